From an optimization exercise on the open Yosys and OpenROAD flow, aimed at small area, a short achievable clock period and few clock cycles; shortcuts taken in it are not production practice.
Only simulation tests tie the RTL to the original design; equivalence was not proved.
The runs stand in the order in which they began. Some may have run side by side, so a run need not build on the results above it, and the first need not be the original design.
The series may have gaps, and a smaller design here may also do less where the tests do not look.

==> flow/design.v <==
module rasterizer #(
    parameter COORD_W = 12,       
    parameter ATTR_W = 24,        
    parameter NUM_ATTR = 2,       
    parameter SUBPIX_BITS = 4     
) (
    input logic clk,
    input logic rst_n,
    input logic prim_valid,
    output logic prim_ready,
    input logic [COORD_W-1:0] v0_x, v0_y,   
    input logic [COORD_W-1:0] v1_x, v1_y,   
    input logic [COORD_W-1:0] v2_x, v2_y,   
    input logic [COORD_W-1:0] v0_z, v0_w,   
    input logic [COORD_W-1:0] v1_z, v1_w,
    input logic [COORD_W-1:0] v2_z, v2_w,
    input logic [NUM_ATTR*ATTR_W-1:0] v0_attr,
    input logic [NUM_ATTR*ATTR_W-1:0] v1_attr,
    input logic [NUM_ATTR*ATTR_W-1:0] v2_attr,
    output logic frag_valid,
    input logic frag_ready,
    output logic [COORD_W-1:0] frag_x, frag_y,
    output logic [COORD_W-1:0] frag_z,
    output logic [NUM_ATTR*ATTR_W-1:0] frag_attr,
    input logic [COORD_W-1:0] vp_x, vp_y, vp_w, vp_h,
    input logic [COORD_W-1:0] sc_x, sc_y, sc_w, sc_h,
    output logic [31:0] perf_prims_in,
    output logic [31:0] perf_frags_out,
    output logic [31:0] perf_pixels_covered
);
    function automatic [2:0] bdec(input [2:0] b);
        case (b)
            3'b001, 3'b010: bdec = 3'b001;
            3'b011:         bdec = 3'b010;
            3'b100:         bdec = 3'b110;
            3'b101, 3'b110: bdec = 3'b101;
            default:        bdec = 3'b000;
        endcase
    endfunction
    function automatic [25:0] bt26(input [2:0] d, input [25:0] m);
        logic [25:0] mag;
        mag = d[1] ? {m[24:0], 1'b0} : (d[0] ? m : 26'd0);
        bt26 = d[2] ? ~mag : mag;
    endfunction
    function automatic [23:0] bt24(input [2:0] d, input [23:0] m);
        logic [23:0] mag;
        mag = d[1] ? {m[22:0], 1'b0} : (d[0] ? m : 24'd0);
        bt24 = d[2] ? ~mag : mag;
    endfunction
    function automatic [2:0] nd13(input [12:0] v);
        logic [2:0] n;
        n = 3'd7;
        for (int k = 6; k >= 1; k--) begin
            if ((v[12:0] >> (2*k-1)) == 13'd0 || (v[12:0] >> (2*k-1)) == (13'h1fff >> (2*k-1)))
                n = 3'(k);
        end
        nd13 = n;
    endfunction
    function automatic [3:0] nd26(input [25:0] v);
        logic [3:0] n;
        n = 4'd13;
        for (int k = 12; k >= 1; k--) begin
            if ((v >> (2*k-1)) == 26'd0 || (v >> (2*k-1)) == (26'h3ffffff >> (2*k-1)))
                n = 4'(k);
        end
        nd26 = n;
    endfunction
    function automatic [2:0] max3(input [2:0] a, input [2:0] b, input [2:0] c);
        logic [2:0] m;
        m = (a > b) ? a : b;
        max3 = (m > c) ? m : c;
    endfunction
    logic l_full;
    logic [2:0][11:0] lx, ly, lz, lw;
    logic [2:0][1:0][23:0] lA;
    logic s1_last;
    assign prim_ready = ~l_full | s1_last;
    always_ff @(posedge clk) begin
        if (prim_ready) begin
            lx <= {v2_x, v1_x, v0_x};
            ly <= {v2_y, v1_y, v0_y};
            lz <= {v2_z, v1_z, v0_z};
            lw <= {v2_w, v1_w, v0_w};
            lA <= {v2_attr, v1_attr, v0_attr};
        end
    end
    always_ff @(posedge clk or negedge rst_n) begin
        if (!rst_n) begin
            l_full <= 1'b0;
            perf_prims_in <= '0;
        end else if (prim_ready) begin
            l_full <= prim_valid;
            if (prim_valid) perf_prims_in <= perf_prims_in + 32'd1;
        end
    end
    logic g_full;
    logic [2:0] s1_cnt;
    wire s1_go = l_full & ~g_full;
    assign s1_last = s1_go & (s1_cnt == 3'd6);
    wire s1_first = (s1_cnt == 3'd0);
    wire [2:0] s1_j = 3'd6 - s1_cnt;
    logic [2:0][12:0] la, lb;
    always_comb begin
        la[0] = {1'b0, ly[1]} - {1'b0, ly[2]};
        la[1] = {1'b0, ly[2]} - {1'b0, ly[0]};
        la[2] = {1'b0, ly[0]} - {1'b0, ly[1]};
        lb[0] = {1'b0, lx[2]} - {1'b0, lx[1]};
        lb[1] = {1'b0, lx[0]} - {1'b0, lx[2]};
        lb[2] = {1'b0, lx[1]} - {1'b0, lx[0]};
    end
    logic [2:0][23:0] gz;           
    logic [2:0][1:0][25:0] ga;      
    logic [25:0] gS;                
    logic [2:0][14:0] s1_wx;
    logic [2:0][2:0] s1_d;
    logic [14:0] s1_b2x, s1_b1x;
    logic [2:0] s1_d2, s1_d1, s1_d1n;
    always_comb begin
        for (int k = 0; k < 3; k++) begin
            s1_wx[k] = {2'b00, lw[k], 1'b0};
            s1_d[k] = bdec(s1_wx[k][2*s1_j +: 3]);
        end
        s1_b2x = {lb[2][12], lb[2], 1'b0};
        s1_b1x = {lb[1][12], lb[1], 1'b0};
        s1_d2 = bdec(s1_b2x[2*s1_j +: 3]);
        s1_d1 = bdec(s1_b1x[2*s1_j +: 3]);
        s1_d1n = {~s1_d1[2] & (s1_d1[1] | s1_d1[0]), s1_d1[1], s1_d1[0]};
    end
    always_ff @(posedge clk) begin
        if (s1_go) begin
            for (int k = 0; k < 3; k++) begin
                gz[k] <= (s1_first ? 24'd0 : {gz[k][21:0], 2'b00}) +
                         bt24(s1_d[k], {12'd0, lz[k]}) + {23'd0, s1_d[k][2]};
                for (int i = 0; i < 2; i++)
                    ga[k][i] <= (s1_first ? 26'd0 : {ga[k][i][23:0], 2'b00}) +
                                bt26(s1_d[k], {2'b00, lA[k][i]}) + {25'd0, s1_d[k][2]};
            end
            gS <= (s1_first ? 26'd0 : {gS[23:0], 2'b00}) +
                  bt26(s1_d2, {{13{la[1][12]}}, la[1]}) + {25'd0, s1_d2[2]} +
                  bt26(s1_d1n, {{13{la[2][12]}}, la[2]}) + {25'd0, s1_d1n[2]};
        end
    end
    always_ff @(posedge clk or negedge rst_n) begin
        if (!rst_n) s1_cnt <= 3'd0;
        else if (s1_go) s1_cnt <= s1_last ? 3'd0 : s1_cnt + 3'd1;
    end
    logic [2:0][12:0] g_a, g_b;
    logic [2:0][11:0] g_w;
    logic [2:0][1:0][1:0] g_a3;
    logic [1:0] g_t;
    logic [11:0] g_xt, g_yt, g_minx, g_maxx, g_miny, g_maxy;
    logic g_extok, g_empty;
    logic [1:0] c_t;
    logic [11:0] c_xt, c_yt, c_mnx, c_mxx, c_mny, c_mxy;
    logic [11:0] c_minx, c_maxx, c_miny, c_maxy, c_sxe, c_sye, c_dx, c_dy;
    logic [23:0] k0, k1, k2;
    always_comb begin
        k0 = {ly[0], lx[0]};
        k1 = {ly[1], lx[1]};
        k2 = {ly[2], lx[2]};
        if (k0 <= k1) c_t = (k0 <= k2) ? 2'd0 : 2'd2;
        else          c_t = (k1 <= k2) ? 2'd1 : 2'd2;
        c_xt = lx[c_t];
        c_yt = ly[c_t];
        c_mnx = (lx[0] < lx[1]) ? ((lx[0] < lx[2]) ? lx[0] : lx[2]) : ((lx[1] < lx[2]) ? lx[1] : lx[2]);
        c_mny = (ly[0] < ly[1]) ? ((ly[0] < ly[2]) ? ly[0] : ly[2]) : ((ly[1] < ly[2]) ? ly[1] : ly[2]);
        c_mxx = (lx[0] > lx[1]) ? ((lx[0] > lx[2]) ? lx[0] : lx[2]) : ((lx[1] > lx[2]) ? lx[1] : lx[2]);
        c_mxy = (ly[0] > ly[1]) ? ((ly[0] > ly[2]) ? ly[0] : ly[2]) : ((ly[1] > ly[2]) ? ly[1] : ly[2]);
        c_sxe = sc_x + sc_w;
        c_sye = sc_y + sc_h;
        c_minx = (c_mnx < sc_x) ? sc_x : c_mnx;
        c_miny = (c_mny < sc_y) ? sc_y : c_mny;
        c_maxx = (c_mxx > c_sxe) ? c_sxe : c_mxx;
        c_maxy = (c_mxy > c_sye) ? c_sye : c_mxy;
        c_dx = c_mxx - c_mnx;
        c_dy = c_mxy - c_mny;
    end
    always_ff @(posedge clk) begin
        if (s1_go && s1_first) begin
            g_a <= la;
            g_b <= lb;
            g_w <= lw;
            for (int k = 0; k < 3; k++)
                for (int i = 0; i < 2; i++)
                    g_a3[k][i] <= lA[k][i][1:0];
            g_t <= c_t;
            g_xt <= c_xt;
            g_yt <= c_yt;
            g_minx <= c_minx;
            g_maxx <= c_maxx;
            g_miny <= c_miny;
            g_maxy <= c_maxy;
            g_extok <= ~c_dx[11] & ~c_dy[11];
            g_empty <= (c_minx > c_maxx) | (c_miny > c_maxy);
        end
    end
    localparam [1:0] BK_FREE = 2'd0, BK_FULL = 2'd1, BK_TUSE = 2'd2, BK_TDONE = 2'd3;
    localparam [1:0] M_SKIP = 2'd0, M_FAST = 2'd1, M_SLOW = 2'd2;
    logic [1:0][1:0] bk_st;
    logic wsel, start_full;
    logic [4:0] s2_cnt;
    wire s2_go = g_full & (bk_st[wsel] == BK_FREE) & ~start_full;
    logic [1:0][2:0][12:0] bk_ex, bk_ey;
    logic [1:0][2:0][25:0] bk_Bx, bk_By;
    logic [1:0][23:0] bk_Zx, bk_Zy;
    logic [1:0][1:0][25:0] bk_Lx, bk_Ly;
    logic [1:0][23:0] bk_S;
    logic [1:0][11:0] bk_minx, bk_maxx, bk_maxy;
    logic [1:0][2:0][1:0][1:0] bk_a3;
    logic [1:0][1:0] bk_mode;
    logic [25:0] st_B;
    logic [23:0] st_Z;
    logic [1:0][25:0] st_L;
    logic [1:0] st_t;
    logic [11:0] st_xt, st_yt, st_miny, st_tgt;
    logic [2:0][25:0] xy_B;
    logic [23:0] xy_Z;
    logic [1:0][25:0] xy_L;
    wire s2_neg = gS[25];
    wire s2_zero = (gS == 26'd0);
    wire s2_skip = g_empty | (g_extok & s2_neg);
    wire s2_fast = ~g_empty & g_extok & ~s2_neg & ~s2_zero;
    wire [2:0] s2_nx = max3(nd13(g_a[0]), nd13(g_a[1]), nd13(g_a[2]));
    wire [2:0] s2_ny = max3(nd13(g_b[0]), nd13(g_b[1]), nd13(g_b[2]));
    wire [3:0] s2_nxy = {1'b0, s2_nx} + {1'b0, s2_ny};
    wire [3:0] s2_ns = nd26(gS);
    wire [3:0] s2_tot = s2_skip ? 4'd1 : ((s2_nxy > s2_ns) ? s2_nxy : s2_ns);
    wire s2_last = s2_go & (s2_cnt == {1'b0, s2_tot - 4'd1});
    wire s2_phx = (s2_cnt < {2'b00, s2_nx});
    wire s2_xend = (s2_cnt == {2'b00, s2_nx - 3'd1});
    wire s2_yend = (s2_cnt == {1'b0, s2_nxy - 4'd1});
    logic [2:0][25:0] xyn_B;
    logic [23:0] xyn_Z;
    logic [1:0][25:0] xyn_L;
    logic [3:0] xy_j;
    logic xy_first;
    logic [2:0][2:0] xy_d;
    logic [2:0][14:0] xy_mx;
    always_comb begin
        xy_j = s2_phx ? ({1'b0, s2_nx} - 4'd1 - s2_cnt[3:0]) : (s2_nxy - 4'd1 - s2_cnt[3:0]);
        xy_first = (s2_cnt == 5'd0) | (s2_cnt == {2'b00, s2_nx});
        for (int k = 0; k < 3; k++) begin
            xy_mx[k] = s2_phx ? {g_a[k][12], g_a[k], 1'b0} : {g_b[k][12], g_b[k], 1'b0};
            xy_d[k] = bdec(xy_mx[k][2*xy_j[2:0] +: 3]);
            xyn_B[k] = (xy_first ? 26'd0 : {xy_B[k][23:0], 2'b00}) +
                       bt26(xy_d[k], {14'd0, g_w[k]}) + {25'd0, xy_d[k][2]};
        end
        xyn_Z = (xy_first ? 24'd0 : {xy_Z[21:0], 2'b00}) +
                bt24(xy_d[0], gz[0]) + bt24(xy_d[1], gz[1]) + bt24(xy_d[2], gz[2]) +
                {23'd0, xy_d[0][2]} + {23'd0, xy_d[1][2]} + {23'd0, xy_d[2][2]};
        for (int i = 0; i < 2; i++)
            xyn_L[i] = (xy_first ? 26'd0 : {xy_L[i][23:0], 2'b00}) +
                       bt26(xy_d[0], ga[0][i]) + bt26(xy_d[1], ga[1][i]) + bt26(xy_d[2], ga[2][i]) +
                       {25'd0, xy_d[0][2]} + {25'd0, xy_d[1][2]} + {25'd0, xy_d[2][2]};
    end
    logic [25:0] stn_B;
    logic [23:0] stn_Z;
    logic [1:0][25:0] stn_L;
    wire s2_sact = (s2_cnt < {1'b0, s2_ns});
    logic [3:0] st_j;
    logic [26:0] st_sx;
    logic [2:0] st_d;
    logic st_first;
    always_comb begin
        st_j = s2_ns - 4'd1 - s2_cnt[3:0];
        st_sx = {gS, 1'b0};
        st_d = bdec(st_sx[2*st_j +: 3]);
        st_first = (s2_cnt == 5'd0);
        stn_B = (st_first ? 26'd0 : {st_B[23:0], 2'b00}) + bt26(st_d, {14'd0, g_w[g_t]}) + {25'd0, st_d[2]};
        stn_Z = (st_first ? 24'd0 : {st_Z[21:0], 2'b00}) + bt24(st_d, gz[g_t]) + {23'd0, st_d[2]};
        for (int i = 0; i < 2; i++)
            stn_L[i] = (st_first ? 26'd0 : {st_L[i][23:0], 2'b00}) + bt26(st_d, ga[g_t][i]) + {25'd0, st_d[2]};
    end
    always_ff @(posedge clk) begin
        if (s2_go) begin
            xy_B <= xyn_B;
            xy_Z <= xyn_Z;
            xy_L <= xyn_L;
            if (s2_xend) begin
                bk_Bx[wsel] <= xyn_B;
                bk_Zx[wsel] <= xyn_Z;
                bk_Lx[wsel] <= xyn_L;
            end
            if (s2_yend) begin
                bk_By[wsel] <= xyn_B;
                bk_Zy[wsel] <= xyn_Z;
                bk_Ly[wsel] <= xyn_L;
            end
            if (s2_sact) begin
                st_B <= stn_B;
                st_Z <= stn_Z;
                st_L <= stn_L;
            end
            if (s2_last) begin
                bk_ex[wsel] <= g_a;
                bk_ey[wsel] <= g_b;
                bk_S[wsel] <= gS[23:0];
                bk_minx[wsel] <= g_minx;
                bk_maxx[wsel] <= g_maxx;
                bk_maxy[wsel] <= g_maxy;
                bk_a3[wsel] <= g_a3;
                bk_mode[wsel] <= s2_skip ? M_SKIP : (s2_fast ? M_FAST : M_SLOW);
                st_t <= g_t;
                st_xt <= g_xt;
                st_yt <= g_yt;
                st_miny <= g_miny;
                st_tgt <= ~s2_fast ? g_minx :
                          (g_xt < g_minx) ? g_minx : ((g_xt > g_maxx) ? g_maxx : g_xt);
            end
        end
    end
    logic t_act, t_rows, tsel;
    logic [1:0] t_dir;                  
    logic [11:0] t_x, t_y, t_miny, t_tgt;
    logic [2:0][23:0] t_e;
    logic [2:0][25:0] t_B;
    logic [23:0] t_Z;
    logic [1:0][25:0] t_L;
    logic e_act, e_tag;
    logic e_free;
    wire e_adv;
    wire [2:0][12:0] tp_ex = bk_ex[tsel];
    wire [2:0][12:0] tp_ey = bk_ey[tsel];
    wire [11:0] tp_minx = bk_minx[tsel];
    wire [11:0] tp_maxx = bk_maxx[tsel];
    wire [11:0] tp_maxy = bk_maxy[tsel];
    wire tp_slow = (bk_mode[tsel] == M_SLOW);
    logic [2:0][23:0] t_exs, t_eys;
    always_comb begin
        for (int k = 0; k < 3; k++) begin
            t_exs[k] = {{11{tp_ex[k][12]}}, tp_ex[k]};
            t_eys[k] = {{11{tp_ey[k][12]}}, tp_ey[k]};
        end
    end
    logic t_cov0, t_covL, t_needR, t_needL, t_needX;
    logic [2:0][23:0] el;
    always_comb begin
        t_cov0 = ~(t_e[0][23] | t_e[1][23] | t_e[2][23]);
        for (int k = 0; k < 3; k++) el[k] = t_e[k] - t_exs[k];
        t_covL = (t_x != tp_minx) & ~(el[0][23] | el[1][23] | el[2][23]);
        t_needR = 1'b0; t_needL = 1'b0; t_needX = 1'b0;
        for (int k = 0; k < 3; k++) begin
            if (t_e[k][23]) begin
                if (tp_ex[k][12]) t_needL = 1'b1;
                else if (tp_ex[k] != 13'd0) t_needR = 1'b1;
                else t_needX = 1'b1;
            end
        end
    end
    wire t_at_tgt = (t_y == t_miny) & (t_x == t_tgt);
    wire t_in_rows = t_rows | t_at_tgt;
    wire t_last_row = (t_y == tp_maxy);
    wire t_found = t_in_rows & (tp_slow | (t_cov0 & ~t_covL));
    wire t_offer = t_act & t_found;
    wire t_take = t_offer & e_adv & e_free;
    wire t_empty = t_needX | (t_needR & t_needL) |
                   (t_needR & ((t_x == tp_maxx) | (t_dir == 2'd2))) |
                   (t_needL & ((t_x == tp_minx) | (t_dir == 2'd1)));
    localparam [2:0] OP_HOLD = 3'd0, OP_DX = 3'd1, OP_NDX = 3'd2, OP_DY = 3'd3;
    logic [2:0] t_op;
    logic [1:0] t_dir_n;
    logic t_fin;
    always_comb begin
        t_op = OP_HOLD;
        t_dir_n = t_dir;
        t_fin = 1'b0;
        if (t_act) begin
            if (!t_in_rows) begin
                if (t_y != t_miny) t_op = OP_DY;
                else if (t_x < t_tgt) t_op = OP_DX;
                else t_op = OP_NDX;
            end else if (t_found) begin
                if (t_take) begin
                    if (t_last_row) t_fin = 1'b1;
                    else begin t_op = OP_DY; t_dir_n = 2'd0; end
                end
            end else if (t_cov0) begin
                t_op = OP_NDX; t_dir_n = 2'd2;
            end else if (t_empty) begin
                if (t_last_row) t_fin = 1'b1;
                else begin t_op = OP_DY; t_dir_n = 2'd0; end
            end else if (t_needR) begin
                t_op = OP_DX; t_dir_n = 2'd1;
            end else begin
                t_op = OP_NDX; t_dir_n = 2'd2;
            end
        end
    end
    wire t_ldsel = t_act ? ~tsel : tsel;
    wire t_ld = (~t_act | t_fin) & start_full & (bk_st[t_ldsel] == BK_FULL);
    wire t_ld_skip = (bk_mode[t_ldsel] == M_SKIP);
    logic [2:0][23:0] t_en;
    logic [2:0][25:0] t_Bn;
    logic [23:0] t_Zn;
    logic [1:0][25:0] t_Ln;
    wire t_inv = (t_op == OP_NDX);
    wire t_useY = (t_op == OP_DY);
    logic [2:0][23:0] t_de;
    logic [2:0][25:0] t_db;
    logic [23:0] t_dz;
    logic [1:0][25:0] t_dl;
    always_comb begin
        for (int k = 0; k < 3; k++) begin
            t_de[k] = t_useY ? t_eys[k] : t_exs[k];
            t_db[k] = t_useY ? bk_By[tsel][k] : bk_Bx[tsel][k];
            t_en[k] = t_e[k] + (t_inv ? ~t_de[k] : t_de[k]) + {23'd0, t_inv};
            t_Bn[k] = t_B[k] + (t_inv ? ~t_db[k] : t_db[k]) + {25'd0, t_inv};
        end
        t_dz = t_useY ? bk_Zy[tsel] : bk_Zx[tsel];
        t_Zn = t_Z + (t_inv ? ~t_dz : t_dz) + {23'd0, t_inv};
        for (int i = 0; i < 2; i++) begin
            t_dl[i] = t_useY ? bk_Ly[tsel][i] : bk_Lx[tsel][i];
            t_Ln[i] = t_L[i] + (t_inv ? ~t_dl[i] : t_dl[i]) + {25'd0, t_inv};
        end
    end
    always_ff @(posedge clk) begin
        if (t_ld && !t_ld_skip) begin
            t_x <= st_xt;
            t_y <= st_yt;
            t_miny <= st_miny;
            t_tgt <= st_tgt;
            for (int k = 0; k < 3; k++) begin
                t_e[k] <= (st_t == 2'(k)) ? bk_S[t_ldsel] : 24'd0;
                t_B[k] <= (st_t == 2'(k)) ? st_B : 26'd0;
            end
            t_Z <= st_Z;
            t_L <= st_L;
        end else if (t_op != OP_HOLD) begin
            t_e <= t_en;
            t_B <= t_Bn;
            t_Z <= t_Zn;
            t_L <= t_Ln;
            if (t_op == OP_DX) t_x <= t_x + 12'd1;
            if (t_op == OP_NDX) t_x <= t_x - 12'd1;
            if (t_op == OP_DY) t_y <= t_y + 12'd1;
        end
    end
    always_ff @(posedge clk or negedge rst_n) begin
        if (!rst_n) begin
            t_act <= 1'b0;
            t_rows <= 1'b0;
            t_dir <= 2'd0;
            tsel <= 1'b0;
        end else begin
            if (t_ld) begin
                t_act <= ~t_ld_skip;
                t_rows <= 1'b0;
                t_dir <= 2'd0;
                tsel <= t_ld_skip ? ~t_ldsel : t_ldsel;
            end else if (t_fin) begin
                t_act <= 1'b0;
                tsel <= ~tsel;
            end else begin
                if (t_in_rows) t_rows <= 1'b1;
                t_dir <= t_dir_n;
            end
        end
    end
    always_ff @(posedge clk or negedge rst_n) begin
        if (!rst_n) begin
            g_full <= 1'b0;
            s2_cnt <= 5'd0;
            wsel <= 1'b0;
            start_full <= 1'b0;
            bk_st <= '0;
        end else begin
            if (s1_last) g_full <= 1'b1;
            else if (s2_last) g_full <= 1'b0;
            if (s2_go) s2_cnt <= s2_last ? 5'd0 : s2_cnt + 5'd1;
            if (s2_last) wsel <= ~wsel;
            if (s2_last) start_full <= 1'b1;
            else if (t_ld) start_full <= 1'b0;
            for (int b = 0; b < 2; b++) begin
                if (s2_last && wsel == 1'(b)) bk_st[b] <= BK_FULL;
                else if (t_ld && t_ldsel == 1'(b)) bk_st[b] <= t_ld_skip ? BK_FREE : BK_TUSE;
                else if (t_fin && tsel == 1'(b)) bk_st[b] <= BK_TDONE;
                else if (bk_st[b] == BK_TDONE && !(e_act && e_tag == 1'(b))) bk_st[b] <= BK_FREE;
            end
        end
    end
    logic [11:0] e_x, e_y;
    logic [2:0][23:0] e_e;
    logic [2:0][25:0] e_B;
    logic [23:0] e_Z;
    logic [1:0][25:0] e_L;
    logic skid_v;
    assign e_adv = ~skid_v;
    wire [11:0] ep_maxx = bk_maxx[e_tag];
    wire ep_slow = (bk_mode[e_tag] == M_SLOW);
    logic [2:0][23:0] e_en;
    logic [2:0][25:0] e_Bn;
    logic [23:0] e_Zn;
    logic [1:0][25:0] e_Ln;
    logic e_cov, e_covN, e_cont, e_emit;
    logic [1:0][9:0] e_attr;
    logic [1:0][1:0] e_corr;
    always_comb begin
        for (int k = 0; k < 3; k++) begin
            e_en[k] = e_e[k] + {{11{bk_ex[e_tag][k][12]}}, bk_ex[e_tag][k]};
            e_Bn[k] = e_B[k] + bk_Bx[e_tag][k];
        end
        e_Zn = e_Z + bk_Zx[e_tag];
        for (int i = 0; i < 2; i++) e_Ln[i] = e_L[i] + bk_Lx[e_tag][i];
        e_cov = ~(e_e[0][23] | e_e[1][23] | e_e[2][23]);
        e_covN = ~(e_en[0][23] | e_en[1][23] | e_en[2][23]);
        e_cont = e_act & (e_x != ep_maxx) & (ep_slow | e_covN);
        e_emit = e_act & e_cov;
        e_free = ~e_cont;
        for (int i = 0; i < 2; i++) begin
            e_corr[i] = 2'(bk_a3[e_tag][0][i] * e_B[0][25:24]) +
                        2'(bk_a3[e_tag][1][i] * e_B[1][25:24]) +
                        2'(bk_a3[e_tag][2][i] * e_B[2][25:24]);
            e_attr[i] = {e_L[i][25:24] - e_corr[i], e_L[i][23:16]};
        end
    end
    always_ff @(posedge clk) begin
        if (e_adv) begin
            if (e_cont) begin
                e_x <= e_x + 12'd1;
                e_e <= e_en;
                e_B <= e_Bn;
                e_Z <= e_Zn;
                e_L <= e_Ln;
            end else if (t_offer) begin
                e_x <= t_x;
                e_y <= t_y;
                e_e <= t_e;
                e_B <= t_B;
                e_Z <= t_Z;
                e_L <= t_L;
            end
        end
    end
    always_ff @(posedge clk or negedge rst_n) begin
        if (!rst_n) begin
            e_act <= 1'b0;
            e_tag <= 1'b0;
            perf_pixels_covered <= '0;
        end else if (e_adv) begin
            if (!e_cont) begin
                e_act <= t_offer;
                if (t_offer) e_tag <= tsel;
            end
            if (e_emit) perf_pixels_covered <= perf_pixels_covered + 32'd1;
        end
    end
    localparam int P1 = 12;
    localparam int P2 = 6;
    logic d0_v, d1_v, d2_v;
    logic [11:0] d0_x, d0_y, d1_x, d1_y, d2_x, d2_y;
    logic [1:0][9:0] d0_a, d1_a, d2_a;
    logic [23:0] d0_R, d0_S, d1_R, d1_S, d2_R, d2_S;
    logic [11:0] d2_q;
    wire [23:0] rr [0:24];
    wire [23:0] qq;
    genvar gi;
    generate
        for (gi = 23; gi >= 0; gi--) begin : divrow
            localparam int W = 24 - gi;
            wire [23:0] rin = (gi == 23) ? d0_R : ((gi == P1 - 1) ? d1_R : ((gi == P2 - 1) ? d2_R : rr[gi + 1]));
            wire [23:0] sv = (gi >= P1) ? d0_S : ((gi >= P2) ? d1_S : d2_S);
            wire [W:0] df = {1'b0, rin[23:gi]} - {1'b0, sv[W-1:0]};
            wire big;
            wire q;
            if (gi == 0) begin : nb
                assign big = 1'b0;
            end else begin : hb
                assign big = |sv[23:W];
            end
            assign q = ~big & ~df[W];
            if (gi == 0) begin : r0
                assign rr[gi] = q ? df[W-1:0] : rin;
            end else begin : rn
                assign rr[gi] = q ? {df[W-1:0], rin[gi-1:0]} : rin;
            end
            assign qq[gi] = q;
        end
    endgenerate
    always_ff @(posedge clk) begin
        if (e_adv) begin
            d0_x <= e_x;
            d0_y <= e_y;
            d0_a <= e_attr;
            d0_R <= e_Z;
            d0_S <= bk_S[e_tag];
            d1_x <= d0_x;
            d1_y <= d0_y;
            d1_a <= d0_a;
            d1_R <= rr[P1];
            d1_S <= d0_S;
            d2_x <= d1_x;
            d2_y <= d1_y;
            d2_a <= d1_a;
            d2_R <= rr[P2];
            d2_S <= d1_S;
            d2_q <= qq[11:0];
        end
    end
    always_ff @(posedge clk or negedge rst_n) begin
        if (!rst_n) begin
            d0_v <= 1'b0;
            d1_v <= 1'b0;
            d2_v <= 1'b0;
        end else if (e_adv) begin
            d0_v <= e_emit;
            d1_v <= d0_v;
            d2_v <= d1_v;
        end
    end
    wire [11:0] dq = {d2_q[11:P2], qq[P2-1:0]};
    wire [11:0] dz = (d2_S == 24'd0) ? 12'd0 : dq;
    logic [11:0] sk_x, sk_y, sk_z;
    logic [1:0][9:0] sk_a;
    logic [1:0][9:0] o_a;
    wire push = d2_v & e_adv;
    wire out_rdy = ~frag_valid | frag_ready;
    always_ff @(posedge clk) begin
        if (out_rdy) begin
            if (skid_v) begin
                frag_x <= sk_x; frag_y <= sk_y; frag_z <= sk_z; o_a <= sk_a;
            end else begin
                frag_x <= d2_x; frag_y <= d2_y; frag_z <= dz; o_a <= d2_a;
            end
        end else if (push) begin
            sk_x <= d2_x; sk_y <= d2_y; sk_z <= dz; sk_a <= d2_a;
        end
    end
    always_ff @(posedge clk or negedge rst_n) begin
        if (!rst_n) begin
            frag_valid <= 1'b0;
            skid_v <= 1'b0;
            perf_frags_out <= '0;
        end else begin
            if (out_rdy) begin
                frag_valid <= skid_v | push;
                skid_v <= 1'b0;
            end else if (push) begin
                skid_v <= 1'b1;
            end
            if (frag_valid && frag_ready) perf_frags_out <= perf_frags_out + 32'd1;
        end
    end
    assign frag_attr = {14'd0, o_a[1], 14'd0, o_a[0]};
endmodule
==> flow/run.sh <==
#!/bin/bash
# synth_recipe.tcl (not shown) runs the flow's synth.tcl, then flattens the netlist and writes it again
# the make line also repeats each setting of config.mk as NAME=value (left out here)
make -C /OpenROAD-flow-scripts/flow DESIGN_CONFIG=/design/flow/config.mk WORK_HOME=/design/flow/orfs CLKGATE_MAP_FILE= SYNTH_SCRIPT=/design/flow/synth_recipe.tcl finish
==> flow/config.mk <==
export PLATFORM = sky130hd
export DESIGN_NAME = rasterizer
export DESIGN_NICKNAME = rasterizer
export VERILOG_FILES = /design/flow/design.v
export SDC_FILE = /design/flow/constraint.sdc
export NUM_CORES = 8
export LEC_CHECK = 0
export CAP_MARGIN = 20
export CORE_MARGIN = 2
export CORE_UTILIZATION = 45
export PLACE_DENSITY = 0.6
export SLEW_MARGIN = 20
==> flow/constraint.sdc <==
create_clock -name core_clock -period 55.0 [get_ports {clk}]
set_input_delay 11.0000 -clock core_clock [delete_from_list [all_inputs] [get_ports {clk}]]
set_output_delay 11.0000 -clock core_clock [all_outputs]
set_load 0.01 [all_outputs]
==> results of run 1 <==
## worst max-delay path, delay by kind of cell (launching register included)
family	cells	cell delay, ns
flops	1	0.62
simple gates	10	1.26
buf+inv	7	1.78
fa+ha+maj	6	1.91
mux	2	0.57
compound gates	88	17.94
## cells in the mapped netlist (103+ instances only)
cell type | count | share of area (%)
a21boi_0 | 153 | 0.56
a21o_1 | 419 | 1.5
a21oi_1 | 1192 | 2.9
a221oi_1 | 159 | 0.68
and2_1 | 616 | 1.9
and3_1 | 226 | 0.69
clkbuf_1 | 580 | 1.1
dfrtp_1 | 124 | 1.5
edfxtp_1 | 2876 | 42
fa_1 | 224 | 2.2
ha_1 | 1616 | 9.9
inv_1 | 1245 | 2.3
mux2_2 | 488 | 2.7
mux2i_1 | 480 | 2.4
mux4_2 | 184 | 2.0
nand2_1 | 1334 | 2.5
nand2b_1 | 187 | 0.57
nand3_1 | 256 | 0.63
nand4_1 | 117 | 0.36
nor2_1 | 1092 | 2.0
nor2b_1 | 158 | 0.49
nor3_1 | 269 | 0.66
o21a_1 | 103 | 0.38
o21ai_0 | 1311 | 3.2
o21bai_1 | 249 | 0.92
o22ai_1 | 154 | 0.47
o31ai_1 | 103 | 0.38
xnor2_1 | 1459 | 6.3
xor2_1 | 497 | 2.1
## layer usage
layer  track usage (%)  share of wire, %  vias to the layer above
li1                  -                 -                    70002
met1              36.6                47                    71729
met2              37.9                43                     4412
met3              3.18               6.8                      726
met4              6.70               2.8                        4
met5                 0            0.0046                        -
## cell families after synthesis
group | Yosys count | share of synthesized area, %
XOR/XNOR | 1960 | 8.45
adder cells (fa/ha/maj) | 1840 | 12.1
AND/OR/NAND/NOR | 4523 | 10.7
AO/OA/AOI/OAI | 4513 | 13.9
flip-flops | 3000 | 43.9
multiplexers | 1161 | 7.15
buffers and inverters | 1986 | 3.75
other | 1 | 0.00184
## area by class of cell
type	count	area [µm²]	share of cell area, %
multi-input cells	14025	107000	47.1
diodes	10	25.0	0.0110
well taps	5976	7480	3.28
repair buffers	715	6760	2.97
clock buffers	415	9270	4.07
inverters	1250	4720	2.07
flip-flops and latches	3000	89500	39.3
clock inverters	229	2740	1.20
## cell usage in the layout (no fill, tap or decap), types with 103 or more instances in the layout
master,netlist,routed
and3_1,226,225
o21a_1,103,103
clkdlybuf4s50_1,0,492
inv_1,1245,1241
fa_1,224,224
mux2_2,488,487
edfxtp_1,2876,2876
xor2_1,497,496
o21ai_0,1311,1306
mux2i_1,480,478
a21boi_0,153,153
nand2b_1,187,184
clkbuf_16,0,358
a21oi_1,1192,1188
nor2b_1,158,156
dfrtp_1,124,119
a221oi_1,159,159
xnor2_1,1459,1454
nand3_1,256,255
nand4_1,117,117
o22ai_1,154,154
ha_1,1616,1613
nand2_1,1334,1328
buf_4,31,210
o21bai_1,249,248
nor2_1,1092,1083
mux4_2,184,182
and2_1,616,610
nor3_1,269,256
a21o_1,419,419
## how the worst min path moves through the flow
stage               startpoint  endpoint  slack [ns]  cells past startpoint
floorplan               e_y[0]   d0_y[0]        0.40                      0
global placement        e_y[2]   d0_y[2]        0.40                      0
detailed placement      e_y[1]   d0_y[1]        0.40                      0
CTS                    g_yt[7]  st_yt[7]        0.41                      0
global route           g_yt[7]  st_yt[7]        0.41                      0
finish                d1_x[11]  d2_x[11]        0.42                      0
## per-stage QoR
step	setup slack (ns)	instances	util, %
global route	27.81	25613	50.4
detailed placement	30.61	24965	47.7
global placement	30.49	24965	47.7
CTS	30.51	25609	50.4
finish	30.54	25620	50.4
floorplan	22.65	19011	-
==> metrics.csv, run 1 <==
metric;value;unit
Post-synth top flop;edfxtp_1;
Die W;677;µm
1st-iter DRT viols;13153;
Crit Path Class;register to register;
CP Capture Type;register;
post-synth cell types;107;
Worst Tran Pin Value;1.19;ns
FFs w/ async S/R, synth;4.13;%
final net count;21575;
Bufs on Longest Clock Path;4;
port bufs;493;
Final setup viols;0;
max frequency;40.9;MHz
GPL Wtd Cong;0.923;
Critical path origin;d2_S[1];
Fin. Hold Viols;0;
Hold-fix buffers, CTS;0;
first-pass GRT wire length;874000;µm
initial antenna violation count;36;
DRC Markers;0;
vias after detailed routing;146873;
maximum fanout along the worst path;38;
placed inst area;216000;µm²
HP Class;register to register;
final instance area;228000;µm²
CP max stage delay;0.65;ns
Fin Hold WS;0.415;ns
DP HPWL;432000;µm
die footprint;458000;µm²
EDFF count, synth;2876;
reg2reg start;d2_S[1];
GR Util All Layers;24.7;%
final slew viol count;0;
H-Tree Depth;5;
Total Wirelength;582000;µm
Starting Density;45.1;%
Setup TNS;0;ns
# IOs;570;
Vias/cell;5.73;
root buffer cell;clkbuf_16;
CTS tree;yes;
gr ovfl total;0;
Crit path arrival time;25.15;ns
max cap viols;0;
reg-to-reg endpoint;frag_z[0];
Post-Syn Area;204000;µm²
per-cell routed wire length;22.7;µm
final worst path period share;44.5;%
worst path required time;55.70;ns
clock skew;0.0770;ns
Slowest-stage cell, CP;o41ai_1;
CP dominant cell by count;o21ai_0;
R2R depth;113;
clock sinks;3000;
clk latency of the worst-skew pair;1.02;ns
vias in the first global route;141606;
#FFs+latches synth;3000;
num rows;247;
Area growth, synth to finish;11.8;%
R2R Setup Slk;30.54;ns
core area;452000;µm²
TritonCTS buffer count;355;
clock-pin slew on the worst setup and hold paths;0.06;ns
status;complete, no violations;
largest net degree at the start of global routing;179;
Critical Path Start Type;register;
post-CTS resize count;0;
postcts setup bufs;0;
RSZ-0062 raised after global routing;false;
Post-Synthesis Cells;18984;
Final Critical Period;24.46;ns
Setup crit end;frag_z[0];
drt pass-1 iters;8;
Yosys Warn Count;1;
register area share after synthesis;43.9;%
share of cells above drive strength 1;8.32;%
die height;677;µm
Rel. slew slack;20.8;%
fill count;40224;
Avg Inst Size Synth;10.7;µm²
post-route ant nets;0;
Testbench counts, summed over its fixed seeds: cycles 6,159.
Power of run 1 is not shown: default switching activity piles up to over one toggle a cycle in this logic, so the estimate is an artifact.
==> inputs of run 2 (changes only) <==
--- a/flow/design.v
+++ b/flow/design.v
@@ -74,8 +74,10 @@
     logic [2:0][11:0] lx, ly, lz, lw;
     logic [2:0][1:0][23:0] lA;
+    logic [11:0] lsx, lsy, lsw, lsh;
     logic s1_last;
-    assign prim_ready = ~l_full | s1_last;
+    logic pr_q;
+    assign prim_ready = pr_q;
     always_ff @(posedge clk) begin
-        if (prim_ready) begin
+        if (pr_q) begin
             lx <= {v2_x, v1_x, v0_x};
             ly <= {v2_y, v1_y, v0_y};
@@ -83,4 +85,8 @@
             lw <= {v2_w, v1_w, v0_w};
             lA <= {v2_attr, v1_attr, v0_attr};
+            lsx <= sc_x;
+            lsy <= sc_y;
+            lsw <= sc_w;
+            lsh <= sc_h;
         end
     end
@@ -89,5 +95,5 @@
             l_full <= 1'b0;
             perf_prims_in <= '0;
-        end else if (prim_ready) begin
+        end else if (pr_q) begin
             l_full <= prim_valid;
             if (prim_valid) perf_prims_in <= perf_prims_in + 32'd1;
@@ -127,4 +133,7 @@
         s1_d1n = {~s1_d1[2] & (s1_d1[1] | s1_d1[0]), s1_d1[1], s1_d1[0]};
     end
+    wire [25:0] gS_n = (s1_first ? 26'd0 : {gS[23:0], 2'b00}) +
+                       bt26(s1_d2, {{13{la[1][12]}}, la[1]}) + {25'd0, s1_d2[2]} +
+                       bt26(s1_d1n, {{13{la[2][12]}}, la[2]}) + {25'd0, s1_d1n[2]};
     always_ff @(posedge clk) begin
         if (s1_go) begin
@@ -136,9 +145,11 @@
                                 bt26(s1_d[k], {2'b00, lA[k][i]}) + {25'd0, s1_d[k][2]};
             end
-            gS <= (s1_first ? 26'd0 : {gS[23:0], 2'b00}) +
-                  bt26(s1_d2, {{13{la[1][12]}}, la[1]}) + {25'd0, s1_d2[2]} +
-                  bt26(s1_d1n, {{13{la[2][12]}}, la[2]}) + {25'd0, s1_d1n[2]};
+            gS <= gS_n;
         end
     end
+    wire l_full_n = pr_q ? prim_valid : l_full;
+    wire g_full_n = s1_last | (g_full & ~s2_last);
+    wire [2:0] s1_cnt_n = s1_go ? (s1_last ? 3'd0 : s1_cnt + 3'd1) : s1_cnt;
+    wire pr_n = ~l_full_n | (~g_full_n & (s1_cnt_n == 3'd6));
     always_ff @(posedge clk or negedge rst_n) begin
         if (!rst_n) s1_cnt <= 3'd0;
@@ -151,4 +162,7 @@
     logic [11:0] g_xt, g_yt, g_minx, g_maxx, g_miny, g_maxy;
     logic g_extok, g_empty;
+    logic [2:0] g_nx, g_ny;
+    logic [3:0] g_nxy, g_ns, g_tot;
+    logic g_skip, g_fast;
     logic [1:0] c_t;
     logic [11:0] c_xt, c_yt, c_mnx, c_mxx, c_mny, c_mxy;
@@ -167,8 +181,8 @@
         c_mxx = (lx[0] > lx[1]) ? ((lx[0] > lx[2]) ? lx[0] : lx[2]) : ((lx[1] > lx[2]) ? lx[1] : lx[2]);
         c_mxy = (ly[0] > ly[1]) ? ((ly[0] > ly[2]) ? ly[0] : ly[2]) : ((ly[1] > ly[2]) ? ly[1] : ly[2]);
-        c_sxe = sc_x + sc_w;
-        c_sye = sc_y + sc_h;
-        c_minx = (c_mnx < sc_x) ? sc_x : c_mnx;
-        c_miny = (c_mny < sc_y) ? sc_y : c_mny;
+        c_sxe = lsx + lsw;
+        c_sye = lsy + lsh;
+        c_minx = (c_mnx < lsx) ? lsx : c_mnx;
+        c_miny = (c_mny < lsy) ? lsy : c_mny;
         c_maxx = (c_mxx > c_sxe) ? c_sxe : c_mxx;
         c_maxy = (c_mxy > c_sye) ? c_sye : c_mxy;
@@ -193,6 +207,19 @@
             g_extok <= ~c_dx[11] & ~c_dy[11];
             g_empty <= (c_minx > c_maxx) | (c_miny > c_maxy);
+            g_nx <= c_nx;
+            g_ny <= c_ny;
+            g_nxy <= {1'b0, c_nx} + {1'b0, c_ny};
+        end
+        if (s1_last) begin
+            g_ns <= c_ns;
+            g_tot <= c_skip ? 4'd1 : ((g_nxy > c_ns) ? g_nxy : c_ns);
+            g_skip <= c_skip;
+            g_fast <= ~g_empty & g_extok & ~gS_n[25] & (gS_n != 26'd0);
         end
     end
+    wire [2:0] c_nx = max3(nd13(la[0]), nd13(la[1]), nd13(la[2]));
+    wire [2:0] c_ny = max3(nd13(lb[0]), nd13(lb[1]), nd13(lb[2]));
+    wire [3:0] c_ns = nd26(gS_n);
+    wire c_skip = g_empty | (g_extok & gS_n[25]);
     localparam [1:0] BK_FREE = 2'd0, BK_FULL = 2'd1, BK_TUSE = 2'd2, BK_TDONE = 2'd3;
     localparam [1:0] M_SKIP = 2'd0, M_FAST = 2'd1, M_SLOW = 2'd2;
@@ -201,8 +228,8 @@
     logic [4:0] s2_cnt;
     wire s2_go = g_full & (bk_st[wsel] == BK_FREE) & ~start_full;
-    logic [1:0][2:0][12:0] bk_ex, bk_ey;
-    logic [1:0][2:0][25:0] bk_Bx, bk_By;
-    logic [1:0][23:0] bk_Zx, bk_Zy;
-    logic [1:0][1:0][25:0] bk_Lx, bk_Ly;
+    logic [1:0][2:0][12:0] bk_ex;
+    logic [1:0][2:0][25:0] bk_Bx;
+    logic [1:0][23:0] bk_Zx;
+    logic [1:0][1:0][25:0] bk_Lx;
     logic [1:0][23:0] bk_S;
     logic [1:0][11:0] bk_minx, bk_maxx, bk_maxy;
@@ -214,20 +241,18 @@
     logic [1:0] st_t;
     logic [11:0] st_xt, st_yt, st_miny, st_tgt;
+    logic [2:0][12:0] st_ey;
     logic [2:0][25:0] xy_B;
     logic [23:0] xy_Z;
     logic [1:0][25:0] xy_L;
-    wire s2_neg = gS[25];
-    wire s2_zero = (gS == 26'd0);
-    wire s2_skip = g_empty | (g_extok & s2_neg);
-    wire s2_fast = ~g_empty & g_extok & ~s2_neg & ~s2_zero;
-    wire [2:0] s2_nx = max3(nd13(g_a[0]), nd13(g_a[1]), nd13(g_a[2]));
-    wire [2:0] s2_ny = max3(nd13(g_b[0]), nd13(g_b[1]), nd13(g_b[2]));
-    wire [3:0] s2_nxy = {1'b0, s2_nx} + {1'b0, s2_ny};
-    wire [3:0] s2_ns = nd26(gS);
-    wire [3:0] s2_tot = s2_skip ? 4'd1 : ((s2_nxy > s2_ns) ? s2_nxy : s2_ns);
+    wire s2_skip = g_skip;
+    wire s2_fast = g_fast;
+    wire [2:0] s2_nx = g_nx;
+    wire [2:0] s2_ny = g_ny;
+    wire [3:0] s2_nxy = g_nxy;
+    wire [3:0] s2_ns = g_ns;
+    wire [3:0] s2_tot = g_tot;
     wire s2_last = s2_go & (s2_cnt == {1'b0, s2_tot - 4'd1});
     wire s2_phx = (s2_cnt < {2'b00, s2_nx});
     wire s2_xend = (s2_cnt == {2'b00, s2_nx - 3'd1});
-    wire s2_yend = (s2_cnt == {1'b0, s2_nxy - 4'd1});
     logic [2:0][25:0] xyn_B;
     logic [23:0] xyn_Z;
@@ -274,7 +299,9 @@
     always_ff @(posedge clk) begin
         if (s2_go) begin
-            xy_B <= xyn_B;
-            xy_Z <= xyn_Z;
-            xy_L <= xyn_L;
+            if (s2_cnt < {1'b0, s2_nxy}) begin
+                xy_B <= xyn_B;
+                xy_Z <= xyn_Z;
+                xy_L <= xyn_L;
+            end
             if (s2_xend) begin
                 bk_Bx[wsel] <= xyn_B;
@@ -282,9 +309,4 @@
                 bk_Lx[wsel] <= xyn_L;
             end
-            if (s2_yend) begin
-                bk_By[wsel] <= xyn_B;
-                bk_Zy[wsel] <= xyn_Z;
-                bk_Ly[wsel] <= xyn_L;
-            end
             if (s2_sact) begin
                 st_B <= stn_B;
@@ -294,5 +316,5 @@
             if (s2_last) begin
                 bk_ex[wsel] <= g_a;
-                bk_ey[wsel] <= g_b;
+                st_ey <= g_b;
                 bk_S[wsel] <= gS[23:0];
                 bk_minx[wsel] <= g_minx;
@@ -321,5 +343,8 @@
     wire e_adv;
     wire [2:0][12:0] tp_ex = bk_ex[tsel];
-    wire [2:0][12:0] tp_ey = bk_ey[tsel];
+    logic [2:0][12:0] tp_ey;
+    logic [2:0][25:0] t_By;
+    logic [23:0] t_Zy;
+    logic [1:0][25:0] t_Ly;
     wire [11:0] tp_minx = bk_minx[tsel];
     wire [11:0] tp_maxx = bk_maxx[tsel];
@@ -403,12 +428,12 @@
         for (int k = 0; k < 3; k++) begin
             t_de[k] = t_useY ? t_eys[k] : t_exs[k];
-            t_db[k] = t_useY ? bk_By[tsel][k] : bk_Bx[tsel][k];
+            t_db[k] = t_useY ? t_By[k] : bk_Bx[tsel][k];
             t_en[k] = t_e[k] + (t_inv ? ~t_de[k] : t_de[k]) + {23'd0, t_inv};
             t_Bn[k] = t_B[k] + (t_inv ? ~t_db[k] : t_db[k]) + {25'd0, t_inv};
         end
-        t_dz = t_useY ? bk_Zy[tsel] : bk_Zx[tsel];
+        t_dz = t_useY ? t_Zy : bk_Zx[tsel];
         t_Zn = t_Z + (t_inv ? ~t_dz : t_dz) + {23'd0, t_inv};
         for (int i = 0; i < 2; i++) begin
-            t_dl[i] = t_useY ? bk_Ly[tsel][i] : bk_Lx[tsel][i];
+            t_dl[i] = t_useY ? t_Ly[i] : bk_Lx[tsel][i];
             t_Ln[i] = t_L[i] + (t_inv ? ~t_dl[i] : t_dl[i]) + {25'd0, t_inv};
         end
@@ -426,4 +451,8 @@
             t_Z <= st_Z;
             t_L <= st_L;
+            tp_ey <= st_ey;
+            t_By <= xy_B;
+            t_Zy <= xy_Z;
+            t_Ly <= xy_L;
         end else if (t_op != OP_HOLD) begin
             t_e <= t_en;
@@ -460,4 +489,5 @@
         if (!rst_n) begin
             g_full <= 1'b0;
+            pr_q <= 1'b1;
             s2_cnt <= 5'd0;
             wsel <= 1'b0;
@@ -467,4 +497,5 @@
             if (s1_last) g_full <= 1'b1;
             else if (s2_last) g_full <= 1'b0;
+            pr_q <= pr_n;
             if (s2_go) s2_cnt <= s2_last ? 5'd0 : s2_cnt + 5'd1;
             if (s2_last) wsel <= ~wsel;
@@ -545,19 +576,44 @@
         end
     end
-    localparam int P1 = 12;
-    localparam int P2 = 6;
-    logic d0_v, d1_v, d2_v;
-    logic [11:0] d0_x, d0_y, d1_x, d1_y, d2_x, d2_y;
-    logic [1:0][9:0] d0_a, d1_a, d2_a;
-    logic [23:0] d0_R, d0_S, d1_R, d1_S, d2_R, d2_S;
-    logic [11:0] d2_q;
+    localparam int NST = 6;
+    localparam int B1 = 17, B2 = 13, B3 = 10, B4 = 7, B5 = 4, B6 = 2;
+    logic [NST:1] dv;
+    logic [NST:1][11:0] dx, dy, dq;
+    logic [NST:1][1:0][9:0] da;
+    logic [NST:1][23:0] dR, dS;
     wire [23:0] rr [0:24];
     wire [23:0] qq;
+    wire [NST:0][23:0] stS;
+    assign stS[0] = bk_S[e_tag];
+    genvar gk;
+    generate
+        for (gk = 1; gk <= NST; gk++) begin : sts
+            assign stS[gk] = dS[gk];
+        end
+    endgenerate
+    function automatic int stage_of(input int r);
+        if (r >= B1) stage_of = 0;
+        else if (r >= B2) stage_of = 1;
+        else if (r >= B3) stage_of = 2;
+        else if (r >= B4) stage_of = 3;
+        else if (r >= B5) stage_of = 4;
+        else if (r >= B6) stage_of = 5;
+        else stage_of = 6;
+    endfunction
     genvar gi;
     generate
         for (gi = 23; gi >= 0; gi--) begin : divrow
             localparam int W = 24 - gi;
-            wire [23:0] rin = (gi == 23) ? d0_R : ((gi == P1 - 1) ? d1_R : ((gi == P2 - 1) ? d2_R : rr[gi + 1]));
-            wire [23:0] sv = (gi >= P1) ? d0_S : ((gi >= P2) ? d1_S : d2_S);
+            localparam int ST = stage_of(gi);
+            localparam bit FIRST = (gi == 23) || (stage_of(gi + 1) != ST);
+            wire [23:0] rin;
+            if (gi == 23) begin : ri0
+                assign rin = e_Z;
+            end else if (FIRST) begin : rir
+                assign rin = dR[ST];
+            end else begin : rip
+                assign rin = rr[gi + 1];
+            end
+            wire [23:0] sv = stS[ST];
             wire [W:0] df = {1'b0, rin[23:gi]} - {1'b0, sv[W-1:0]};
             wire big;
@@ -577,41 +633,45 @@
         end
     endgenerate
+    localparam logic [11:0] QM0 = 12'h000;
+    localparam logic [11:0] QM1 = 12'h000;
+    localparam logic [11:0] QM2 = 12'hc00;    
+    localparam logic [11:0] QM3 = 12'h380;    
+    localparam logic [11:0] QM4 = 12'h070;    
+    localparam logic [11:0] QM5 = 12'h00c;    
+    localparam logic [11:0] QM6 = 12'h003;    
     always_ff @(posedge clk) begin
         if (e_adv) begin
-            d0_x <= e_x;
-            d0_y <= e_y;
-            d0_a <= e_attr;
-            d0_R <= e_Z;
-            d0_S <= bk_S[e_tag];
-            d1_x <= d0_x;
-            d1_y <= d0_y;
-            d1_a <= d0_a;
-            d1_R <= rr[P1];
-            d1_S <= d0_S;
-            d2_x <= d1_x;
-            d2_y <= d1_y;
-            d2_a <= d1_a;
-            d2_R <= rr[P2];
-            d2_S <= d1_S;
-            d2_q <= qq[11:0];
+            dx[1] <= e_x;
+            dy[1] <= e_y;
+            da[1] <= e_attr;
+            dR[1] <= rr[B1];
+            dS[1] <= bk_S[e_tag];
+            dq[1] <= 12'd0;
+            dx[2] <= dx[1]; dy[2] <= dy[1]; da[2] <= da[1]; dS[2] <= dS[1];
+            dR[2] <= rr[B2]; dq[2] <= dq[1];
+            dx[3] <= dx[2]; dy[3] <= dy[2]; da[3] <= da[2]; dS[3] <= dS[2];
+            dR[3] <= rr[B3]; dq[3] <= dq[2] | (qq[11:0] & QM2);
+            dx[4] <= dx[3]; dy[4] <= dy[3]; da[4] <= da[3]; dS[4] <= dS[3];
+            dR[4] <= rr[B4]; dq[4] <= dq[3] | (qq[11:0] & QM3);
+            dx[5] <= dx[4]; dy[5] <= dy[4]; da[5] <= da[4]; dS[5] <= dS[4];
+            dR[5] <= rr[B5]; dq[5] <= dq[4] | (qq[11:0] & QM4);
+            dx[6] <= dx[5]; dy[6] <= dy[5]; da[6] <= da[5]; dS[6] <= dS[5];
+            dR[6] <= rr[B6]; dq[6] <= dq[5] | (qq[11:0] & QM5);
         end
     end
     always_ff @(posedge clk or negedge rst_n) begin
-        if (!rst_n) begin
-            d0_v <= 1'b0;
-            d1_v <= 1'b0;
-            d2_v <= 1'b0;
-        end else if (e_adv) begin
-            d0_v <= e_emit;
-            d1_v <= d0_v;
-            d2_v <= d1_v;
-        end
+        if (!rst_n) dv <= '0;
+        else if (e_adv) dv <= {dv[NST-1:1], e_emit};
     end
-    wire [11:0] dq = {d2_q[11:P2], qq[P2-1:0]};
-    wire [11:0] dz = (d2_S == 24'd0) ? 12'd0 : dq;
+    wire [11:0] dqf = dq[NST] | (qq[11:0] & QM6);
+    wire [11:0] dz = (dS[NST] == 24'd0) ? 12'd0 : dqf;
+    wire d_last_v = dv[NST];
+    wire [11:0] d_last_x = dx[NST];
+    wire [11:0] d_last_y = dy[NST];
+    wire [1:0][9:0] d_last_a = da[NST];
     logic [11:0] sk_x, sk_y, sk_z;
     logic [1:0][9:0] sk_a;
     logic [1:0][9:0] o_a;
-    wire push = d2_v & e_adv;
+    wire push = d_last_v & e_adv;
     wire out_rdy = ~frag_valid | frag_ready;
     always_ff @(posedge clk) begin
@@ -620,8 +680,8 @@
                 frag_x <= sk_x; frag_y <= sk_y; frag_z <= sk_z; o_a <= sk_a;
             end else begin
-                frag_x <= d2_x; frag_y <= d2_y; frag_z <= dz; o_a <= d2_a;
+                frag_x <= d_last_x; frag_y <= d_last_y; frag_z <= dz; o_a <= d_last_a;
             end
         end else if (push) begin
-            sk_x <= d2_x; sk_y <= d2_y; sk_z <= dz; sk_a <= d2_a;
+            sk_x <= d_last_x; sk_y <= d_last_y; sk_z <= dz; sk_a <= d_last_a;
         end
     end
==> run 2 against run 1 <==
Against the previous run:
- now fails the layout checks on antenna violations
- register-to-register slack improved by 11 ns
- global-route usage about the same
- via count is 1.6% higher
- final area rose by 2.1%
- sequential cell count rose by 222
- wire length rose by 2.5%
- critical path depth down 112
- non-clock buffer count increased by 10
- clock skew shrank 0.0091 ns
- synthesized area increased by 2.1%
- sequential share of layout area up 2.1 points
- final cell count up 1.3%
==> metrics.csv, run 2 <==
metric;value;unit;change
status;failed layout checks;;
layout violations;antenna violations;;
final slew viol count;0;;unchanged
register area share after synthesis;46.2;%;+2.3 points
Avg Inst Size Synth;10.9;µm²;+1.7%
GRT busiest layer;met1;;
cell family with most CP delay;flip-flops;;
post-CTS resize count;0;;unchanged
clock skew;0.0679;ns;-0.00911 ns
CTS tree;yes;;
most frequent cells in the layout;edfxtp_1 (3094), ha_1 (1612), xnor2_1 (1330), a21oi_1 (1321), nor2_1 (1246);;
per-cell routed wire length;23.0;µm;+1.1%
Fin. Hold Viols;0;;unchanged
root buffer cell;clkbuf_16;;
core area;460000;µm²;+1.9%
placed instance count;25270;;+1.2%
crit-path cells;clkdlybuf4s50_1;;
gr ovfl total;0;;unchanged
TritonCTS buffer count;370;;+4.2%
CP Capture Type;primary output;;
final worst path period share;24.8;%;-20 points
Vias/cell;5.75;;+0.28%
cell taking the most area after synthesis;edfxtp_1;;
final instance area;232000;µm²;+2.1%
Critical Path Start Type;register;;
Yosys Warn Count;1;;unchanged
Post-Layout Cell Count;25963;;+1.3%
fill count;40938;;+1.8%
Total Wirelength;597000;µm;+2.5%
# IOs;570;;unchanged
most common cell after layout, fill and taps aside;edfxtp_1;;
H-Tree Depth;5;;unchanged
post-route ant nets;1;;+1
vias after detailed routing;149253;;+1.6%
Slowest-stage cell, CP;dfstp_4;;
max frequency;73.4;MHz;+80%
most common library cells after synthesis;edfxtp_1 (3094), ha_1 (1614), xnor2_1 (1332);;
EDFF count, synth;3094;;+7.6%
placed inst area;220000;µm²;+2.2%
num rows;249;;+0.81%
Setup TNS;0;ns;unchanged
Post-synth top flop;edfxtp_1;;
die height;684;µm;+1.1%
Area growth, synth to finish;11.8;%;about the same
worst path required time;44.00;ns;-11.70 ns
Bufs on Longest Clock Path;4;;unchanged
RSZ-0062 raised after global routing;false;;
vias in the first global route;141971;;+0.26%
CP max stage delay;0.92;ns;+0.27 ns
Post-Syn Area;208000;µm²;+2.1%
top post-synthesis cells by area;edfxtp_1 (45%), ha_1 (9.7%), xnor2_1 (5.6%);;
Synth top area share;44.7;%;+2.3 points
register area;96100;µm²;+7.4%
Die W;684;µm;+1.1%
DP HPWL;444000;µm;+2.7%
met2 usage;36.4;%;-1.4 points
maximum fanout along the worst path;38;;unchanged
max cap viols;0;;unchanged
Final Critical Period;13.62;ns;-10.83 ns
Crit Path Class;register to primary output;;
GR Util met3;4.65;%;+1.5 points
final net count;21719;;+0.67%
largest net degree at the start of global routing;147;;-18%
1st-iter DRT viols;14517;;+10%
GR Util All Layers;24.7;%;+0.027 points
share of cells above drive strength 1;7.90;%;-0.42 points
met1 Track Usage GR;37.4;%;+0.78 points
Worst Path Buf+Inv;1;;-6
first-pass GRT wire length;890000;µm;+1.8%
FFs w/ async S/R, synth;3.97;%;-0.16 points
Rel. slew slack;14.0;%;-6.8 points
GPL Wtd Cong;0.911;;-1.3%
clock sinks;3222;;+7.4%
die footprint;467000;µm²;+2.1%
Worst Tran Pin Value;1.28;ns;+0.0954 ns
Starting Density;45.2;%;+0.097 points
clk latency of the worst-skew pair;1.02;ns;about the same
HP Class;register to register;;
#FFs+latches synth;3222;;+7.4%
port bufs;493;;unchanged
clock-pin slew on the worst setup and hold paths;0.06;ns;about the same
footprint of the multi-input gates;105000;µm²;-1.9%
initial antenna violation count;33;;-8.3%
Hold-fix buffers, CTS;0;;unchanged
DRC Markers;0;;unchanged
most numerous cell in the Yosys netlist;edfxtp_1;;
drt pass-1 iters;6;;-2
Post-Synthesis Cells;19074;;+0.47%
postcts setup bufs;0;;unchanged
post-synth cell types;121;;+13%
Final setup viols;0;;unchanged
Crit path arrival time;2.62;ns;-22.53 ns
run 2: cell types whose count changed after synthesis, moves of 54 or more:
| cell | delta |
|---|---|
| a21o_1 | -103 |
| a21oi_1 | +134 |
| a221o_1 | +107 |
| edfxtp_1 | +218 |
| inv_1 | -54 |
| mux4_2 | -156 |
| nand2_1 | -202 |
| nor2_1 | +166 |
| nor2b_1 | +67 |
| nor3_1 | +95 |
| o21ai_0 | -306 |
| o22ai_1 | +84 |
| xnor2_1 | -127 |
run 2: stage by stage:
step | worst slack [ns] | util (%) | hold slack (ns)
after floorplan | 28.75 | - | 0.400
after global placement | 41.29 | 47.9 | 0.401
after detailed placement | 41.23 | 47.9 | 0.405
after CTS | 41.15 | 50.5 | 0.407
after global routing | 40.11 | 50.5 | 0.414
final | 41.38 | 50.5 | 0.410
run 2: layer usage:
layer	routed length, µm	share of wire [%]
met5	80	0.013
met3	52200	8.8
met1	282000	47
met4	13300	2.2
met2	249000	42
run 2: cell families after synthesis:
| logic type | after synthesis | share of synthesized area (%) |
|---|---|---|
| flip-flops | 3222 | 46.2 |
| AO/OA/AOI/OAI | 4512 | 14.0 |
| adder cells (fa/ha/maj) | 1838 | 11.9 |
| multiplexers | 1071 | 5.65 |
| other | 1 | 0.00180 |
| AND/OR/NAND/NOR | 4740 | 11.2 |
| XOR/XNOR | 1789 | 7.55 |
| buffers and inverters | 1901 | 3.54 |
run 2: layout make-up:
cell class,count,share of cell area (%)
antenna,11,0.0118
timing repair buffer,725,2.94
multi-input combinational,13978,45.2
clock inverter,224,0.946
sequential,3222,41.4
tap,6149,3.31
clock buffer,458,4.25
inverter,1196,1.94
run 2: path summary, 6_finish.rpt:
path / from / end / slack, ns / cells past startpoint
min in group asynchronous: rst_n / t_dir[0] / 10.15 / 1
worst min-delay path: xy_Z[22] / t_Zy[22] / 0.41 / 0
worst max register to register: dS[73] / dR[106] / 41.45 / 56
max in group asynchronous: rst_n / skid_v / 43.36 / 2
worst min register to register: xy_Z[22] / t_Zy[22] / 0.41 / 0
worst max-delay path: pr_q / prim_ready / 41.38 / 1
Testbench counts for the RTL of run 2, summed over its fixed seeds: cycles 6,183.
Power of run 2 is left out for the same reason.
==> inputs of run 3 (changes only) <==
--- a/flow/design.v
+++ b/flow/design.v
@@ -76,6 +76,8 @@
     logic [11:0] lsx, lsy, lsw, lsh;
     logic s1_last;
-    logic pr_q;
-    assign prim_ready = pr_q;
+    logic npr_q;
+    wire pr_q = ~npr_q;
+    logic pr_port;
+    assign prim_ready = pr_port;
     always_ff @(posedge clk) begin
         if (pr_q) begin
@@ -215,5 +217,5 @@
             g_tot <= c_skip ? 4'd1 : ((g_nxy > c_ns) ? g_nxy : c_ns);
             g_skip <= c_skip;
-            g_fast <= ~g_empty & g_extok & ~gS_n[25] & (gS_n != 26'd0);
+            g_fast <= ~g_empty & g_extok & ~gS_n[25];
         end
     end
@@ -385,29 +387,32 @@
     logic [2:0] t_op;
     logic [1:0] t_dir_n;
-    logic t_fin;
+    logic t_move, t_fin;
     always_comb begin
         t_op = OP_HOLD;
         t_dir_n = t_dir;
+        t_move = 1'b0;
         t_fin = 1'b0;
-        if (t_act) begin
-            if (!t_in_rows) begin
-                if (t_y != t_miny) t_op = OP_DY;
-                else if (t_x < t_tgt) t_op = OP_DX;
-                else t_op = OP_NDX;
-            end else if (t_found) begin
-                if (t_take) begin
-                    if (t_last_row) t_fin = 1'b1;
-                    else begin t_op = OP_DY; t_dir_n = 2'd0; end
-                end
-            end else if (t_cov0) begin
-                t_op = OP_NDX; t_dir_n = 2'd2;
-            end else if (t_empty) begin
+        if (!t_in_rows) begin
+            if (t_y != t_miny) t_op = OP_DY;
+            else if (t_x < t_tgt) t_op = OP_DX;
+            else t_op = OP_NDX;
+            t_move = t_act;
+        end else if (t_found) begin
+            t_op = OP_DY;
+            if (t_take) begin
+                t_dir_n = 2'd0;
                 if (t_last_row) t_fin = 1'b1;
-                else begin t_op = OP_DY; t_dir_n = 2'd0; end
-            end else if (t_needR) begin
-                t_op = OP_DX; t_dir_n = 2'd1;
-            end else begin
-                t_op = OP_NDX; t_dir_n = 2'd2;
+                else t_move = 1'b1;
             end
+        end else if (t_cov0) begin
+            t_op = OP_NDX; t_dir_n = 2'd2; t_move = t_act;
+        end else if (t_empty) begin
+            t_op = OP_DY; t_dir_n = 2'd0;
+            if (t_last_row) t_fin = t_act;
+            else t_move = t_act;
+        end else if (t_needR) begin
+            t_op = OP_DX; t_dir_n = 2'd1; t_move = t_act;
+        end else begin
+            t_op = OP_NDX; t_dir_n = 2'd2; t_move = t_act;
         end
     end
@@ -455,5 +460,5 @@
             t_Zy <= xy_Z;
             t_Ly <= xy_L;
-        end else if (t_op != OP_HOLD) begin
+        end else if (t_move) begin
             t_e <= t_en;
             t_B <= t_Bn;
@@ -480,5 +485,5 @@
                 t_act <= 1'b0;
                 tsel <= ~tsel;
-            end else begin
+            end else if (t_act) begin
                 if (t_in_rows) t_rows <= 1'b1;
                 t_dir <= t_dir_n;
@@ -489,5 +494,6 @@
         if (!rst_n) begin
             g_full <= 1'b0;
-            pr_q <= 1'b1;
+            npr_q <= 1'b0;
+            pr_port <= 1'b1;
             s2_cnt <= 5'd0;
             wsel <= 1'b0;
@@ -497,5 +503,6 @@
             if (s1_last) g_full <= 1'b1;
             else if (s2_last) g_full <= 1'b0;
-            pr_q <= pr_n;
+            npr_q <= ~pr_n;
+            pr_port <= pr_n;
             if (s2_go) s2_cnt <= s2_last ? 5'd0 : s2_cnt + 5'd1;
             if (s2_last) wsel <= ~wsel;
@@ -576,6 +583,6 @@
         end
     end
-    localparam int NST = 6;
-    localparam int B1 = 17, B2 = 13, B3 = 10, B4 = 7, B5 = 4, B6 = 2;
+    localparam int NST = 7;
+    localparam int B1 = 18, B2 = 14, B3 = 11, B4 = 8, B5 = 6, B6 = 4, B7 = 2;
     logic [NST:1] dv;
     logic [NST:1][11:0] dx, dy, dq;
@@ -599,5 +606,6 @@
         else if (r >= B5) stage_of = 4;
         else if (r >= B6) stage_of = 5;
-        else stage_of = 6;
+        else if (r >= B7) stage_of = 6;
+        else stage_of = 7;
     endfunction
     genvar gi;
@@ -633,11 +641,10 @@
         end
     endgenerate
-    localparam logic [11:0] QM0 = 12'h000;
-    localparam logic [11:0] QM1 = 12'h000;
-    localparam logic [11:0] QM2 = 12'hc00;    
-    localparam logic [11:0] QM3 = 12'h380;    
-    localparam logic [11:0] QM4 = 12'h070;    
-    localparam logic [11:0] QM5 = 12'h00c;    
-    localparam logic [11:0] QM6 = 12'h003;    
+    localparam logic [11:0] QM2 = 12'h800;    
+    localparam logic [11:0] QM3 = 12'h700;    
+    localparam logic [11:0] QM4 = 12'h0c0;    
+    localparam logic [11:0] QM5 = 12'h030;    
+    localparam logic [11:0] QM6 = 12'h00c;    
+    localparam logic [11:0] QM7 = 12'h003;    
     always_ff @(posedge clk) begin
         if (e_adv) begin
@@ -658,4 +665,6 @@
             dx[6] <= dx[5]; dy[6] <= dy[5]; da[6] <= da[5]; dS[6] <= dS[5];
             dR[6] <= rr[B6]; dq[6] <= dq[5] | (qq[11:0] & QM5);
+            dx[7] <= dx[6]; dy[7] <= dy[6]; da[7] <= da[6]; dS[7] <= dS[6];
+            dR[7] <= rr[B7]; dq[7] <= dq[6] | (qq[11:0] & QM6);
         end
     end
@@ -664,5 +673,5 @@
         else if (e_adv) dv <= {dv[NST-1:1], e_emit};
     end
-    wire [11:0] dqf = dq[NST] | (qq[11:0] & QM6);
+    wire [11:0] dqf = dq[NST] | (qq[11:0] & QM7);
     wire [11:0] dz = (dS[NST] == 24'd0) ? 12'd0 : dqf;
     wire d_last_v = dv[NST];
==> flow/flow/run.sh (new file) <==
#!/bin/bash
set -uo pipefail
export BUFFER_PORTS_ARGS="-buffer_cell sky130_fd_sc_hd__buf_4"
R=orfs/results/sky130hd/rasterizer/base

bash standard.sh > standard_flow.log 2>&1
st=$?

antenna_nets() {
    printf 'read_db %s\ncheck_antennas\n' "$R/6_final.odb" > check_antennas.tcl
    openroad -no_init -exit check_antennas.tcl > check_antennas.log 2>&1
    grep -c "Found [1-9][0-9]* net violations" check_antennas.log
}

for dens in 0.58 0.62 0.56; do
    if [[ $st -eq 0 && -f $R/6_final.odb ]] && [[ $(antenna_nets) -eq 0 ]]; then
        break
    fi
    echo "retrying place and route with PLACE_DENSITY=$dens" >> standard_flow_retry.log
    bash standard.sh clean_place clean_cts clean_route clean_finish >> standard_flow_retry.log 2>&1
    rm -f out/final.def
    bash standard.sh PLACE_DENSITY=$dens finish >> standard_flow_retry.log 2>&1
    st=$?
done
exit $st
==> flow/standard.sh (new file) <==
#!/bin/bash
# synth_recipe.tcl (not shown) runs the flow's synth.tcl, then flattens the netlist and writes it again
# the make line also repeats each setting of config.mk as NAME=value (left out here)
make -C /OpenROAD-flow-scripts/flow DESIGN_CONFIG=/design/flow/config.mk WORK_HOME=/design/flow/orfs CLKGATE_MAP_FILE= SYNTH_SCRIPT=/design/flow/synth_recipe.tcl "${@:-finish}"
removed: flow/run.sh
==> run 3 against run 2 <==
Against the previous run:
- synthesized cell count grew 2.4%
- final area grew 1.1%
- fmax grew 7.3%
- critical endpoint unchanged
- synthesized area grew 1.8%
- the run now finishes clean
- via count grew 1.6%
- critical path depth is the same
- critical path type unchanged
==> metrics.csv, run 3 <==
metric;value;unit;change
RSZ-0062 raised after global routing;false;;
Post-Synthesis Cells;19526;;+2.4%
clk latency of the worst-skew pair;1.02;ns;about the same
initial antenna violation count;35;;+6.1%
DP HPWL;446000;µm;+0.39%
worst hold stages;0;;unchanged
1st-iter DRT viols;14984;;+3.2%
Vias/cell;5.73;;-0.26%
final net count;22165;;+2.1%
top post-synthesis cells by area;edfxtp_1 (45%), ha_1 (9.6%), xnor2_1 (5.9%);;
Avg Inst Size Synth;10.8;µm²;-0.54%
Yosys Warn Count;1;;unchanged
H-Tree Depth;5;;unchanged
most numerous cell in the Yosys netlist;edfxtp_1;;
area share of xor/xnor cells in the synthesized design;7.47;%;-0.073 points
Final Critical Period;12.70;ns;-0.925 ns
EDFF count, synth;3190;;+3.1%
R2R depth;48;;-14%
cell family with most CP delay;flip-flops;;
Post-synth top flop;edfxtp_1;;
max cap viols;0;;unchanged
share of cells above drive strength 1;9.79;%;+1.9 points
register area share after synthesis;46.8;%;+0.56 points
CP max stage delay;0.57;ns;-0.35 ns
Starting Density;45.2;%;+0.057 points
#FFs+latches synth;3320;;+3.0%
port bufs;493;;unchanged
Slowest-stage cell, CP;dfstp_2;;
fraction of synthesized area in multiplexers;5.59;%;-0.054 points
per-cell routed wire length;22.7;µm;-1.3%
CTS tree;yes;;
Synth top area share;45.2;%;+0.56 points
first-pass GRT wire length;893000;µm;+0.36%
placed inst area;223000;µm²;+1.2%
postcts setup bufs;0;;unchanged
Die W;690;µm;+0.90%
Hold Path Origin;da[27];;
largest net degree at the start of global routing;200;;+36%
FFs w/ async S/R, synth;3.92;%;-0.057 points
root buffer cell;clkbuf_16;;
top layer in use;met5;;
Area growth, synth to finish;11.0;%;
metal1 wirelength;283000;µm;+0.57%
die footprint;476000;µm²;+1.8%
HP Class;register to register;;
Worst Tran Pin Value;1.22;ns;-0.0600 ns
vias in the first global route;143362;;+0.98%
clock skew;0.0926;ns;+0.0247 ns
Synth Area in Compound Gates;13.6;%;-0.46 points
Post-Syn Area;212000;µm²;+1.8%
gr ovfl total;0;;unchanged
GPL Wtd Cong;0.945;;+3.7%
post-CTS resize count;0;;unchanged
TritonCTS buffer count;376;;+1.6%
Hold-fix buffers, CTS;0;;unchanged
hold endpoint;da[47];;
Total Wirelength;600000;µm;+0.50%
max frequency;78.8;MHz;+7.3%
final slew viol count;0;;unchanged
GR Util All Layers;24.5;%;-0.21 points
final worst path period share;23.1;%;-1.7 points
metal2 WL;252000;µm;+1.0%
cell taking the most area after synthesis;edfxtp_1;;
post-synth cell types;109;;-9.9%
die height;690;µm;+0.90%
R2R Setup Slk;42.60;ns;+1.15 ns
core area;468000;µm²;+1.7%
status;complete, no violations;;
most common cell after layout, fill and taps aside;edfxtp_1;;
most common library cells after synthesis;edfxtp_1 (3190), ha_1 (1618), xnor2_1 (1436);;
largest family of logic cells by synthesized area;compound AO/OA/AOI/OAI gates;;
Rel. slew slack;17.9;%;+3.8 points
reg-to-reg endpoint;g_tot[0];;
most frequent cells in the layout;edfxtp_1 (3190), ha_1 (1615), xnor2_1 (1433), a21oi_1 (1334), nor2_1 (1215);;
clock-pin slew on the worst setup and hold paths;0.06;ns;about the same
post-route ant nets;0;;-1
Crit path arrival time;1.70;ns;-0.92 ns
worst path required time;44.00;ns;about the same
Post-Synth Adder-Cell Area;11.7;%;-0.19 points
maximum fanout along the worst path;1;;-97%
Final setup viols;0;;unchanged
Bufs on Longest Clock Path;4;;unchanged
Fin. Hold Viols;0;;unchanged
num rows;251;;+0.80%
met3 wire length;46600;µm;-11%
reg2reg start;lx[1];;
Critical Path Start Type;register;;
clock sinks;3320;;+3.0%
Setup TNS;0;ns;unchanged
CP Capture Type;primary output;;
Worst Path Buf+Inv;1;;unchanged
vias after detailed routing;151634;;+1.6%
# IOs;570;;unchanged
Crit Path Class;register to primary output;;
Critical Path Stages;1;;unchanged
DRC Markers;0;;unchanged
crit-path cells;buf_4;;
final instance area;235000;µm²;+1.1%
drt pass-1 iters;6;;unchanged
post-synthesis simple-gate area fraction;11.4;%;+0.24 points
==> run 3: cell types whose count changed in the layout (fill, tap and decap cells not counted), sizes merged, moves of 57 or more <==
| cell | delta |
|---|---|
| a211oi | +118 |
| a221o | -143 |
| a221oi | -122 |
| a22oi | +77 |
| a31oi | +57 |
| and3 | +83 |
| buf | +485 |
| clkdlybuf4s50 | -492 |
| edfxtp | +96 |
| nor3 | +93 |
| o21ai | +102 |
| xnor2 | +101 |
| xor2 | -88 |
==> run 3: routing by layer <==
| layer | GRT usage (%) | up-vias |
|---|---|---|
| met5 | 0 | - |
| met4 | 7.05 | 6 |
| met3 | 3.60 | 756 |
| met2 | 36.3 | 5233 |
| met1 | 37.0 | 73332 |
| li1 | - | 72307 |
==> run 3: final cells by class <==
type	count	area, µm²
Antenna cell	12	30.0
Clock buffer	440	9780
Clock inverter	239	2350
Fill cell	41858	233000
Inverter	1220	4620
Multi-Input combinational cell	14299	106000
Sequential cell	3320	99100
Tap cell	6198	7750
Timing Repair Buffer	718	5580
==> run 3: through the flow <==
step	util (%)	hold slack (ns)	setup WS, ns	std cells
6_report	50.2	0.411	42.30	26446
3_5_place_dp	47.6	0.405	41.63	25753
4_1_cts	50.2	0.406	42.20	26432
5_1_grt	50.2	0.413	41.73	26438
3_3_place_gp	47.6	0.400	41.67	25752
2_1_floorplan	-	0.400	28.52	19553
==> run 3: cells by family (layout without fill, tap and decap cells) <==
kind of cell,Yosys count,count (layout)
AO/OA/AOI/OAI,4597,4597
XOR/XNOR,1803,1803
adder cells (fa/ha/maj),1842,1842
buffers and inverters,1934,2617
flip-flops,3320,3320
multiplexers,1093,1093
other,1,40
AND/OR/NAND/NOR,4936,4936
==> run 3: how the worst max path moves through the flow <==
stage,from,endpoint,slack [ns]
after floorplan,wsel,xy_B[0],28.52
after global placement,frag_ready,sk_y[5],41.67
after detailed placement,frag_ready,sk_y[5],41.63
after CTS,pr_port,prim_ready,42.20
after global routing,lx[1],g_tot[0],41.73
final,pr_port,prim_ready,42.30
Testbench counts for the RTL of run 3, summed over its fixed seeds: cycles 5,912.
Power of run 3 is left out for the same reason.

[port drivers added, routing unchanged]
The results above use ideal ports. As a check the final layouts listed here were re-extracted and re-timed, cells and wires unchanged.
Step 1 sets driving cells, clkbuf_16 on the clock port and buf_2 on the other inputs (assumed; they add their load-dependent delay and slew).
Step 2 also shifts input and output timing later by t, the mid clock arrival at the registers, as if the neighbouring blocks saw the same clock.
Slacks: no drivers / after step 1 / after step 2; pairs: no drivers / after step 1.
run	t (ns)	setup WS [ns]	clock arrival spread, ns	cell pins on the clock port's net
run 1	1.107	30.545 / 30.545 / 30.545	0.082 / 0.081	1
run 2	1.092	41.379 / 41.266 / 41.245	0.076 / 0.076	1
run 3	1.115	42.304 / 42.168 / 41.665	0.096 / 0.096	1
The setup slack of run 3, which loses most, moves by -0.136 ns with the drivers and by -0.639 ns with both steps.
